Context: an optimization exercise on an open-source flow, tuned for small area. The choices shown serve that exercise and are no tape-out recipe.
The RTL was checked by simulation tests, not by an equivalence proof against the original design.
The runs stand in the order in which they began. Some may have run side by side, so a run need not build on the results above it, and the first need not be the original design.
Not every run is shown, and edits may drop behaviour that the tests do not exercise.
The clock cells of runs 7 to 10 come from the design's own scripts or RTL, not from TritonCTS.
The flow treats the clock pin as an ideal source. Dropping or thinning the clock tree relies on that and would not hold on a real chip.

File: design/flow/run.sh
#!/bin/bash
# synth_recipe.tcl (not shown) runs the flow's synth.tcl, then flattens the netlist and writes it again
# the make line also repeats each setting of config.mk as NAME=value (left out here)
make -C /OpenROAD-flow-scripts/flow DESIGN_CONFIG=/design/flow/config.mk WORK_HOME=/design/flow/orfs CLKGATE_MAP_FILE= SYNTH_SCRIPT=/design/flow/synth_recipe.tcl finish
File: design/flow/config.mk
export PLATFORM = sky130hd
export DESIGN_NAME = gppm_top
export DESIGN_NICKNAME = gppm_top
export VERILOG_FILES = /design/flow/design.v
export SDC_FILE = /design/flow/constraint.sdc
export NUM_CORES = 4
export LEC_CHECK = 0
export CAP_MARGIN = 20
export CORE_MARGIN = 2
export CORE_UTILIZATION = 40
export SLEW_MARGIN = 20
File: design/flow/constraint.sdc
create_clock -name core_clock -period 10.0 [get_ports {clk}]
set_input_delay 2.0000 -clock core_clock [delete_from_list [all_inputs] [get_ports {clk}]]
set_output_delay 2.0000 -clock core_clock [all_outputs]
set_load 0.01 [all_outputs]
File: design/flow/design.v
`timescale 1ns / 1ps
module FSM (
  input wire clk,
  input wire reset,
  output reg [2:0] ra1,
  output reg [2:0] ra2,
  output wire rf_we,
  output reg [2:0] wa,
  output reg [31:0] imm,
  output reg [1:0] wd_sel,
  output reg [2:0] alu_op,
  output wire ld_we,
  output wire c_enable,
  output wire c_limit_we,
  output wire c_reset,
  input wire isZero,
  input wire limit_reached
);
  parameter 
  init_leds         = 8'b00010000,  
  check_bounds      = 8'b00000000,  
  counter_reset     = 8'b00000100,  
  cut               = 8'b00110000,  
  init_bound        = 8'b01010000,  
  init_counter      = 8'b01110000,  
  init_mask         = 8'b10010000,  
  init_shift_offset = 8'b10110000,  
  left_shift        = 8'b11010000,  
  rotate            = 8'b11110000,  
  set_counter       = 8'b00000010,  
  set_leds          = 8'b00001000,  
  wait_counter      = 8'b00000001;  
  reg [7:0] state;
  reg [7:0] nextstate;
  always @* begin
    nextstate = state;  
    case (state)
      init_leds        : begin
        begin
          nextstate = init_bound;
        end
      end
      check_bounds     : begin
        if (!isZero) begin
          nextstate = counter_reset;
        end
        else if (isZero) begin
          nextstate = cut;
        end
      end
      counter_reset    : begin
        begin
          nextstate = wait_counter;
        end
      end
      cut              : begin
        begin
          nextstate = rotate;
        end
      end
      init_bound       : begin
        begin
          nextstate = init_counter;
        end
      end
      init_counter     : begin
        begin
          nextstate = init_mask;
        end
      end
      init_mask        : begin
        begin
          nextstate = init_shift_offset;
        end
      end
      init_shift_offset: begin
        begin
          nextstate = set_counter;
        end
      end
      left_shift       : begin
        begin
          nextstate = check_bounds;
        end
      end
      rotate           : begin
        begin
          nextstate = counter_reset;
        end
      end
      set_counter      : begin
        begin
          nextstate = set_leds;
        end
      end
      set_leds         : begin
        begin
          nextstate = left_shift;
        end
      end
      wait_counter     : begin
        if (!limit_reached) begin
          nextstate = wait_counter;
        end
        else if (limit_reached) begin
          nextstate = set_leds;
        end
      end
    endcase
  end
  assign c_enable = state[0];
  assign c_limit_we = state[1];
  assign c_reset = state[2];
  assign ld_we = state[3];
  assign rf_we = state[4];
  always @(posedge clk or posedge reset) begin
    if (reset)
      state <= init_leds;
    else
      state <= nextstate;
  end
  always @(posedge clk or posedge reset) begin
    if (reset) begin
      alu_op[2:0] <= 3'b000;
      imm[31:0] <= 32'h0;
      ra1[2:0] <= 3'b000;
      ra2[2:0] <= 3'b000;
      wa[2:0] <= 3'b000;
      wd_sel[1:0] <= 2'b01;
    end
    else begin
      alu_op[2:0] <= 3'b000;  
      imm[31:0] <= 32'h0;  
      ra1[2:0] <= 3'b000;  
      ra2[2:0] <= 3'b000;  
      wa[2:0] <= 3'b000;  
      wd_sel[1:0] <= 2'b00;  
      case (nextstate)
        init_leds        : begin
          wd_sel[1:0] <= 2'b01;
        end
        check_bounds     : begin
          alu_op[2:0] <= 3'b011;
          ra2[2:0] <= 3'b001;
        end
        cut              : begin
          alu_op[2:0] <= 3'b111;
          ra2[2:0] <= 3'b011;
          wd_sel[1:0] <= 2'b10;
        end
        init_bound       : begin
          imm[31:0] <= 32'h100;
          wa[2:0] <= 3'b001;
        end
        init_counter     : begin
          imm[31:0] <= 32'h2710;
          wa[2:0] <= 3'b010;
        end
        init_mask        : begin
          imm[31:0] <= 32'hFF;
          wa[2:0] <= 3'b011;
        end
        init_shift_offset: begin
          imm[31:0] <= 32'h1;
          wa[2:0] <= 3'b100;
        end
        left_shift       : begin
          alu_op[2:0] <= 3'b100;
          ra2[2:0] <= 3'b100;
          wd_sel[1:0] <= 2'b10;
        end
        rotate           : begin
          ra2[2:0] <= 3'b100;
          wd_sel[1:0] <= 2'b10;
        end
        set_counter      : begin
          ra1[2:0] <= 3'b010;
        end
      endcase
    end
  end
endmodule
`timescale 1ns / 1ps
module ALU(
    input [31:0] op1,
    input [31:0] op2,
	 input [2:0] operator,
    output reg [31:0] result,
    output reg isZero
    );
	parameter
		ADD = 3'b000,
		SUB = 3'b001,
		GREATER_THAN = 3'b010,
		LESS_THAN = 3'b011,
		LEFT_SHIFT = 3'b100,
		RIGHT_SHIFT = 3'b101,
		OR = 3'b110,
		AND = 3'b111;
	always @ (op1 or op2 or operator)
	begin
		case(operator)
			ADD: result = op1 + op2;
			SUB: result = op1 - op2;
			GREATER_THAN: result = op1 > op2;
			LESS_THAN: result = op1 < op2;
			LEFT_SHIFT: result = op1 << op2;
			RIGHT_SHIFT: result = op1 >> op2;
			OR: result = op1 | op2;
			AND: result = op1 & op2;
			default: result = 32'hX;
		endcase
	end
	always @ (result)
	begin
		isZero = (result == 0);
	end
endmodule
`timescale 1ns / 1ps
module reg_file(
    input clk,
    input write_enabled,
    input [2:0] ra1,
    input [2:0] ra2,
    input [2:0] wa,
	 input [31:0] wd,
    output[31:0] rd1,
    output [31:0] rd2
    );
	reg [31:0] registers [0:7];
	assign rd1 = registers[ra1];
	assign rd2 = registers[ra2];
	always @ (posedge clk)
	begin
		if(write_enabled)
			registers[wa] <= wd; 
	end
endmodule
`timescale 1ns / 1ps
module counter(
	 input clk,
	 input reset,
    input [31:0] limit,
    input limit_we,
    input enable,
    output reg limit_reached
    );
	reg [31:0] count_limit;
	reg [31:0] count;
	reg counting;
	always @ (posedge clk)
	begin
		counting <= enable && !limit_reached;
		if(reset)
		begin
			count <= 32'b0;
			counting <= 0;
			limit_reached <= 0;
		end
		if(limit_we)
		begin
			count_limit <= limit;
		end
		if(counting)
		begin
			if(count < count_limit)
			begin
				count <= count + 1;
			end
			else
			begin
				counting <= 0;
				limit_reached <= 1;
			end
		end
	end
endmodule
`timescale 1ns / 1ps
module gppm_top (
	input clk,
	input reset,
	input [7:0] sw,
	output reg [7:0] leds
);
reg rf_we;
reg [2:0] ra1;
reg [2:0] ra2;
reg [2:0] wa;
reg [31:0] wd;
reg [31:0] rd1;
reg [31:0] rd2;
wire rf_we_wire;
wire [2:0] ra1_wire;
wire [2:0] ra2_wire;
wire [2:0] wa_wire;
wire [31:0] rd1_wire;
wire [31:0] rd2_wire;
reg_file rf(clk, rf_we, ra1, ra2, wa, wd, rd1_wire, rd2_wire);
reg [2:0] alu_operator;
reg [31:0] alu_result;
reg alu_isZero;
wire [2:0] alu_operator_wire;
wire [31:0] alu_result_wire;
wire alu_isZero_wire;
ALU alu(rd1, rd2, alu_operator, alu_result_wire, alu_isZero_wire);
reg c_reset;
reg [31:0] c_limit;
reg c_limit_we;
reg c_enable;
reg c_limit_reached;
wire c_reset_wire;
wire c_limit_reached_wire;
wire c_limit_we_wire;
wire c_enable_wire;
counter counter(clk, c_reset, c_limit, c_limit_we, c_enable, c_limit_reached_wire);
reg [31:0] imm;
reg [1:0] wd_sel;
reg ld_we;
wire [31:0] imm_wire;
wire [1:0] wd_sel_wire;
wire ld_we_wire;
FSM fsm(clk, reset, ra1_wire, ra2_wire, rf_we_wire, wa_wire, imm_wire, wd_sel_wire, alu_operator_wire, ld_we_wire, c_enable_wire, c_limit_we_wire, c_reset_wire, alu_isZero, c_limit_reached);
always @ (rd1)
begin
	c_limit = rd1;
end
always @ (alu_isZero_wire)
begin
	alu_isZero = alu_isZero_wire;
end
always @ (alu_result_wire)
begin
	alu_result = alu_result_wire;
end
always @ (c_limit_reached_wire)
begin
	c_limit_reached = c_limit_reached_wire;
end
always @ (*)
begin
	ra1 = ra1_wire;
	ra2 = ra2_wire;
	rd1 = rd1_wire;
	rd2 = rd2_wire;
	rf_we = rf_we_wire;
	wa = wa_wire;
	alu_operator = alu_operator_wire;
	ld_we = ld_we_wire;
	c_enable = c_enable_wire;
	c_limit_we = c_limit_we_wire;
	c_reset = c_reset_wire;
end
always @ (posedge clk or posedge reset)
begin
	if(reset)
		leds <= 8'b0;
	else if(ld_we)
		leds <= rd1[7:0];
end
always @ (imm_wire or wd_sel_wire or sw or alu_result or rd1)
begin
	imm = imm_wire;
	wd_sel = wd_sel_wire;
	case(wd_sel)
		2'b00: wd = imm;
		2'b01: wd = sw;
		2'b10: wd = alu_result;
		2'b11: wd = rd1;
		default: wd = 32'hX;
	endcase
end
endmodule
==> results of run 1 <==
[cell type report]
cell class | count | area [um^2] | area share
Multi-Input combinational cell | 1342 | 9965 | 0.4310
Timing Repair Buffer | 51 | 425.4 | 0.01840
Clock inverter | 25 | 286.5 | 0.01239
Inverter | 118 | 442.9 | 0.01916
Tap cell | 680 | 850.8 | 0.03680
Clock buffer | 46 | 1033 | 0.04470
Sequential cell | 353 | 10110 | 0.4375
[cell usage in the layout, fill, tap and decap left out, types with 15 or more instances in the layout]
cell type and n:
nand3_1 34, dfxtp_1 34, o21ai_0 109, clkdlybuf4s50_1 17
and3_1 15, mux2_2 45, nand2_1 117, nor3_1 57
inv_1 113, edfxtp_1 288, nor2_1 164, dfrtp_1 27
nand2b_1 37, nor4_1 18, clkbuf_16 40, xnor2_1 18
o31ai_1 35, nand4_1 21, ha_1 96, a21o_1 17
a211oi_1 18, buf_4 34, o211ai_1 33, a22oi_1 16
mux4_2 52, mux2i_1 87, nor2b_1 27, a21oi_1 99
o22ai_1 17
[metrics by stage]
step	util	area [um^2]	setup slack (ns)	hold WS [ns]	std cells
after detailed placement	0.4238	21780	2.661	0.4749	2544
after global routing	0.4497	23120	1.883	0.5223	2615
after floorplan	-	20810	4.060	0.4361	1908
after global placement	0.4234	21770	2.954	0.4618	2544
final	0.4497	23120	2.434	0.4986	2615
after CTS	0.4494	23100	2.644	0.4980	2615
[worst max path at each step]
stage / startpoint / to / slack [ns] / depth (start not counted)
final: fsm.ra2[2]$_DFF_PP0_ / fsm.state[2]$_DFF_PP0_ / 2.43 / 19
after global routing: fsm.ra2[1]$_DFF_PP0_ / fsm.state[2]$_DFF_PP0_ / 1.88 / 19
after CTS: fsm.ra2[2]$_DFF_PP0_ / fsm.state[2]$_DFF_PP0_ / 2.64 / 19
after detailed placement: fsm.ra2[2]$_DFF_PP0_ / fsm.state[2]$_DFF_PP0_ / 2.66 / 19
after global placement: fsm.ra2[2]$_DFF_PP0_ / fsm.state[2]$_DFF_PP0_ / 2.95 / 19
after floorplan: fsm.ra2[1]$_DFF_PP0_ / fsm.wa[0]$_DFF_PP0_ / 4.06 / 24
[kinds of logic after synthesis]
logic type               Yosys count  share of synthesized area
AO/OA/AOI/OAI                    460                     0.1447
XOR/XNOR                          21                   0.008839
adder cells (fa/ha/maj)           97                    0.05868
buffers and inverters            213                    0.03980
flip-flops                       353                     0.4857
multiplexers                     190                     0.1266
other                              1                  0.0001802
AND/OR/NAND/NOR                  573                     0.1356
[registers in the layout, indices dropped and copies added (netlist names), 3 cells and up]
signal and cells:
fsm.state 8, fsm.imm 4, counter.count_limit 32, leds 8, fsm.wa 3, rf.registers 256, counter.count 32, fsm.ra2 3
[layer usage]
metal / vias up / share of wire / track usage
met1: 7794 / 0.45 / 0.3465
li1: 7223 / - / -
met5: - / 0 / 0
met3: 119 / 0.077 / 0.04801
met4: 0 / 0.034 / 0.08754
met2: 561 / 0.43 / 0.3654
[worst min-delay path, delay by kind of cell, from the launching register on]
kind / cells / cell delay [ns]
compound gates: 1 / 0.07
flops: 1 / 0.32
simple gates: 1 / 0.07
==> flow_metrics.py, run 1 <==
metrics = {
    "status": {
        "status": "complete, no violations",
    },
    "setup_path": {
        "reg2reg_slack_ns": 2.43,
        "cp_top_family": "compound AO/OA/AOI/OAI gates",
        "critPathBufInv": 3,
        "cp.arrival_ns": 8.00,
        "r2r_end": "fsm.state[2]$_DFF_PP0_",
        "worstPathRequired_ns": 10.43,
        "end_kind": "register",
        "cp_slowest_cell": "dfrtp_4",
        "worst_setup_path_start_kind": "register",
        "slowest_delay_ns": 0.85,
        "ff2ff_path_depth": 19,
        "regToRegStartpoint": "fsm.ra2[2]$_DFF_PP0_",
        "cp_max_fo": 74,
        "crit_chain": "buf_4 -> mux2i_1 -> a22oi_1 -> nand2_1 -> buf_4 -> inv_2 -> ha_1 -> nor3b_1 -> nor3_1 -> a21oi_1 -> o31ai_1 -> o21ai_0 -> xnor2_1 -> a221oi_1 -> nand4_1 -> nor4_1 -> nand4b_1 -> nor3_1 -> o221ai_1",
        "critPathKind": "reg -> reg",
    },
    "yosys": {
        "synth_cells": 1908,
        "ys_warn_count": 5,
        "synth_common_cells": "edfxtp_1, nor2_1, nand2_1",
        "yosysMostFrequentCell": "edfxtp_1",
        "syn_area_per_cell_um2": 10.91,
        "async_flop_share": 0.08782,
        "synth_area_um2": 20810,
        "ys_seq_area_frac": 0.4857,
        "synth_top_area_frac": 0.4156,
        "synthFlopType": "edfxtp_1",
        "synth_edf_count": 288,
        "ys_top_cells_by_area": "edfxtp_1, ha_1, mux4_2",
        "yosysTopAreaCell": "edfxtp_1",
        "ys_ff_latch": 353,
        "synth_nets": 2015,
        "synth.distinct_cells": 91,
    },
    "floorplanning": {
        "dieArea_um2": 53870,
        "num_rows": 83,
        "die_x_um": 232.1,
        "core_um2": 51410,
        "die_h_um": 232.1,
        "start_util": 0.4048,
        "io_pins": 18,
    },
    "cts": {
        "clock_path_buffers": 3,
        "path_clk_slew_ns": 0.06,
        "clkLatencyLatePin_ns": 0.59,
        "post_cts_resized": 0,
        "htreeDepth": 2,
        "cts_tree": "done",
        "post_cts_buffers": 0,
        "clock-root-buffer": "clkbuf_16",
        "cts_hold_buf": 0,
        "numCtsBuffers": 40,
        "clock-sinks": 353,
    },
    "worst_hold_path": {
        "hold_end": "counter.limit_reached$_DFF_P_",
        "min_path_cells": 2,
        "hp-start": "counter.counting$_DFF_P_",
        "hold_path_class": "reg -> reg",
    },
    "sta": {
        "period_needed_ns": 7.566,
        "setup_viol": 0,
        "fin_skew_ns": 0.04945,
        "period_share": 0.7566,
        "hold_viol_final": 0,
        "rsz0062_at_grt": "no",
        "finalSetupTns_ns": 0,
        "tightestPinTransition_ns": 1.093,
        "fmax_mhz": 132.2,
        "slew_violations": 0,
        "slew_headroom": 0.2651,
    },
    "layout": {
        "antenna_cells": 0,
        "synthToLayoutAreaGrowth_pct": 11.09,
        "finalNetCount": 2013,
        "nFillCells": 4733,
        "drive_above_1_share": 0.1276,
    },
    "drt": {
        "drt-pass1-iter-count": 6,
        "route.detailed.drc": 0,
        "drt-initial-drc-count": 1533,
        "vias": 15700,
        "antenna_left": 0,
        "drt_wl_total_mm": 64.73,
        "viasPerCell": 6.003,
        "drt-wirelength-per-cell_um": 24.75,
    },
    "grt": {
        "grt_pass1_vias": 15400,
        "antenna_found_initial": 0,
        "grt_usage": 0.2427,
        "grt_max_degree": 75,
        "grt_pass1_wl_mm": 98.48,
        "gr-total-overflow": 0,
    },
    "placement": {
        "post-dp-hpwl_mm": 46.24,
        "numPortBuffers": 17,
        "gp_congestion": 0.9976,
    },
    "run": {
        "cap_violations": 0,
    },
}
Power of run 1 is not shown: the default activity estimate is doubtful for this run.
==> inputs of run 2 (changes only) <==
==> design/flow/design.v (replaced) <==
`timescale 1ns / 1ps
module gppm_top (
  input clk,
  input reset,
  input [7:0] sw,
  output [7:0] leds
);
  reg [13:0] c;
  reg [7:0] pat;
  reg shown;
  wire upd = (c == 14'b01011111000111);
  wire sel = pat[6];
  wire cap = ~shown & ~c[5];
  always @(posedge clk) begin
    if (reset)
      c <= 14'b11110101011111;
    else if (upd)
      c <= sel ? 14'b01011101010111 : 14'b01110101011111;
    else
      c <= {c[12:0], c[12] ^ c[13]};
  end
  wire ld_sw = cap & ~upd;
  wire hold = ~cap & ~upd;
  always @(posedge clk)
    pat <= ({8{upd}} & {pat[6:0], pat[7]}) | ({8{ld_sw}} & {sw[0], sw[7:1]}) | ({8{hold}} & pat);
  always @(posedge clk or posedge reset) begin
    if (reset)
      shown <= 1'b0;
    else if (upd)
      shown <= 1'b1;
  end
  assign leds = pat & {8{shown}};
endmodule
--- a/design/flow/config.mk
+++ b/design/flow/config.mk
@@ -9,3 +9,5 @@
 export CORE_MARGIN = 2
 export CORE_UTILIZATION = 40
+export CTS_BUF_LIST = sky130_fd_sc_hd__clkbuf_16
+export CTS_CLUSTER_SIZE = 30
 export SLEW_MARGIN = 20
==> run 2 against run 1 <==
  * Via count is 96% lower
  * Synthesized cell count is 96% lower
  * Final area is 95% lower
  * Setup slack better by 4.1 ns
  * Area after synthesis is 96% lower
  * Routed wire length is 98% lower
==> flow_metrics.py, run 2 <==
metrics = {
    "status": {
        "status": "complete, no violations",
    },
    "grt": {
        "grt_usage": 0.1436,
        "grt_max_degree": 14,
        "grt_pass1_wl_mm": 2.760,
        "grt_pass1_vias": 609,
        "gr-total-overflow": 0,
        "antenna_found_initial": 0,
    },
    "drt": {
        "drt_wl_total_mm": 1.596,
        "drt-initial-drc-count": 8,
        "drt-pass1-iter-count": 3,
        "vias": 595,
        "route.detailed.drc": 0,
        "antenna_left": 0,
        "viasPerCell": 4.837,
        "drt-wirelength-per-cell_um": 12.98,
    },
    "placement": {
        "post-dp-hpwl_mm": 1.166,
        "numPortBuffers": 17,
        "gp_congestion": 0.7833,
    },
    "yosys": {
        "synth.distinct_cells": 24,
        "synth_common_cells": "dfxtp_1, mux2_2, and2_1",
        "synth_top_area_frac": 0.4829,
        "ys_top_cells_by_area": "dfxtp_1, mux2_2, mux2_4",
        "yosysMostFrequentCell": "dfxtp_1",
        "ys_warn_count": 1,
        "synth_edf_count": 0,
        "synth_nets": 89,
        "synth_area_um2": 912.1,
        "synthFlopType": "dfxtp_1",
        "synth_cells": 78,
        "async_flop_share": 0.04348,
        "ys_seq_area_frac": 0.5103,
        "yosysTopAreaCell": "dfxtp_1",
        "syn_area_per_cell_um2": 11.69,
        "ys_ff_latch": 23,
    },
    "setup_path": {
        "slowest_delay_ns": 0.53,
        "critPathKind": "reg -> out",
        "reg2reg_slack_ns": 8.09,
        "ff2ff_path_depth": 3,
        "cp.arrival_ns": 1.44,
        "cp.depth": 2,
        "cp_max_fo": 10,
        "regToRegStartpoint": "c[5]$_SDFF_PP0_",
        "cp_slowest_cell": "clkdlybuf4s50_1",
        "worst_setup_path_start_kind": "register",
        "cp_top_family": "buffers and inverters",
        "r2r_end": "pat[4]$_DFF_P_",
        "end_kind": "primary output",
        "endpoint": "leds[7]",
        "worstPathRequired_ns": 8.00,
        "critPathBufInv": 1,
        "crit_start": "shown$_DFFE_PP0N_",
        "crit_chain": "and2_1 -> clkdlybuf4s50_1",
    },
    "floorplanning": {
        "start_util": 0.4163,
        "dieArea_um2": 2678,
        "core_um2": 2191,
        "io_pins": 18,
        "die_x_um": 51.75,
        "die_h_um": 51.75,
        "num_rows": 17,
    },
    "layout": {
        "finalNetCount": 107,
        "synthToLayoutAreaGrowth_pct": 28.53,
        "regMostFlops": "c",
        "antenna_cells": 0,
        "top_regs": "c: 14 flops, pat: 8 flops, shown: 1 flops",
        "largest_reg_flops": 14,
        "final_core_util": 0.5351,
        "layout_common_cells": "dfxtp_1, clkdlybuf4s50_1, mux2_2",
        "final_common_cell": "dfxtp_1",
        "drive_above_1_share": 0.2421,
        "nFillCells": 206,
    },
    "worst_hold_path": {
        "hold_path_class": "reg -> reg",
    },
    "cts": {
        "post_cts_buffers": 0,
        "htreeDepth": 1,
        "post_cts_resized": 0,
        "cts_tree": "done",
        "path_clk_slew_ns": 0.06,
        "clock-root-buffer": "clkbuf_16",
        "numCtsBuffers": 3,
        "clock-sinks": 23,
        "clkLatencyLatePin_ns": 0.25,
        "cts_hold_buf": 0,
        "clock_path_buffers": 2,
    },
    "sta": {
        "setup_viol": 0,
        "fin_skew_ns": 0.001787,
        "period_needed_ns": 3.438,
        "slew_violations": 0,
        "fmax_mhz": 290.9,
        "slew_headroom": 0.5346,
        "hold_viol_final": 0,
        "rsz0062_at_grt": "no",
        "finalSetupTns_ns": 0,
        "fin_hold_ws_ns": 0.4461,
        "tightestPinTransition_ns": 0.6955,
        "period_share": 0.3438,
    },
    "run": {
        "cap_violations": 0,
    },
}
## run 2: how the worst min path moves through the flow
| stage | from | to | cells after the start |
|---|---|---|---|
| floorplan | c[3]$_SDFF_PP1_ | c[4]$_SDFF_PP1_ | 1 |
| global placement | c[1]$_SDFF_PP1_ | c[2]$_SDFF_PP1_ | 1 |
| detailed placement | c[7]$_SDFF_PP0_ | c[8]$_SDFF_PP1_ | 1 |
| CTS | c[7]$_SDFF_PP0_ | c[8]$_SDFF_PP1_ | 1 |
| global route | c[9]$_SDFF_PP0_ | c[10]$_SDFF_PP1_ | 1 |
| finish | c[11]$_SDFF_PP1_ | c[12]$_SDFF_PP1_ | 1 |
## run 2: logic make-up (layout without fill, tap and decap cells)
kind of cell / Yosys count / in the layout / synth area share
AO/OA/AOI/OAI: 4 / 4 / 0.03292
adder cells (fa/ha/maj): 1 / 1 / 0.01372
buffers and inverters: 6 / 23 / 0.03429
flip-flops: 23 / 23 / 0.5103
multiplexers: 16 / 16 / 0.2181
AND/OR/NAND/NOR: 28 / 28 / 0.1907
## run 2: worst register-to-register path: stages (launching register included)
cell and delay (ns):
dfxtp_1 0.32, nand4bb_1 0.21, or4_1 0.85, mux2_4 0.41
## run 2: per-stage QoR
step	instances	worst slack (ns)	cell area, um^2
global route	123	6.484	1172
finish	123	6.562	1172
detailed placement	119	6.834	1094
global placement	119	6.824	1094
CTS	123	6.539	1172
floorplan	78	7.321	912.1
## run 2: routing by layer
metal	routed length, um	vias up	track usage	share of wire
li1	-	305	-	-
met3	49	4	0.02586	0.031
met2	758	10	0.2244	0.47
met4	24	0	0.06579	0.015
met1	763	276	0.1924	0.48
met5	0	-	0	0
## run 2: area by class of cell
| cell class | instances | area (um^2) | area share |
|---|---|---|---|
| tap | 28 | 35.03 | 0.02988 |
| timing repair buffer | 17 | 170.2 | 0.1451 |
| multi-input combinational | 49 | 415.4 | 0.3543 |
| sequential | 23 | 465.4 | 0.3970 |
| clock buffer | 3 | 75.07 | 0.06403 |
| inverter | 2 | 7.507 | 0.006403 |
| clock inverter | 1 | 3.754 | 0.003202 |
Power of run 2 is not shown: the default activity estimate is doubtful for this run.
==> inputs of run 3 (changes only) <==
==> design/flow/flow/run.sh (new file) <==
#!/bin/bash
# Own layout flow: the standard synthesis, then its combinational logic re-mapped
# by ABC for area (registers kept as synthesised: same names and cells), checked
# equivalent to the standard netlist, then the standard ORFS flow from floorplan
# on, with the smallest buffer on the ports.
set -euo pipefail
W=$(pwd)
F=$W/flow
R=$W/orfs/results/$FLOW_PLATFORM/gppm_top/base
LIB=$FLOW_HOME/platforms/$FLOW_PLATFORM/lib/sky130_fd_sc_hd__tt_025C_1v80.lib

bash standard.sh synth > $W/log_synth.txt 2>&1

mkdir -p $W/remap
cd $W/remap
cp $R/1_2_yosys.v std_1_2_yosys.v
python3 $F/libmodels.py $LIB cells_models.v > $W/log_libmodels.txt 2>&1
DU=$(sed -n '/DONT_USE_CELLS/,/^$/p' $FLOW_HOME/platforms/$FLOW_PLATFORM/config.mk \
  | grep -oE 'sky130_fd_sc_hd__\w+' | sed 's/^/-dont_use /' | tr '\n' ' ')
cat > remap.ys <<EOF
read_verilog cells_models.v
read_verilog std_1_2_yosys.v
hierarchy -top $FLOW_TOP
flatten
hierarchy -top $FLOW_TOP
rename -hide w:*.*
techmap
opt -fast
abc -liberty $LIB $DU -script $F/remap.abc
opt_clean -purge
splitnets
opt_clean -purge
hilomap -singleton -hicell sky130_fd_sc_hd__conb_1 HI -locell sky130_fd_sc_hd__conb_1 LO
read_liberty -lib -ignore_redef $LIB
tee -o remap_stat.txt stat -liberty $LIB
check -assert -mapped
write_verilog -noattr -nohex -nodec -selected remapped.v
EOF
cat > equiv.ys <<EOF
read_liberty -ignore_miss_func $LIB
read_verilog std_1_2_yosys.v
rename $FLOW_TOP gold
read_verilog remapped.v
rename $FLOW_TOP gate
flatten
rename -hide w:_*
async2sync
opt_clean
equiv_make gold gate equiv
hierarchy -top equiv
equiv_simple -seq 2
equiv_induct
equiv_status -assert
EOF
if yosys -s remap.ys > $W/log_remap.txt 2>&1 && yosys -s equiv.ys > $W/log_equiv.txt 2>&1; then
  cp remapped.v $R/1_2_yosys.v
  echo "using the re-mapped netlist" > $W/log_choice.txt
else
  echo "re-mapping failed or not proven equivalent: using the standard netlist" > $W/log_choice.txt
fi
cd $W

bash standard.sh "BUFFER_PORTS_ARGS=-buffer_cell sky130_fd_sc_hd__buf_1" finish > $W/log_finish.txt 2>&1
==> design/flow/flow/libmodels.py (new file) <==
#!/usr/bin/env python3
"""Write Verilog models of a liberty file's cells: combinational cells as assign
statements, every other cell (flip-flops, latches, tristates) as a blackbox."""
import re, sys
lib, out = sys.argv[1], sys.argv[2]
txt = open(lib).read()

def blocks(s, kw):
    # yield (name, body) of top-level "kw (name) { ... }" groups in s
    for m in re.finditer(r'\b%s\s*\(\s*"?([\w\[\]]+)"?\s*\)\s*\{' % kw, s):
        i = m.end(); d = 1
        while d:
            c = s[i]
            if c == '{': d += 1
            elif c == '}': d -= 1
            i += 1
        yield m.group(1), s[m.end():i - 1], m.start(), i

def vexpr(f):
    f = f.replace('"', '').strip()
    toks = re.findall(r"[A-Za-z_]\w*|[!&|^()'+*]|1|0", f)
    outt = []; prev = None
    for t in toks:
        operand_start = re.match(r'[A-Za-z_]|\(|!|1|0', t)
        if prev is not None and operand_start and (re.match(r"[A-Za-z_\d]", prev) or prev in (')', "'")):
            outt.append('&')
        if t == "'":
            # postfix not: wrap previous operand
            outt.append("^1'b1")
        elif t == '!': outt.append('~')
        elif t == '+': outt.append('|')
        elif t == '*': outt.append('&')
        elif t in ('1', '0'): outt.append("1'b" + t)
        else: outt.append(t)
        prev = t
    return ' '.join(outt)

res = []
cells = list(blocks(txt, 'cell'))
for name, body, _, _ in cells:
    # strip nested pin groups to get cell-level attributes
    pins = [(pn, pb) for pn, pb, _, _ in blocks(body, 'pin')]
    seq = re.search(r'\b(ff|latch|statetable|ff_bank|latch_bank)\s*\(', body) is not None
    ports = []
    for pn, pb in pins:
        d = re.search(r'direction\s*:\s*"?(\w+)"?', pb)
        if not d: continue
        fn = re.search(r'\bfunction\s*:\s*"([^"]*)"', pb)
        tri = re.search(r'three_state', pb)
        if d.group(1) not in ('input','output','inout'): continue
        if any(q[0] == pn for q in ports): continue
        ports.append((pn, d.group(1), fn.group(1) if fn else None, tri))
    if not ports: continue
    comb = not seq and all(p[2] for p in ports if p[1] == 'output') and not any(p[3] for p in ports) \
        and any(p[1] == 'output' for p in ports)
    decl = ', '.join(p[0] for p in ports)
    lines = []
    if not comb: lines.append('(* blackbox *)')
    lines.append('module %s(%s);' % (name, decl))
    for pn, d, fn, _ in ports:
        lines.append('  %s %s;' % ({'input': 'input', 'output': 'output', 'inout': 'inout'}[d], pn))
    if comb:
        for pn, d, fn, _ in ports:
            if d == 'output':
                lines.append('  assign %s = %s;' % (pn, vexpr(fn)))
    lines.append('endmodule')
    res.append('\n'.join(lines))
open(out, 'w').write('\n'.join(res) + '\n')
==> design/flow/flow/remap.abc (new file) <==
strash
&get -n
&dch -f
&nf -R 1000
&put
topo
==> design/flow/standard.sh (new file) <==
#!/bin/bash
# synth_recipe.tcl (not shown) runs the flow's synth.tcl, then flattens the netlist and writes it again
# the make line also repeats each setting of config.mk as NAME=value (left out here)
make -C /OpenROAD-flow-scripts/flow DESIGN_CONFIG=/design/flow/config.mk WORK_HOME=/design/flow/orfs CLKGATE_MAP_FILE= SYNTH_SCRIPT=/design/flow/synth_recipe.tcl "${@:-finish}"
==> design/flow/config.mk (replaced) <==
export PLATFORM = sky130hd
export DESIGN_NAME = gppm_top
export DESIGN_NICKNAME = gppm_top
export VERILOG_FILES = /design/flow/design.v
export SDC_FILE = /design/flow/constraint.sdc
export NUM_CORES = 4
export LEC_CHECK = 0
export CAP_MARGIN = 20
export CORE_AREA = 3 3 63 63
export CTS_BUF_LIST = sky130_fd_sc_hd__clkbuf_8
export DIE_AREA = 0 0 66 66
export SLEW_MARGIN = 20
removed: design/flow/run.sh
==> run 3 against run 2 <==
  * Sequential share of layout area increased by 7.4 points
  * Global-route usage fell by 6.6 points
  * Largest cell class unchanged
  * Still clean on timing, DRC and antenna
  * Highest routed layer is now met3
  * Via count rose by 3.9%
  * Critical path type unchanged
==> flow_metrics.py, run 3 <==
metrics = {
    "grt": {
        "antenna_found_initial": 0,
        "grt_usage": 0.07801,
        "gr-total-overflow": 0,
        "grt_pass1_vias": 603,
        "grt_max_degree": 21,
        "grt_pass1_wl_mm": 2.628,
    },
    "setup_path": {
        "end_kind": "primary output",
        "cp_slowest_cell": "dfrtp_1",
        "cp_max_fo": 10,
        "cp_top_family": "flip-flops",
        "crit_chain": "and2_0 -> buf_1",
        "critPathKind": "reg -> out",
        "ff2ff_path_depth": 6,
        "worst_setup_path_start_kind": "register",
        "reg2reg_slack_ns": 7.95,
        "regToRegStartpoint": "c[2]$_SDFF_PP1_",
        "worstPathRequired_ns": 8.00,
        "r2r_end": "c[11]$_SDFF_PP1_",
        "slowest_delay_ns": 0.48,
        "critPathBufInv": 1,
        "cp.arrival_ns": 1.06,
    },
    "layout": {
        "top_regs": "c: 14 flops, pat: 8 flops, shown: 1 flops",
        "nFillCells": 373,
        "regMostFlops": "c",
        "antenna_cells": 0,
        "drive_above_1_share": 0.02913,
        "final_core_util": 0.2913,
        "final_common_cell": "dfxtp_1",
        "synthToLayoutAreaGrowth_pct": 20.27,
        "multi_input_area_um2": 344.1,
        "layout_common_cells": "dfxtp_1, buf_1, nor2_1",
        "finalNetCount": 114,
        "largest_reg_flops": 14,
        "regArea_um2": 465.4,
    },
    "drt": {
        "vias": 618,
        "drt-pass1-iter-count": 3,
        "antenna_left": 0,
        "drt-initial-drc-count": 26,
        "route.detailed.drc": 0,
        "drt_wl_total_mm": 1.549,
        "viasPerCell": 4.148,
        "drt-wirelength-per-cell_um": 10.40,
    },
    "yosys": {
        "ys_warn_count": 1,
        "synth_cells": 82,
        "synth_nets": 92,
        "syn_area_per_cell_um2": 10.01,
        "synth_area_um2": 820.8,
    },
    "sta": {
        "finalSetupTns_ns": 0,
        "tightestPinTransition_ns": 0.8617,
        "fin_skew_ns": 0.004534,
        "period_share": 0.3060,
        "slew_headroom": 0.4234,
        "hold_viol_final": 0,
        "setup_viol": 0,
        "slew_violations": 0,
        "rsz0062_at_grt": "no",
        "fmax_mhz": 326.8,
        "period_needed_ns": 3.060,
        "fin_hold_ws_ns": 0.4318,
    },
    "worst_hold_path": {
        "hold_end": "c[10]$_SDFF_PP1_",
        "hp-start": "c[9]$_SDFF_PP0_",
        "min_path_cells": 2,
        "hold_path_class": "reg -> reg",
    },
    "placement": {
        "post-dp-hpwl_mm": 1.182,
        "numPortBuffers": 17,
        "gp_congestion": 0.7794,
    },
    "cts": {
        "clock-root-buffer": "clkbuf_8",
        "cts_hold_buf": 0,
        "post_cts_resized": 0,
        "post_cts_buffers": 0,
        "cts_tree": "done",
        "clock_path_buffers": 2,
        "clkLatencyLatePin_ns": 0.26,
        "clock-sinks": 23,
        "htreeDepth": 1,
        "numCtsBuffers": 3,
        "path_clk_slew_ns": 0.08,
    },
    "floorplanning": {
        "die_h_um": 66,
        "die_x_um": 66,
        "io_pins": 18,
        "num_rows": 21,
        "dieArea_um2": 4356,
        "start_util": 0.2422,
        "core_um2": 3390,
    },
    "status": {
        "status": "complete, no violations",
    },
    "run": {
        "cap_violations": 0,
    },
}
## run 3: cell types whose count changed in the layout (fill, tap and decap cells not counted), moves of 4 or more
cell / change
mux2_2: -11
and2_0: +8
mux2_4: -5
a21oi_1: +8
nand2_1: +4
and2_1: -8
buf_1: +17
or2_2: -4
nor2_1: +7
clkdlybuf4s50_1: -17
mux2i_1: +8
## run 3: cell type report
cell class,count,share of cell area
Inverter,3,0.01141
Tap cell,46,0.05830
Clock inverter,1,0.003802
Sequential cell,23,0.4715
Clock buffer,3,0.04183
Timing Repair Buffer,17,0.06464
Multi-Input combinational cell,56,0.3485
## run 3: worst max-delay path by stage
stage,cells after the start,slack [ns],startpoint,endpoint
2_1_floorplan,1,7.38,shown$_DFFE_PP0N_,leds[0]
5_1_grt,2,6.82,shown$_DFFE_PP0N_,leds[6]
6_report,2,6.94,shown$_DFFE_PP0N_,leds[6]
3_5_place_dp,3,7.15,reset,c[7]$_SDFF_PP0_
3_3_place_gp,3,7.18,reset,c[7]$_SDFF_PP0_
4_1_cts,2,6.91,shown$_DFFE_PP0N_,leds[6]
## run 3: stage by stage
stage | worst slack [ns] | instance area [um^2] | instances
after floorplan | 7.383 | 820.8 | 82
after CTS | 6.913 | 987.2 | 149
after global placement | 7.179 | 942.2 | 145
after detailed placement | 7.149 | 942.2 | 145
after global routing | 6.822 | 987.2 | 149
final | 6.940 | 987.2 | 149
## run 3: per-layer routing
metal | vias up | track usage | share of wire | wire length [um]
li1 | 319 | - | - | -
met1 | 280 | 0.1003 | 0.50 | 772
met2 | 19 | 0.1164 | 0.41 | 631
met3 | 0 | 0.04252 | 0.094 | 145
met4 | 0 | 0.01269 | 0 | 0
met5 | - | 0 | 0 | 0
## run 3: worst min-delay path, cell delays in order (launching register included)
cell and delay (ns):
dfxtp_1 0.30, clkinv_1 0.05, nand2_1 0.04
Power of run 3 is not shown: the default activity estimate is doubtful for this run.
==> inputs of run 4 (changes only) <==
==> design/flow/design.v (replaced) <==
`timescale 1ns / 1ps
module gppm_top (
  input clk,
  input reset,
  input [7:0] sw,
  output [7:0] leds
);
  localparam [13:0] M  = 14'd5461;
  localparam [7:0]  PI = 8'hFF;
  localparam [13:0] T  = 14'b01111100011111;
  localparam [13:0] R  = 14'b11010101111100;
  localparam [13:0] S1 = 14'b11010101111110;
  localparam [13:0] S2 = 14'b01110101011111;
  reg [13:0] q;
  reg [7:0] p;
  reg shown_n;   
  wire shown = ~shown_n;
  wire [13:0] c = q ^ M;
  wire [7:0] pat = p ^ PI;
  wire upd = (c == T);
  wire sel = pat[6];
  wire cap = ~shown & ~c[7];
  reg [13:0] c_next;
  always @* begin
    if (reset)
      c_next = R;
    else if (upd)
      c_next = sel ? S2 : S1;
    else
      c_next = {c[12:0], c[12] ^ c[13]};
  end
  always @(posedge clk)
    q <= c_next ^ M;
  wire [7:0] pat_next = ({8{upd}} & {pat[6:0], pat[7]}) |
                        ({8{cap & ~upd}} & {sw[0], sw[7:1]}) |
                        ({8{~cap & ~upd}} & pat);
  always @(posedge clk)
    p <= pat_next ^ PI;
  always @(posedge clk or posedge reset) begin
    if (reset)
      shown_n <= 1'b1;
    else if (upd)
      shown_n <= 1'b0;
  end
  assign leds = pat & {8{shown}};
endmodule
==> design/flow/flow/run.sh (replaced) <==
#!/bin/bash
# Own layout flow: the standard synthesis, then an area-oriented re-synthesis of
# the same RTL (flow/mysynth.py: its registers renamed to the standard
# synthesis's, and proven equivalent to the standard netlist with Yosys), then
# the standard ORFS flow from floorplan on, with the smallest buffer on the ports.
set -euo pipefail
W=$(pwd)
F=$W/flow
R=$W/orfs/results/$FLOW_PLATFORM/gppm_top/base
LIB=$FLOW_HOME/platforms/$FLOW_PLATFORM/lib/sky130_fd_sc_hd__tt_025C_1v80.lib

bash standard.sh synth > $W/log_synth.txt 2>&1

mkdir -p $W/mysynth
cd $W/mysynth
cp $R/1_2_yosys.v std_1_2_yosys.v
if python3 $F/mysynth.py $W/mysynth/std_1_2_yosys.v $FLOW_DESIGN $LIB $FLOW_TOP $F $W/mysynth/chosen.v \
    > $W/log_mysynth.txt 2>&1; then
  cp chosen.v $R/1_2_yosys.v
fi
cd $W

bash standard.sh "BUFFER_PORTS_ARGS=-buffer_cell sky130_fd_sc_hd__buf_1" finish > $W/log_finish.txt 2>&1
==> design/flow/flow/abc_a.abc (new file) <==
strash
&get -n
&dch -f
&nf -R 1000
&put
topo
==> design/flow/flow/abc_b.abc (new file) <==
strash
dch -f
map -a
topo
==> design/flow/flow/abc_c.abc (new file) <==
strash
&get -n
&st
&synch2
&nf -R 1000
&put
topo
==> design/flow/flow/abc_d.abc (new file) <==
strash
&get -n
&dch -f
&nf -R 1000
&put
mfs2 -a
strash
&get -n
&dch -f
&nf -R 1000
&put
topo
==> design/flow/flow/mysynth.py (new file) <==
#!/usr/bin/env python3
"""Area-oriented re-synthesis for the own flow.

Synthesises the design again from design.v with Yosys and an area-oriented ABC
script, renames its registers to the standard synthesis's names (same register
bits, same cells), proves the result equivalent to the standard netlist with
Yosys's equiv passes, and writes the smallest proven netlist. Falls back to the
standard netlist if no candidate is proven.
usage: mysynth.py STD_NETLIST DESIGN_V LIB TOP FLOWDIR OUT_NETLIST"""
import os, re, subprocess, sys

std, design, lib, top, fdir, out = sys.argv[1:7]
cfg = open(os.path.join(os.environ['FLOW_HOME'], 'platforms', os.environ['FLOW_PLATFORM'], 'config.mk')).read()
m = re.search(r'DONT_USE_CELLS\s*\+?=((?:.*\\\n)*.*)', cfg)
dont = re.findall(r'sky130_fd_sc_hd__\w+', m.group(1)) if m else []
du = ' '.join('-dont_use %s' % c for c in dont)

def sh(cmd, log):
    with open(log, 'w') as f:
        return subprocess.run(cmd, shell=True, stdout=f, stderr=subprocess.STDOUT).returncode

FF = re.compile(r'^(\s*)(sky130_fd_sc_hd__\w+)\s+(\\\S+|\w+)\s*\((.*?)\);', re.M | re.S)
SEQ = re.compile(r'sky130_fd_sc_hd__(df|edf|sdf|sedf|dl)')
def flops(text):
    """(type, name, Q net) of each register cell"""
    res = []
    for mo in FF.finditer(text):
        if SEQ.match(mo.group(2)):
            q = re.search(r'\.Q\(\s*(\\\S+|[\w\[\]]+)\s*\)', mo.group(4))
            res.append((mo.group(2), mo.group(3), q.group(1) if q else None))
    return res

def base(t):
    return re.sub(r'_\d+$', '', t)

std_text = open(std).read()
std_ff = flops(std_text)
std_by_q = {q: (t, n) for t, n, q in std_ff}

scripts = sorted(f for f in os.listdir(fdir) if f.startswith('abc_') and f.endswith('.abc'))
best = None
for s in scripts:
    tag = s[:-4]
    net = 'my_%s.v' % tag
    ys = f"""read_verilog -sv {design}
hierarchy -check -top {top}
synth -top {top} -flatten -nofsm -noshare
dfflibmap -liberty {lib} {du}
opt
abc -liberty {lib} {du} -script {os.path.join(fdir, s)}
opt_clean -purge
splitnets
opt_clean -purge
hilomap -singleton -hicell sky130_fd_sc_hd__conb_1 HI -locell sky130_fd_sc_hd__conb_1 LO
read_liberty -lib -ignore_redef {lib}
check -assert -mapped
tee -o stat_{tag}.txt stat -liberty {lib}
write_verilog -noattr -nohex -nodec -selected {net}
"""
    open('synth_%s.ys' % tag, 'w').write(ys)
    if sh('yosys -s synth_%s.ys' % tag, 'log_synth_%s.txt' % tag):
        print(tag, 'synthesis failed'); continue
    text = open(net).read()
    my_ff = flops(text)
    ok = len(my_ff) == len(std_ff)
    ren = {}
    for t, n, q in my_ff:
        if q not in std_by_q or base(std_by_q[q][0]) != base(t):
            ok = False; break
        ren[n] = std_by_q[q]
    if not ok or len(set(v[1] for v in ren.values())) != len(std_ff):
        print(tag, 'registers do not pair with the standard synthesis'); continue
    def sub(mo):
        t, n = mo.group(2), mo.group(3)
        if SEQ.match(t) and n in ren:
            return mo.group(1) + ren[n][0] + ' ' + ren[n][1] + ' (' + mo.group(4) + ');'
        return mo.group(0)
    text = FF.sub(sub, text)
    ren_net = 'ren_%s.v' % tag
    open(ren_net, 'w').write(text)
    eq = f"""read_liberty -ignore_miss_func {lib}
read_verilog {std}
rename {top} gold
read_verilog {ren_net}
rename {top} gate
flatten
rename -hide w:_*
async2sync
opt_clean
equiv_make gold gate equiv
hierarchy -top equiv
equiv_simple -seq 2
equiv_induct
equiv_status -assert
"""
    open('equiv_%s.ys' % tag, 'w').write(eq)
    if sh('yosys -s equiv_%s.ys' % tag, 'log_equiv_%s.txt' % tag):
        print(tag, 'not proven equivalent'); continue
    area = float(re.search(r'Chip area for module .*?: ([\d.]+)', open('stat_%s.txt' % tag).read()).group(1))
    print(tag, 'proven, area', area)
    if best is None or area < best[0]:
        best = (area, ren_net)
if best:
    print('using', best[1])
    open(out, 'w').write(open(best[1]).read())
else:
    print('no candidate proven: keeping the standard netlist')
    sys.exit(1)
removed: design/flow/flow/libmodels.py
removed: design/flow/flow/remap.abc
==> run 4 against run 3 <==
  * Still clean
  * Core utilization down 2.9 points
  * Register-to-register slack worse by 0.08 ns
  * Final cell count decreased by 3.4%
  * First-iteration DRC count rose by 27%
  * Non-clock buffer count did not move
  * Clock-buffer cell count unchanged
  * Critical path type unchanged
==> flow_metrics.py, run 4 <==
metrics = {
    "cts": {
        "htreeDepth": 1,
        "clkLatencyLatePin_ns": 0.26,
        "numCtsBuffers": 3,
        "clock-root-buffer": "clkbuf_8",
        "cts_hold_buf": 0,
        "path_clk_slew_ns": 0.08,
        "post_cts_buffers": 0,
        "post_cts_resized": 0,
        "clock_path_buffers": 2,
        "clock-sinks": 23,
        "cts_tree": "done",
    },
    "floorplanning": {
        "die_h_um": 66,
        "start_util": 0.2126,
        "core_um2": 3390,
        "io_pins": 18,
        "die_x_um": 66,
        "dieArea_um2": 4356,
        "num_rows": 21,
    },
    "drt": {
        "route.detailed.drc": 0,
        "drt-pass1-iter-count": 4,
        "vias": 622,
        "antenna_left": 0,
        "drt-wirelength-per-cell_um": 10.42,
        "viasPerCell": 4.319,
        "drt_wl_total_mm": 1.500,
        "drt-initial-drc-count": 33,
    },
    "yosys": {
        "syn_area_per_cell_um2": 9.360,
        "synth_area_um2": 720.7,
        "ys_warn_count": 1,
        "synth_nets": 87,
        "synth_cells": 77,
    },
    "layout": {
        "layout_common_cells": "dfxtp_1, nor2_1, buf_1",
        "synthToLayoutAreaGrowth_pct": 23.26,
        "antenna_cells": 0,
        "largest_reg_flops": 14,
        "top_regs": "q: 14 flops, p: 8 flops, shown_n: 1 flops",
        "regMostFlops": "q",
        "drive_above_1_share": 0.05102,
        "nFillCells": 370,
        "final_common_cell": "dfxtp_1",
        "finalNetCount": 109,
    },
    "setup_path": {
        "end_kind": "primary output",
        "reg2reg_slack_ns": 7.87,
        "crit_start": "shown_n$_DFFE_PP1N_",
        "cp.arrival_ns": 1.11,
        "r2r_end": "p[0]$_DFF_P_",
        "critPathKind": "reg -> out",
        "endpoint": "leds[0]",
        "cp_slowest_cell": "dfstp_2",
        "regToRegStartpoint": "q[7]$_SDFF_PP0_",
        "slowest_delay_ns": 0.63,
        "cp_max_fo": 9,
        "ff2ff_path_depth": 7,
        "worstPathRequired_ns": 8.00,
        "worst_setup_path_start_kind": "register",
        "crit_chain": "nor2_1 -> buf_1",
    },
    "sta": {
        "fmax_mhz": 321.9,
        "slew_headroom": 0.4088,
        "hold_viol_final": 0,
        "period_share": 0.3107,
        "finalSetupTns_ns": 0,
        "rsz0062_at_grt": "no",
        "fin_skew_ns": 0.003021,
        "slew_violations": 0,
        "tightestPinTransition_ns": 0.8801,
        "setup_viol": 0,
        "period_needed_ns": 3.107,
    },
    "grt": {
        "antenna_found_initial": 0,
        "grt_max_degree": 14,
        "gr-total-overflow": 0,
        "grt_pass1_vias": 567,
        "grt_usage": 0.07348,
        "grt_pass1_wl_mm": 2.428,
    },
    "run": {
        "cap_violations": 0,
    },
    "placement": {
        "numPortBuffers": 17,
        "post-dp-hpwl_mm": 1.172,
        "gp_congestion": 0.7824,
    },
    "status": {
        "status": "complete, no violations",
    },
    "worst_hold_path": {
        "hold_path_class": "reg -> reg",
    },
}
-- run 4: critical path, delay by kind of cell, from the launching register on --
kind / cells / cell delay, ns
buf+inv: 1 / 0.13
flops: 1 / 0.63
simple gates: 1 / 0.08
-- run 4: worst min-delay path by stage --
stage,start,endpoint,slack [ns],cells after the start
after floorplan,q[2]$_DFF_P_,q[3]$_SDFF_PP1_,0.36,1
after global placement,q[2]$_DFF_P_,q[3]$_SDFF_PP1_,0.38,1
after detailed placement,q[2]$_DFF_P_,q[3]$_SDFF_PP1_,0.37,1
after CTS,q[2]$_DFF_P_,q[3]$_SDFF_PP1_,0.39,1
after global routing,q[2]$_DFF_P_,q[3]$_SDFF_PP1_,0.42,1
final,q[2]$_DFF_P_,q[3]$_SDFF_PP1_,0.39,1
-- run 4: area by class of cell --
class                   instances  area [um^2]  area share
repair buffers                 17        63.81     0.07183
flip-flops and latches         23        466.7      0.5254
inverters                       3        11.26     0.01268
clock buffers                   3        41.29     0.04648
clock inverters                 1        5.005    0.005634
multi-input cells              51        242.7      0.2732
well taps                      46        57.56     0.06479
-- run 4: stage by stage --
stage	hold WS, ns	util	setup slack [ns]	cells	cell area, um^2
after global placement	0.3753	0.2484	7.188	140	842.1
after floorplan	0.3586	-	7.343	77	720.7
after CTS	0.3909	0.2621	6.895	144	888.4
final	0.3902	0.2621	6.893	144	888.4
after detailed placement	0.3704	0.2484	7.187	140	842.1
after global routing	0.4211	0.2621	6.848	144	888.4
-- run 4: routing by layer --
metal | vias to the layer above | part of all wire | track usage
met1 | 284 | 0.44 | 0.09129
met3 | 5 | 0.071 | 0.01190
met4 | 0 | 0.034 | 0.05330
met2 | 24 | 0.45 | 0.1139
li1 | 309 | - | -
met5 | - | 0 | 0
Power of run 4 is not shown: the default activity estimate is doubtful for this run.
==> inputs of run 5 (changes only) <==
--- a/design/flow/flow/run.sh
+++ b/design/flow/flow/run.sh
@@ -21,3 +21,3 @@
 cd $W
 
-bash standard.sh "BUFFER_PORTS_ARGS=-buffer_cell sky130_fd_sc_hd__buf_1" finish > $W/log_finish.txt 2>&1
+bash standard.sh "BUFFER_PORTS_ARGS=-buffer_cell sky130_fd_sc_hd__buf_1" "POST_CTS_TCL=$F/post_cts.tcl" "CLK_PLAN=1 sky130_fd_sc_hd__clkbuf_8" finish > $W/log_finish.txt 2>&1
==> design/flow/flow/post_cts.tcl (new file) <==
# POST_CTS hook: replace the clock tree CTS built by one buffer (CLK_ROOT_CELL)
# that drives every register's clock pin, placed at the registers' centre.
set block [ord::get_db_block]
set port_net [[$block findBTerm clk] getNet]
set sinks {}
set bufs {}
proc walk {net} {
  global sinks bufs
  foreach it [$net getITerms] {
    if {[$it isOutputSignal]} continue
    set inst [$it getInst]
    set mname [[$inst getMaster] getName]
    if {[string match "*clkbuf*" $mname] || [string match "*clkinv*" $mname] || [string match "*buf_*" $mname]} {
      if {[lsearch $bufs $inst] < 0} {
        lappend bufs $inst
        set out [$inst findITerm X]
        if {$out eq "NULL" || $out eq ""} { set out [$inst findITerm Y] }
        if {$out ne "NULL" && $out ne "" && [$out getNet] ne "NULL"} { walk [$out getNet] }
      }
    } else {
      lappend sinks $it
    }
  }
}
walk $port_net
puts "post_cts: [llength $sinks] clock sinks, [llength $bufs] clock tree cells"
set oldnets {}
foreach b $bufs {
  foreach it [$b getITerms] { set n [$it getNet]; if {$n ne "NULL" && $n ne $port_net && [lsearch $oldnets $n] < 0 && ![$n isSpecial] && [$n getSigType] ne "POWER" && [$n getSigType] ne "GROUND"} { lappend oldnets $n } }
}
foreach it $sinks { $it disconnect }
foreach b $bufs { odb::dbInst_destroy $b }
foreach n $oldnets { if {[llength [$n getITerms]] == 0} { odb::dbNet_destroy $n } }
# CLK_PLAN: "N CELL": N buffers of type CELL on the clock port, each driving the
# clock pins of one group of registers (groups split by x position)
lassign $::env(CLK_PLAN) nbuf cell
set m [[ord::get_db] findMaster $cell]
set keyed {}
foreach it $sinks { set b [[$it getInst] getBBox]; lappend keyed [list [$b xMin] [$b yMin] $it] }
set keyed [lsort -integer -index 0 $keyed]
set n [llength $keyed]
for {set k 0} {$k < $nbuf} {incr k} {
  set buf [odb::dbInst_create $block $m clkbuf_${k}_clk]
  set net [odb::dbNet_create $block clknet_${k}_clk]
  $net setSigType CLOCK
  [$buf findITerm A] connect $port_net
  [$buf findITerm X] connect $net
  foreach it [$buf getITerms] {
    set mt [$it getMTerm]
    if {[$mt getSigType] eq "POWER"} { $it connect [$block findNet VDD] }
    if {[$mt getSigType] eq "GROUND"} { $it connect [$block findNet VSS] }
  }
  set lo [expr {$k * $n / $nbuf}]; set hi [expr {($k + 1) * $n / $nbuf}]
  set xs 0; set ys 0
  foreach e [lrange $keyed $lo [expr {$hi - 1}]] { lassign $e x y it; $it connect $net; incr xs $x; incr ys $y }
  set c [expr {$hi - $lo}]
  $buf setLocation [expr {$xs / $c}] [expr {$ys / $c}]
  $buf setPlacementStatus PLACED
}
detailed_placement
check_placement -verbose
estimate_parasitics -placement
set w 0
foreach pin [get_pins -of_objects [get_cells *] -filter "name==CLK"] { set s [get_property $pin slew_max]; if {$s > $w} {set w $s} }
puts "post_cts: worst register clock slew $w"
--- a/design/flow/config.mk
+++ b/design/flow/config.mk
@@ -8,5 +8,5 @@
 export CAP_MARGIN = 20
 export CORE_AREA = 3 3 63 63
-export CTS_BUF_LIST = sky130_fd_sc_hd__clkbuf_8
 export DIE_AREA = 0 0 66 66
+export PLACE_DENSITY = 0.95
 export SLEW_MARGIN = 20
==> run 5 against run 4 <==
  * The flow now stops in clock tree synthesis
  * Synthesized cell count is the same
  * Area after synthesis unchanged
==> flow_metrics.py, run 5 <==
metrics = {
    "floorplanning": {
        "start_util": 0.2126,
        "die_h_um": 66,
        "num_rows": 21,
        "io_pins": 18,
        "die_x_um": 66,
    },
    "placement": {
        "post-dp-hpwl_mm": 1.139,
        "place_area_um2": 842.1,
        "gp_congestion": 0.7843,
        "numPortBuffers": 17,
        "dp_slack_ns": 7.199,
    },
    "yosys": {
        "synth_nets": 87,
        "ys_warn_count": 1,
        "synth_area_um2": 720.7,
        "syn_area_per_cell_um2": 9.360,
        "synth_cells": 77,
    },
    "status": {
        "lastStage": "clock tree synthesis",
        "status": "did not finish",
        "stop_error": "Error: cts.tcl, 90 can't read \"bufs\": no such variable",
    },
}
[run 5: worst max path at each step]
stage,slack (ns),start,cells past startpoint,to
floorplan,7.34,shown_n$_DFFE_PP1N_,1,leds[0]
global placement,7.21,shown_n$_DFFE_PP1N_,2,leds[5]
detailed placement,7.20,shown_n$_DFFE_PP1N_,2,leds[5]
[run 5: through the flow]
step	std cells	hold slack, ns	utilization
2_1_floorplan	77	0.3586	-
3_3_place_gp	140	0.3677	0.2484
3_5_place_dp	140	0.3741	0.2484
==> inputs of run 6 (changes only) <==
--- a/design/flow/flow/run.sh
+++ b/design/flow/flow/run.sh
@@ -21,3 +21,3 @@
 cd $W
 
-bash standard.sh "BUFFER_PORTS_ARGS=-buffer_cell sky130_fd_sc_hd__buf_1" "POST_CTS_TCL=$F/post_cts.tcl" "CLK_PLAN=1 sky130_fd_sc_hd__clkbuf_8" finish > $W/log_finish.txt 2>&1
+bash standard.sh "BUFFER_PORTS_ARGS=-buffer_cell sky130_fd_sc_hd__buf_1" "POST_CTS_TCL=$F/post_cts.tcl" "CLK_PLAN=2 sky130_fd_sc_hd__clkbuf_4" finish > $W/log_finish.txt 2>&1
==> run 6 against run 5 <==
  * The flow again stops in clock tree synthesis
  * Area after synthesis stayed put
  * Synthesized cell count unchanged
==> flow_metrics.py, run 6 <==
metrics = {
    "status": {
        "status": "did not finish",
        "lastStage": "clock tree synthesis",
        "stop_error": "Error: cts.tcl, 90 can't read \"bufs\": no such variable",
    },
    "floorplanning": {
        "die_x_um": 66,
        "start_util": 0.2126,
        "num_rows": 21,
        "io_pins": 18,
        "die_h_um": 66,
    },
    "placement": {
        "numPortBuffers": 17,
        "gp_congestion": 0.7843,
        "post-dp-hpwl_mm": 1.139,
    },
    "yosys": {
        "ys_warn_count": 1,
        "synth_nets": 87,
        "synth_area_um2": 720.7,
        "syn_area_per_cell_um2": 9.360,
        "synth_cells": 77,
    },
}
## run 6: per-stage QoR
| step | cells | cell area [um^2] | hold slack (ns) | worst slack (ns) | utilization |
|---|---|---|---|---|---|
| after floorplan | 77 | 720.7 | 0.3586 | 7.343 | - |
| after global placement | 140 | 842.1 | 0.3677 | 7.207 | 0.2484 |
| after detailed placement | 140 | 842.1 | 0.3741 | 7.199 | 0.2484 |
## run 6: worst min path at each step
| stage | start | slack (ns) | end |
|---|---|---|---|
| after floorplan | q[2]$_DFF_P_ | 0.36 | q[3]$_SDFF_PP1_ |
| after global placement | q[2]$_DFF_P_ | 0.37 | q[3]$_SDFF_PP1_ |
| after detailed placement | q[2]$_DFF_P_ | 0.37 | q[3]$_SDFF_PP1_ |
==> inputs of run 7 (changes only) <==
--- a/design/flow/flow/run.sh
+++ b/design/flow/flow/run.sh
@@ -21,3 +21,3 @@
 cd $W
 
-bash standard.sh "BUFFER_PORTS_ARGS=-buffer_cell sky130_fd_sc_hd__buf_1" "POST_CTS_TCL=$F/post_cts.tcl" "CLK_PLAN=2 sky130_fd_sc_hd__clkbuf_4" finish > $W/log_finish.txt 2>&1
+bash standard.sh "BUFFER_PORTS_ARGS=-buffer_cell sky130_fd_sc_hd__buf_1" "POST_CTS_TCL=$F/post_cts.tcl" "CLK_PLAN=1 sky130_fd_sc_hd__clkbuf_8" finish > $W/log_finish.txt 2>&1
--- a/design/flow/flow/post_cts.tcl
+++ b/design/flow/flow/post_cts.tcl
@@ -3,8 +3,8 @@
 set block [ord::get_db_block]
 set port_net [[$block findBTerm clk] getNet]
-set sinks {}
-set bufs {}
-proc walk {net} {
-  global sinks bufs
+set ::pc_sinks {}
+set ::pc_bufs {}
+proc pc_walk {net} {
+
   foreach it [$net getITerms] {
     if {[$it isOutputSignal]} continue
@@ -12,23 +12,23 @@
     set mname [[$inst getMaster] getName]
     if {[string match "*clkbuf*" $mname] || [string match "*clkinv*" $mname] || [string match "*buf_*" $mname]} {
-      if {[lsearch $bufs $inst] < 0} {
-        lappend bufs $inst
+      if {[lsearch $::pc_bufs $inst] < 0} {
+        lappend ::pc_bufs $inst
         set out [$inst findITerm X]
         if {$out eq "NULL" || $out eq ""} { set out [$inst findITerm Y] }
-        if {$out ne "NULL" && $out ne "" && [$out getNet] ne "NULL"} { walk [$out getNet] }
+        if {$out ne "NULL" && $out ne "" && [$out getNet] ne "NULL"} { pc_walk [$out getNet] }
       }
     } else {
-      lappend sinks $it
+      lappend ::pc_sinks $it
     }
   }
 }
-walk $port_net
-puts "post_cts: [llength $sinks] clock sinks, [llength $bufs] clock tree cells"
+pc_walk $port_net
+puts "post_cts: [llength $::pc_sinks] clock sinks, [llength $::pc_bufs] clock tree cells"
 set oldnets {}
-foreach b $bufs {
+foreach b $::pc_bufs {
   foreach it [$b getITerms] { set n [$it getNet]; if {$n ne "NULL" && $n ne $port_net && [lsearch $oldnets $n] < 0 && ![$n isSpecial] && [$n getSigType] ne "POWER" && [$n getSigType] ne "GROUND"} { lappend oldnets $n } }
 }
-foreach it $sinks { $it disconnect }
-foreach b $bufs { odb::dbInst_destroy $b }
+foreach it $::pc_sinks { $it disconnect }
+foreach b $::pc_bufs { odb::dbInst_destroy $b }
 foreach n $oldnets { if {[llength [$n getITerms]] == 0} { odb::dbNet_destroy $n } }
 # CLK_PLAN: "N CELL": N buffers of type CELL on the clock port, each driving the
@@ -37,5 +37,5 @@
 set m [[ord::get_db] findMaster $cell]
 set keyed {}
-foreach it $sinks { set b [[$it getInst] getBBox]; lappend keyed [list [$b xMin] [$b yMin] $it] }
+foreach it $::pc_sinks { set b [[$it getInst] getBBox]; lappend keyed [list [$b xMin] [$b yMin] $it] }
 set keyed [lsort -integer -index 0 $keyed]
 set n [llength $keyed]
==> run 7 against run 6 <==
  * Now clean on timing, DRC and antenna
  * Area after synthesis stayed put
  * Synthesized cell count stayed put
==> flow_metrics.py, run 7 <==
metrics = {
    "cts": {
        "clkLatencyLatePin_ns": 0.17,
        "clock-sinks": 23,
        "path_clk_slew_ns": 0.12,
    },
    "layout": {
        "antenna_cells": 0,
        "regMostFlops": "q",
        "finalNetCount": 107,
        "largest_reg_flops": 14,
        "drive_above_1_share": 0.02105,
        "synthToLayoutAreaGrowth_pct": 18.75,
        "layout_common_cells": "dfxtp_1, nor2_1, buf_1",
        "top_regs": "q: 14 flops, p: 8 flops, shown_n: 1 flops",
        "final_common_cell": "dfxtp_1",
        "final_core_util": 0.2525,
    },
    "drt": {
        "drt-initial-drc-count": 47,
        "viasPerCell": 4.298,
        "vias": 606,
        "antenna_left": 0,
        "drt-wirelength-per-cell_um": 10.27,
        "drt-pass1-iter-count": 4,
        "route.detailed.drc": 0,
        "drt_wl_total_mm": 1.448,
    },
    "worst_hold_path": {
        "hold_end": "q[3]$_SDFF_PP1_",
        "min_path_cells": 1,
        "hp-start": "q[2]$_DFF_P_",
        "hold_path_class": "reg -> reg",
    },
    "grt": {
        "grt_usage": 0.06705,
        "grt_pass1_wl_mm": 2.318,
        "grt_max_degree": 24,
        "gr-total-overflow": 0,
        "grt_pass1_vias": 511,
        "antenna_found_initial": 0,
    },
    "setup_path": {
        "critPathBufInv": 1,
        "worstPathRequired_ns": 8.00,
        "ff2ff_path_depth": 7,
        "crit_start": "shown_n$_DFFE_PP1N_",
        "crit_chain": "nor2_1 -> buf_1",
        "cp.arrival_ns": 1.02,
        "reg2reg_slack_ns": 7.85,
        "r2r_end": "p[5]$_DFF_P_",
        "critPathKind": "reg -> out",
        "cp_top_family": "flip-flops",
        "end_kind": "primary output",
        "cp_max_fo": 9,
        "worst_setup_path_start_kind": "register",
        "cp_slowest_cell": "dfstp_2",
        "slowest_delay_ns": 0.64,
        "regToRegStartpoint": "q[7]$_SDFF_PP0_",
    },
    "floorplanning": {
        "die_x_um": 66,
        "dieArea_um2": 4356,
        "die_h_um": 66,
        "num_rows": 21,
        "io_pins": 18,
        "core_um2": 3390,
        "start_util": 0.2126,
    },
    "placement": {
        "dp_slack_ns": 7.199,
        "numPortBuffers": 17,
        "gp_congestion": 0.7843,
        "post-dp-hpwl_mm": 1.139,
    },
    "sta": {
        "tightestPinTransition_ns": 0.8806,
        "fmax_mhz": 331.0,
        "finalSetupTns_ns": 0,
        "rsz0062_at_grt": "no",
        "hold_viol_final": 0,
        "period_share": 0.3021,
        "period_needed_ns": 3.021,
        "slew_headroom": 0.4084,
        "fin_hold_ws_ns": 0.4031,
        "fin_skew_ns": 0.001533,
        "setup_viol": 0,
        "slew_violations": 0,
        "setup_ws_ns": 6.979,
    },
    "status": {
        "status": "complete, no violations",
    },
    "yosys": {
        "synth_area_um2": 720.7,
        "synth_cells": 77,
        "ys_warn_count": 1,
        "syn_area_per_cell_um2": 9.360,
        "synth_nets": 87,
    },
    "run": {
        "cap_violations": 0,
    },
}
[run 7: worst max-delay path by stage]
stage                     endpoint  depth (start not counted)
final                      leds[5]                          2
after global routing       leds[5]                          2
after detailed placement   leds[5]                          2
after global placement     leds[5]                          2
after floorplan            leds[0]                          1
[run 7: metrics by stage]
step / instance area, um^2 / cells
5_1_grt: 855.8 / 141
6_report: 855.8 / 141
3_5_place_dp: 842.1 / 140
2_1_floorplan: 720.7 / 77
3_3_place_gp: 842.1 / 140
[run 7: final cells by class]
cell class                 instances  area, um^2
buffer                             1       13.76
fill                             360        2534
inverter                           3       11.26
multi-input combinational         51       242.7
sequential                        23       466.7
tap                               46       57.56
timing repair buffer              17       63.81
[run 7: metal layers]
layer,routed length (um),track usage
met1,618,0.08489
met2,701,0.1089
met3,101,0.01361
met4,26,0.03046
met5,0,0
Power of run 7 is not shown: the default activity estimate is doubtful for this run.
==> inputs of run 8 (changes only) <==
--- a/design/flow/flow/run.sh
+++ b/design/flow/flow/run.sh
@@ -21,3 +21,3 @@
 cd $W
 
-bash standard.sh "BUFFER_PORTS_ARGS=-buffer_cell sky130_fd_sc_hd__buf_1" "POST_CTS_TCL=$F/post_cts.tcl" "CLK_PLAN=1 sky130_fd_sc_hd__clkbuf_8" finish > $W/log_finish.txt 2>&1
+bash standard.sh "BUFFER_PORTS_ARGS=-buffer_cell sky130_fd_sc_hd__buf_1" "POST_CTS_TCL=$F/post_cts.tcl" "CLK_PLAN=2 sky130_fd_sc_hd__clkbuf_4" finish > $W/log_finish.txt 2>&1
==> run 8 against run 7 <==
  * Still clean on timing, DRC and antenna
  * Worst hold slack worse by 0.0014 ns
  * Register-to-register slack hardly changed
  * Synthesized cell count stayed put
  * Core utilization hardly changed
  * Fmax is 0.28% higher
  * Via count is 0.50% lower
  * Area after synthesis stayed put
  * Critical path type unchanged
  * Largest cell class unchanged
==> flow_metrics.py, run 8 <==
metrics = {
    "setup_path": {
        "crit_chain": "nor2_1 -> buf_1",
        "cp_slowest_cell": "dfstp_2",
        "worst_setup_path_start_kind": "register",
        "worstPathRequired_ns": 8.00,
        "cp_top_family": "flip-flops",
        "critPathBufInv": 1,
        "cp.depth": 2,
        "critPathKind": "reg -> out",
        "cp_max_fo": 9,
        "ff2ff_path_depth": 7,
        "slowest_delay_ns": 0.64,
        "end_kind": "primary output",
        "cp.arrival_ns": 1.01,
    },
    "drt": {
        "drt-wirelength-per-cell_um": 10.04,
        "route.detailed.drc": 0,
        "vias": 603,
        "antenna_left": 0,
        "drt_wl_total_mm": 1.426,
        "drt-initial-drc-count": 44,
        "drt-pass1-iter-count": 3,
        "viasPerCell": 4.246,
    },
    "layout": {
        "drive_above_1_share": 0.03125,
        "fin_cells": 142,
        "synthToLayoutAreaGrowth_pct": 18.92,
        "top_regs": "q: 14 flops, p: 8 flops, shown_n: 1 flops",
        "largest_reg_flops": 14,
        "nFillCells": 367,
        "regMostFlops": "q",
        "layout_common_cells": "dfxtp_1, nor2_1, buf_1",
        "antenna_cells": 0,
        "final_common_cell": "dfxtp_1",
        "finalNetCount": 108,
    },
    "sta": {
        "hold_viol_final": 0,
        "period_needed_ns": 3.013,
        "fmax_mhz": 331.9,
        "rsz0062_at_grt": "no",
        "tightestPinTransition_ns": 0.8856,
        "finalSetupTns_ns": 0,
        "slew_headroom": 0.4050,
        "period_share": 0.3013,
        "fin_skew_ns": 0.01245,
        "slew_violations": 0,
        "setup_viol": 0,
        "setup_ws_ns": 6.987,
        "fin_hold_ws_ns": 0.4017,
    },
    "grt": {
        "gr-total-overflow": 0,
        "grt_max_degree": 13,
        "grt_pass1_wl_mm": 2.325,
        "grt_usage": 0.06882,
        "antenna_found_initial": 0,
        "grt_pass1_vias": 524,
    },
    "floorplanning": {
        "dieArea_um2": 4356,
        "core_um2": 3390,
        "start_util": 0.2126,
        "die_x_um": 66,
        "num_rows": 21,
        "io_pins": 18,
        "die_h_um": 66,
    },
    "worst_hold_path": {
        "min_path_cells": 1,
        "hold_path_class": "reg -> reg",
    },
    "yosys": {
        "synth_area_um2": 720.7,
        "ys_warn_count": 1,
        "syn_area_per_cell_um2": 9.360,
        "synth_nets": 87,
        "synth_cells": 77,
    },
    "placement": {
        "placed_cells": 140,
        "dp_slack_ns": 7.199,
        "post-dp-hpwl_mm": 1.139,
        "gp_congestion": 0.7843,
        "numPortBuffers": 17,
    },
    "cts": {
        "path_clk_slew_ns": 0.11,
        "clock-sinks": 23,
        "clkLatencyLatePin_ns": 0.17,
    },
    "run": {
        "cap_violations": 0,
    },
    "status": {
        "status": "complete, no violations",
    },
}
run 8: cell types whose count changed in the layout (fill, tap and decap cells not counted):
cell,before,now
clkbuf_4,0,2
clkbuf_8,1,0
run 8: cell type report:
type                    count  area, um^2  share of cell area
inverters                   3       11.26             0.01314
repair buffers             17       63.81             0.07445
flip-flops and latches     23       466.7              0.5445
multi-input cells          51       242.7              0.2832
plain buffers               2       15.01             0.01752
well taps                  46       57.56             0.06715
run 8: stage by stage:
step,area (um^2),util
6_report,857.1,0.2529
5_1_grt,857.1,0.2529
3_5_place_dp,842.1,0.2484
2_1_floorplan,720.7,-
3_3_place_gp,842.1,0.2484
run 8: path summary, 6_finish.rpt:
kind,startpoint,end,slack [ns]
min in group asynchronous,reset,shown_n$_DFFE_PP1N_,1.94
setup reg to reg,q[7]$_SDFF_PP0_,p[5]$_DFF_P_,7.86
hold reg to reg,q[2]$_DFF_P_,q[3]$_SDFF_PP1_,0.40
max in group asynchronous,reset,shown_n$_DFFE_PP1N_,8.04
setup / recovery,shown_n$_DFFE_PP1N_,leds[5],6.99
hold / removal,q[2]$_DFF_P_,q[3]$_SDFF_PP1_,0.40
run 8: layer usage:
metal / GRT usage / share of wire
met4: 0.03807 / 0.024
met5: 0 / 0
met2: 0.1101 / 0.48
met3: 0.01871 / 0.066
met1: 0.08282 / 0.43
run 8: worst register-to-register path, delay by kind of cell, from the launching register on:
kind,cells,cell delay [ns]
flops,1,0.38
simple gates,5,1.23
compound gates,1,0.15
buf+inv,1,0.25
Power of run 8 is not shown: the default activity estimate is doubtful for this run.
==> inputs of run 9 (changes only) <==
--- a/design/flow/design.v
+++ b/design/flow/design.v
@@ -8,8 +8,8 @@
   localparam [13:0] M  = 14'd5461;
   localparam [7:0]  PI = 8'hFF;
-  localparam [13:0] T  = 14'b01111100011111;
-  localparam [13:0] R  = 14'b11010101111100;
-  localparam [13:0] S1 = 14'b11010101111110;
-  localparam [13:0] S2 = 14'b01110101011111;
+  localparam [13:0] T  = 14'b01010101010101;
+  localparam [13:0] R  = 14'b11001101010101;
+  localparam [13:0] S1 = 14'b11101111111011;
+  localparam [13:0] S2 = 14'b01010101010111;   
   reg [13:0] q;
   reg [7:0] p;
@@ -18,7 +18,7 @@
   wire [13:0] c = q ^ M;
   wire [7:0] pat = p ^ PI;
-  wire upd = (c == T);
-  wire sel = pat[6];
-  wire cap = ~shown & ~c[7];
+  wire sel = pat[7] & shown;
+  wire upd = (c == (sel ? S2 : T));
+  wire cap = ~shown & c[0] & c[9];
   reg [13:0] c_next;
   always @* begin
@@ -26,5 +26,5 @@
       c_next = R;
     else if (upd)
-      c_next = sel ? S2 : S1;
+      c_next = S1;
     else
       c_next = {c[12:0], c[12] ^ c[13]};
==> run 9 against run 8 <==
  * Still clean
  * Critical path depth unchanged
  * Worst hold slack worse by 0.022 ns
  * Fmax down 0.97%
  * Clock skew shrank 0.0010 ns
  * Setup slack worse by 0.029 ns
  * First-iteration DRC count shrank 18%
  * Final cell count decreased by 1.4%
  * Global-route usage up 0.050 points
  * Critical path type unchanged
  * Critical endpoint is now leds[7]
  * Largest cell class unchanged
==> flow_metrics.py, run 9 <==
metrics = {
    "setup_path": {
        "ff2ff_path_depth": 6,
        "critPathKind": "reg -> out",
        "cp_max_fo": 10,
        "regToRegStartpoint": "q[6]$_DFF_P_",
        "end_kind": "primary output",
        "cp.arrival_ns": 1.04,
        "reg2reg_slack_ns": 7.62,
        "worst_setup_path_start_kind": "register",
        "worstPathRequired_ns": 8.00,
        "r2r_end": "p[6]$_DFF_P_",
    },
    "drt": {
        "vias": 605,
        "antenna_left": 0,
        "drt-initial-drc-count": 36,
        "drt-pass1-iter-count": 4,
        "drt-wirelength-per-cell_um": 9.943,
        "route.detailed.drc": 0,
        "viasPerCell": 4.321,
        "drt_wl_total_mm": 1.392,
    },
    "sta": {
        "period_needed_ns": 3.042,
        "slew_violations": 0,
        "finalSetupTns_ns": 0,
        "slew_headroom": 0.4438,
        "fmax_mhz": 328.7,
        "rsz0062_at_grt": "no",
        "tightestPinTransition_ns": 0.8256,
        "period_share": 0.3042,
        "fin_skew_ns": 0.01144,
        "hold_viol_final": 0,
        "setup_viol": 0,
    },
    "layout": {
        "regMostFlops": "q",
        "nFillCells": 352,
        "synthToLayoutAreaGrowth_pct": 19.12,
        "top_regs": "q: 14 flops, p: 8 flops, shown_n: 1 flops",
        "antenna_cells": 0,
        "layout_common_cells": "dfxtp_1, nor2_1, buf_1",
        "finalNetCount": 106,
        "largest_reg_flops": 14,
        "drive_above_1_share": 0.03191,
        "final_common_cell": "dfxtp_1",
    },
    "yosys": {
        "ys_warn_count": 1,
        "synth_cells": 75,
        "synth_nets": 85,
        "syn_area_per_cell_um2": 9.509,
        "synth_area_um2": 713.2,
    },
    "grt": {
        "grt_max_degree": 13,
        "grt_usage": 0.06932,
        "grt_pass1_vias": 540,
        "grt_pass1_wl_mm": 2.373,
        "gr-total-overflow": 0,
        "antenna_found_initial": 0,
    },
    "floorplanning": {
        "die_h_um": 66,
        "core_um2": 3390,
        "num_rows": 21,
        "io_pins": 18,
        "dieArea_um2": 4356,
        "die_x_um": 66,
        "start_util": 0.2104,
    },
    "cts": {
        "clkLatencyLatePin_ns": 0.17,
        "clock-sinks": 23,
        "path_clk_slew_ns": 0.11,
    },
    "placement": {
        "numPortBuffers": 17,
        "gp_congestion": 0.7697,
        "post-dp-hpwl_mm": 1.098,
    },
    "worst_hold_path": {
        "min_path_cells": 1,
        "hold_end": "q[9]$_SDFF_PP1_",
        "hp-start": "q[8]$_DFF_P_",
        "hold_path_class": "reg -> reg",
    },
    "status": {
        "status": "complete, no violations",
    },
    "run": {
        "cap_violations": 0,
    },
}
[run 9: how the worst max path moves through the flow]
stage                     endpoint                start  depth (start not counted)  slack, ns
after detailed placement   leds[7]  shown_n$_DFFE_PP1N_                          2       7.16
final                      leds[7]  shown_n$_DFFE_PP1N_                          2       6.96
after global routing       leds[7]  shown_n$_DFFE_PP1N_                          2       6.90
after global placement     leds[7]  shown_n$_DFFE_PP1N_                          2       7.15
after floorplan            leds[7]  shown_n$_DFFE_PP1N_                          1       7.32
[run 9: layout make-up]
type	count	area (um^2)	share of cell area
plain buffers	2	15.01	0.01767
inverters	1	3.754	0.004418
multi-input cells	51	242.7	0.2857
flip-flops and latches	23	466.7	0.5493
well taps	46	57.56	0.06775
repair buffers	17	63.81	0.07511
[run 9: per-layer routing]
metal | routed length (um) | track usage | up-vias
met4 | 11 | 0.01523 | 0
met1 | 577 | 0.08229 | 289
met3 | 112 | 0.02891 | 3
met5 | 0 | 0 | -
li1 | - | - | 301
met2 | 690 | 0.1164 | 12
[run 9: worst max-delay path: stages (launching register included)]
cell     delay, ns
dfstp_2       0.64
nor2_1        0.10
buf_1         0.14
[run 9: per-stage QoR]
stage                       util  setup slack, ns  hold WS [ns]  instance area [um^2]  cells
after floorplan                -            7.323        0.3524                 713.2     75
after global placement    0.2462            7.151        0.3708                 834.6    138
after detailed placement  0.2462            7.158        0.3740                 834.6    138
after global routing      0.2506            6.904        0.3911                 849.6    140
final                     0.2506            6.958        0.3796                 849.6    140
Power of run 9 is not shown: the default activity estimate is doubtful for this run.
==> inputs of run 10 (changes only) <==
--- a/design/flow/design.v
+++ b/design/flow/design.v
@@ -7,9 +7,8 @@
 );
   localparam [13:0] M  = 14'd5461;
-  localparam [7:0]  PI = 8'hFF;
   localparam [13:0] T  = 14'b01010101010101;
+  localparam [13:0] T2 = 14'b01010101010111;
   localparam [13:0] R  = 14'b11001101010101;
-  localparam [13:0] S1 = 14'b11101111111011;
-  localparam [13:0] S2 = 14'b01010101010111;   
+  localparam [13:0] S  = 14'b11101111111011;
   reg [13:0] q;
   reg [7:0] p;
@@ -17,7 +16,7 @@
   wire shown = ~shown_n;
   wire [13:0] c = q ^ M;
-  wire [7:0] pat = p ^ PI;
+  wire [7:0] pat = ~p;
   wire sel = pat[7] & shown;
-  wire upd = (c == (sel ? S2 : T));
+  wire upd = (c == (sel ? T2 : T));
   wire cap = ~shown & c[0] & c[9];
   reg [13:0] c_next;
@@ -26,5 +25,5 @@
       c_next = R;
     else if (upd)
-      c_next = S1;
+      c_next = S;
     else
       c_next = {c[12:0], c[12] ^ c[13]};
@@ -36,5 +35,5 @@
                         ({8{~cap & ~upd}} & pat);
   always @(posedge clk)
-    p <= pat_next ^ PI;
+    p <= ~pat_next;
   always @(posedge clk or posedge reset) begin
     if (reset)
==> run 10 against run 9 <==
  * First-iteration DRC count shrank 31%
  * Clock skew shrank 0.0032 ns
  * Largest cell class unchanged
  * Routed wire length grew 0.22%
  * Critical path depth is the same
  * Register-to-register slack is essentially flat
  * Core utilization is the same
  * Area after synthesis is the same
==> flow_metrics.py, run 10 <==
metrics = {
    "floorplanning": {
        "start_util": 0.2104,
        "io_pins": 18,
        "core_um2": 3390,
        "die_h_um": 66,
        "die_x_um": 66,
        "num_rows": 21,
        "dieArea_um2": 4356,
    },
    "layout": {
        "synthToLayoutAreaGrowth_pct": 19.12,
        "finalNetCount": 106,
        "drive_above_1_share": 0.03191,
        "top_regs": "q: 14 flops, p: 8 flops, shown_n: 1 flops",
        "final_common_cell": "dfxtp_1",
        "largest_reg_flops": 14,
        "regMostFlops": "q",
        "stdcell_area_um2": 849.6,
        "antenna_cells": 0,
        "layout_common_cells": "dfxtp_1, nor2_1, buf_1",
    },
    "drt": {
        "wl_met2_um": 683,
        "dr_wl_met3_um": 97,
        "viasPerCell": 4.179,
        "drt_wl_total_mm": 1.395,
        "route.detailed.drc": 0,
        "drt-initial-drc-count": 25,
        "antenna_left": 0,
        "highest_layer": "met3",
        "vias": 585,
        "drt-pass1-iter-count": 4,
        "met1_length_um": 614,
        "drt-wirelength-per-cell_um": 9.964,
    },
    "setup_path": {
        "worst_setup_path_start_kind": "register",
        "r2r_end": "p[5]$_DFF_P_",
        "cp.arrival_ns": 1.07,
        "regToRegStartpoint": "q[6]$_DFF_P_",
        "ff2ff_path_depth": 6,
        "endpoint": "leds[7]",
        "critPathKind": "reg -> out",
        "end_kind": "primary output",
        "reg2reg_slack_ns": 7.61,
        "worstPathRequired_ns": 8.00,
        "crit_start": "shown_n$_DFFE_PP1N_",
        "cp_max_fo": 10,
    },
    "grt": {
        "grt_pass1_vias": 558,
        "grt_pass1_wl_mm": 2.428,
        "antenna_found_initial": 0,
        "grt_max_degree": 13,
        "grt_usage": 0.06811,
        "gr-total-overflow": 0,
    },
    "sta": {
        "hold_viol_final": 0,
        "period_share": 0.3067,
        "fmax_mhz": 326.0,
        "fin_skew_ns": 0.008285,
        "slew_violations": 0,
        "rsz0062_at_grt": "no",
        "finalSetupTns_ns": 0,
        "slew_headroom": 0.4184,
        "period_needed_ns": 3.067,
        "tightestPinTransition_ns": 0.8632,
        "setup_viol": 0,
    },
    "placement": {
        "numPortBuffers": 17,
        "place_area_um2": 834.6,
        "gp_congestion": 0.6806,
        "post-dp-hpwl_mm": 1.086,
    },
    "cts": {
        "clock-sinks": 23,
        "clkLatencyLatePin_ns": 0.17,
        "path_clk_slew_ns": 0.11,
    },
    "status": {
        "status": "complete, no violations",
    },
    "worst_hold_path": {
        "hold_path_class": "reg -> reg",
    },
    "yosys": {
        "synth_nets": 85,
        "ys_warn_count": 1,
        "syn_area_per_cell_um2": 9.509,
        "synth_area_um2": 713.2,
        "synth_cells": 75,
    },
    "run": {
        "cap_violations": 0,
    },
}
## run 10: worst max-delay path, cell delays in order (launching register included)
cell and delay, ns:
dfstp_2 0.65, nor2_1 0.11, buf_1 0.14
## run 10: final cells by class
type,count,area [um^2]
timing repair buffer,17,63.81
sequential,23,466.7
tap,46,57.56
inverter,1,3.754
multi-input combinational,51,242.7
buffer,2,15.01
fill,371,2540
## run 10: stage by stage
| stage | hold WS [ns] | worst slack [ns] | utilization | std cells |
|---|---|---|---|---|
| after floorplan | 0.3524 | 7.323 | - | 75 |
| after global placement | 0.3629 | 7.145 | 0.2462 | 138 |
| after detailed placement | 0.3657 | 7.147 | 0.2462 | 138 |
| after global routing | 0.4198 | 6.863 | 0.2506 | 140 |
| final | 0.3811 | 6.933 | 0.2506 | 140 |
## run 10: per-layer routing
| metal | GRT usage | vias up |
|---|---|---|
| li1 | - | 300 |
| met1 | 0.08592 | 271 |
| met2 | 0.1151 | 14 |
| met3 | 0.02721 | 0 |
| met4 | 0.002538 | 0 |
| met5 | 0 | - |
## run 10: worst min path at each step
stage	startpoint	to	slack, ns	cells past startpoint
after global placement	q[8]$_DFF_P_	q[9]$_SDFF_PP1_	0.36	1
after detailed placement	q[8]$_DFF_P_	q[9]$_SDFF_PP1_	0.37	1
after global routing	q[8]$_DFF_P_	q[9]$_SDFF_PP1_	0.42	1
final	q[8]$_DFF_P_	q[9]$_SDFF_PP1_	0.38	1
after floorplan	q[8]$_DFF_P_	q[9]$_SDFF_PP1_	0.35	1
Power of run 10 is not shown: the default activity estimate is doubtful for this run.

-- what the ideal ports hide --
The results above use ideal ports. As a check the final layouts listed here were re-extracted and re-timed, cells and wires unchanged.
Step 1, drivers: a clkbuf_16 drives clk and a buf_2 each remaining input, both assumed.
Step 2, shift: input delay + t, output delay - t, t = (earliest + latest rising clock arrival at the registers) / 2. This alone moves slack from input paths to output paths.
a / b / c = ideal ports / drivers / drivers and shift; a / b = the first two.
run | t (ns) | slack for setup (ns) | hold slack, ns | clock arrival spread, ns
run 1 | 0.631 | 2.434 / 2.434 / 2.434 | 0.499 / 0.499 / 0.499 | 0.050 / 0.049
run 2 | 0.277 | 6.562 / 6.536 / 6.813 | 0.446 / 0.446 / 0.446 | 0.002 / 0.002
run 3 | 0.280 | 6.940 / 6.916 / 7.161 | 0.432 / 0.432 / 0.432 | 0.005 / 0.005
run 4 | 0.282 | 6.893 / 6.870 / 7.153 | 0.390 / 0.390 / 0.390 | 0.003 / 0.003
run 7 | 0.197 | 6.979 / 6.954 / 7.150 | 0.403 / 0.403 / 0.403 | 0.002 / 0.001
run 8 | 0.191 | 6.987 / 6.960 / 7.150 | 0.402 / 0.402 / 0.402 | 0.012 / 0.013
run 9 | 0.191 | 6.958 / 6.932 / 7.123 | 0.380 / 0.380 / 0.380 | 0.012 / 0.012
run 10 | 0.189 | 6.933 / 6.910 / 7.099 | 0.381 / 0.381 / 0.381 | 0.008 / 0.008
After both steps setup and hold are still met in every run listed.
